Background: an optimization exercise with open tools, aiming at small area, a short achievable clock period and few clock cycles. Do not read the settings as production practice.
Only simulation tests tie the RTL to the original design; equivalence was not proved.
Order is by start time. A run may have started before the one above it ended, and the first run may already hold edits.
Some runs may be left out. An edit can pass the tests and still lose a function that they never use.
Power and IR drop assume default switching activity.

[design.v]
module ysyx_22041412_booth_code #(DATA_WIDTH = 64)(
    input  [DATA_WIDTH-1:0] multiplicand   , 
    input  [2:0]  code           , 
    output [DATA_WIDTH-1:0] product  
);
wire sign = multiplicand[DATA_WIDTH-1];
reg [DATA_WIDTH:0]op1;  
reg op2;        
always @(*)begin
	case (code)
		3'b000: op1= { (DATA_WIDTH+ 1 ){1'b0}};
		3'b001: op1= { sign, multiplicand    };
		3'b010: op1= { sign, multiplicand    };
		3'b011: op1= { multiplicand, 1'b0    };
		3'b100: op1= {~multiplicand, 1'b1    };
		3'b101: op1= {~sign, ~multiplicand   };
		3'b110: op1= {~sign, ~multiplicand   };
		default: op1= { (DATA_WIDTH + 1 ){1'b0}};
		endcase		
end          	
always @(*)begin
	case (code)
		3'b000: op2= 1'b0;
		3'b001: op2= 1'b0;
		3'b010: op2= 1'b0;
		3'b011: op2= 1'b0;
		3'b100: op2= 1'b1;
		3'b101: op2= 1'b1;
		3'b110: op2= 1'b1;
		default: op2= 1'b0;
		endcase		
end          	
assign product = op1[DATA_WIDTH-1:0] + {{DATA_WIDTH-1{1'b0}},op2};
endmodule
module ysyx_22041412_mul(
	input						clk,
	input						rst,
	input   					flush,			 
	input						mul_vaild_i,	 
	input		    [63:0]		multiplicand_i,	 
	input		    [63:0]		multiplier_i,	 
	input						mulw_i,			 
	input			[1:0]		mul_signed,		 
	input						mul_mode,   
	output  reg 		 	    mul_valid_o, 	 
	input						ready_i,
	output	reg		[63:0]		result_lo_o  	 
);
wire [129:0]multiplicand_abs;
wire [64:0]multiplier_abs;
reg [129:0]   multiplicand_r   	;
reg [66:0] 	  multiplier_r  	;
reg [129:0]   result;
wire [129:0]  product;
assign multiplicand_abs[129:64] = (mulw_i | ~mul_signed[1]) ? 66'b0 : {66{multiplicand_i[63]}};
assign multiplicand_abs[63:32]  = (mulw_i) ? 32'b0 : multiplicand_i[63:32];
assign multiplicand_abs[31:0]   = multiplicand_i[31:0];
assign multiplier_abs  [64]     = (mulw_i | ~mul_signed[0]) ? 1'b0 : multiplier_i[63];
assign multiplier_abs  [63:32]  = (mulw_i) ? 32'b0 : multiplier_i[63:32];
assign multiplier_abs  [31:0]   = multiplier_i[31:0];
reg [1:0]state;
parameter IDLE   = 2'b00;
parameter DOING  = 2'b01;
parameter FINISH = 2'b10;
always@(posedge clk) begin
  if(rst)state<=IDLE;
  else if(state==IDLE)  state<= (mul_vaild_i & ~mul_valid_o) ? DOING : IDLE ;
  else if(state==DOING) state<= (~|multiplier_r | &multiplier_r) ? FINISH :
  								(~mul_vaild_i) ? IDLE : DOING;
  else if(state==FINISH)state<= IDLE;
end
always @(posedge clk) begin
	if(rst)begin
			mul_valid_o         <= 1'b0;
			multiplicand_r		<= 0;
			multiplier_r		<= 0;  
	end else begin
		case (state)
		IDLE:begin
			if(mul_vaild_i & ~mul_valid_o)  begin
				multiplicand_r				<= multiplicand_abs;
				result					<= 0;
				multiplier_r				<= {multiplier_abs[64],multiplier_abs,1'b0};  
			end else if(ready_i)begin   
				mul_valid_o         <= 1'b0;
				multiplicand_r		<= 0;
				multiplier_r		<= 0;  
				result			    <= 0;
				result_lo_o         <= 0;
			end
		end
		DOING:begin
			if( |multiplier_r & ~&multiplier_r) begin
				result          <= result + product;
				multiplicand_r  <= multiplicand_r << 2;  
				multiplier_r    <= {{2{multiplier_r[66]}}, multiplier_r[66:2]};
			end  
		end
		FINISH:begin
			mul_valid_o     <= 1'b1;
			result_lo_o     <= (~mul_mode)?result[63:0] :result[127:64];
			multiplicand_r	<= 0;
			multiplier_r    <= 0;  
		end
		default:;
		endcase
	end
end
  ysyx_22041412_booth_code #(130) code (
	        .multiplicand     ( multiplicand_r     ),
			.code             ( multiplier_r[2:0]  ),
            .product          ( product            )
  );
endmodule
module ysyx_22041412_div (
input       clk,
input       rst,
input [63:0]dividend,   
input [63:0]divisor,    
input       div_valid,  
input       divw     ,  
input       div_signed, 
input       div_mode,   
output reg       out_valid, 
output reg[63:0] div_result
);
wire [31:0]dividend_b ;  
wire [31:0]divisor_b ;   
wire [63:0]dividend_abs;
wire [63:0]divisor_abs;
reg  [127:0]dividend_r;
reg  [63:0]divisor_r; 
reg        div_valid_r;
reg [63:0]quotient;      
reg [64:0]remainder; 	 
reg       div_doing; 
reg [5:0] div_count;              
reg       div_end;
assign dividend_b = (divw) ? (div_signed & dividend[31] )?  ~dividend[31:0] +1'b1 :  dividend[31:0] : 32'b0;
assign divisor_b  = (divw) ? (div_signed & divisor[31]  )?  ~divisor [31:0] +1'b1 :  divisor [31:0] : 32'b0;
assign dividend_abs = (div_signed & dividend[63])? ~dividend[63:0] +1'b1 :  dividend;
assign divisor_abs =  (div_signed & divisor[63]) ? ~divisor [63:0] +1'b1 :  divisor;
wire [64:0] dividend_sub;
assign dividend_sub  = dividend_r[127:63] - {{1'b0},divisor_r};
wire [32:0] dividend_sub_32;
assign dividend_sub_32 = dividend_r[95:63] - {{1'b0},divisor_r[31:0]};
always @(posedge clk)begin
    if(rst)begin
        div_doing<=  1'b0; 
    end else begin
        if(div_valid & ~div_doing)begin
            div_doing<=  1'b1;
        end else if(div_doing & out_valid)begin
            div_doing<=  1'b0;      
        end
        else begin
            div_doing<=  div_doing;   
        end
    end
end
reg dividend_signed;
reg divisor_signed;
wire quotient_signed;
wire remainder_signed;
assign quotient_signed  = (((dividend_signed & ~divisor_signed) || (~dividend_signed & divisor_signed)) && (|divisor_r)) ? 1'b1 :1'b0;
assign remainder_signed = dividend_signed;
always @(posedge clk)begin
    if(rst)begin
        out_valid  <= 1'b0;
        div_end    <= 1'b0;
        div_valid_r<= 1'b0;
    end
    else if(div_valid & ~div_doing)begin    
        div_count  <= divw ? 'd31 : 'd63;
        quotient   <= 64'b0;
        div_end    <= 1'b0;
        dividend_r <=  (~divw) ? {{64{1'b0}},dividend_abs} : {{64{1'b0}},dividend_b,{32{1'b0}}};
        divisor_r  <=  (~divw) ? divisor_abs  : {{32{1'b0}},divisor_b };
        div_valid_r<=  1'b1;
        dividend_signed  <= divw ?  dividend[31] : dividend[63];
        divisor_signed   <= divw ?  divisor[31]  : divisor[63] ;
    end
    else if(div_valid_r & ~div_end & ~out_valid)begin  
        case (divw)
        'b1:begin    
            if ( dividend_r[95:63] >= {{1'b0},divisor_r[31:0]}) begin  
                quotient[div_count] <= 1'b1;  
                dividend_r[95:64]   <=dividend_sub_32[31:0];
                dividend_r[63:0]    <=dividend_r[63:0] <<1 ;
            end  
            else begin  
                quotient[div_count] <= 1'b0;  
                dividend_r          <=dividend_r  <<1 ;
            end  
        end
        default :begin   
            if ( dividend_r[127:63] >= {{1'b0},divisor_r}) begin  
                quotient[div_count] <= 1'b1;  
                dividend_r[127:64]  <=dividend_sub[63:0];
                dividend_r[63:0]    <=dividend_r[63:0] <<1 ;
            end  
            else begin  
                quotient[div_count] <= 1'b0;  
                dividend_r          <=dividend_r  <<1 ;
            end  
        end     
        endcase
        div_count  <= div_count - 1'b1;
        div_end    <= (div_count==0) ?1'b1 :1'b0;
    end else if(div_end)begin
        out_valid  <= 1'b1;
        div_end    <= 1'b0;
        div_result <=  div_mode ? (div_signed & remainder_signed  ) ? ((~dividend_r[127:64]) +1'b1): dividend_r[127:64]:
                                  (div_signed & quotient_signed   ) ? ((~quotient) +1'b1) : quotient;
        div_count  <= 6'd0;
    end 
    else if(out_valid)begin
        out_valid<= 1'b0;
        div_count<= 6'd0;
        dividend_r <=  128'b0;
        divisor_r  <=  64'b0;
        div_valid_r<=  1'b0;
    end
end
endmodule
module ysyx_22041412_mdu(
  input         clk,
  input         rst,
  input         valid_i,     
  input  [2:0]  func3_i,     
  input         word_i,      
  input  [63:0] a_i,         
  input  [63:0] b_i,         
  output        ready_o,     
  output [63:0] result_o
);
  wire        is_div = func3_i[2];
  wire [1:0]  mul_signed = (func3_i==3'b000 || func3_i==3'b001) ? 2'b11 :
                           (func3_i==3'b010)                    ? 2'b10 : 2'b00;
  wire        mul_mode   = |func3_i[1:0];
  wire        div_signed = (func3_i==3'b100 || func3_i==3'b110) ? 1'b1 : 1'b0;
  wire        div_mode   = (func3_i[2:1]==2'b11) ? 1'b1 : 1'b0;
  wire        mul_done;
  wire        div_done;
  wire [63:0] mul_result;
  wire [63:0] div_result;
  ysyx_22041412_mul mul (
    .clk           (clk),
    .rst           (rst),
    .flush         (1'b0),
    .mul_vaild_i   (valid_i & ~is_div),
    .multiplicand_i(a_i),
    .multiplier_i  (b_i),
    .mulw_i        (word_i),
    .mul_signed    (mul_signed),
    .mul_mode      (mul_mode),
    .mul_valid_o   (mul_done),
    .ready_i       (1'b1),
    .result_lo_o   (mul_result)
  );
  ysyx_22041412_div div (
    .clk           (clk),
    .rst           (rst),
    .dividend      (a_i),
    .divisor       (b_i),
    .div_valid     (valid_i & is_div),
    .divw          (word_i),
    .div_signed    (div_signed),
    .div_mode      (div_mode),
    .out_valid     (div_done),
    .div_result    (div_result)
  );
  wire [63:0] res = is_div ? div_result : mul_result;
  assign ready_o  = is_div ? div_done : mul_done;
  assign result_o = word_i ? {{32{res[31]}}, res[31:0]} : res;
endmodule
[run.sh]
#!/bin/bash
# synth_recipe.tcl (not shown) runs the flow's synth.tcl, then flattens the netlist and writes it again
# the make line also repeats each setting of config.mk as NAME=value (left out here)
make -C /OpenROAD-flow-scripts/flow DESIGN_CONFIG=/design/flow/config.mk WORK_HOME=/design/flow/orfs CLKGATE_MAP_FILE= SYNTH_SCRIPT=/design/flow/synth_recipe.tcl finish
[config.mk]
export PLATFORM = sky130hd
export DESIGN_NAME = ysyx_22041412_mdu
export DESIGN_NICKNAME = ysyx_22041412_mdu
export VERILOG_FILES = /design/flow/design.v
export SDC_FILE = /design/flow/constraint.sdc
export NUM_CORES = 4
export LEC_CHECK = 0
export CAP_MARGIN = 20
export CORE_MARGIN = 2
export CORE_UTILIZATION = 40
export PLACE_DENSITY = 0.6
export SLEW_MARGIN = 20
[constraint.sdc]
create_clock -name core_clock -period 6.0 [get_ports {clk}]
set_input_delay 1.2000 -clock core_clock [delete_from_list [all_inputs] [get_ports {clk}]]
set_output_delay 1.2000 -clock core_clock [all_outputs]
set_load 0.01 [all_outputs]
==> run_results.csv, run 1 <==
group,metric,value,unit
clock_network,path_clk_slew,60,ps
sta,setup_viol,0,
critical_path,endpoint_kind,"register",
pwr,power.density,236,nW/um^2
grt,grt_max_degree,201,
clock_network,cts-htree-levels,3,
sta,final.setup_skew,35.5,ps
routing,drc,0,
sta,relSlewSlack,22.4,%
worst_hold_path,hp-class,"register to register",
sta,finalSetupTns,0,ps
job,cap_viol_max_count,0,
die,ios,200,
place,finalWeightedCongestion,0.981,
grt,grt.total_usage,27.8,%
critical_path,r2r_slack,400,ps
grt,antenna_found_initial,10,
synthesis,netlist_top_cells_count,"nand2_1, nor2_1, a21oi_1",
grt,grt.overflow.total,0,
sta,rsz0062_at_grt,"false",
sta,hold_viol_final,0,
clock_network,post_cts_resized,0,
pwr,pwr-share-seq,42.2,%
routing,num_vias,47700,
critical_path,arrival,6040,ps
synthesis,syn_area_per_cell,8.43,sq um
synthesis,yosys.area.top_type,"edfxtp_1",
final_layout,fin_cells,7948,
synthesis,ys_warn_count,3,
clock_network,cts_root_buf,"clkbuf_16",
place,postPlaceCellArea,55600,sq um
pwr,p_int,9.79,mW
place,hpwl,144000,microns
routing,ant_nets,0,
routing,drt_iter0_drc,5031,
clock_network,cts_buffers,87,
pwr,swShare,29.3,%
final_layout,area_delta_synth_final,12.6,%
pwr,power_frac_comb,16.5,%
synthesis,synth-seq-area-share,37.7,%
final_layout,fillCellCount,12800,
critical_path,path_cells,"nor2_1 -> nand2_4 -> buf_4 -> o221ai_1 -> ha_1 -> nand4_1 -> nand2b_1 -> or3_1 -> a211oi_1 -> o21bai_1 -> o31a_1 -> o41ai_2 -> a31o_2 -> a41oi_1 -> xnor2_1 -> and2_1",
place,dp.cells,7784,
routing,via_per_inst,6.00,
synthesis,yosysTopAreaCellShare,30.0,%
critical_path,worstSetupPathType,"register to register",
clock_network,cts.sinks,722,
sta,fin_crit,5600,ps
final_layout,layout-drive-gt1-share,5.14,%
sta,worstMarginPinSlew,1150,ps
die,start_util,40.3,%
critical_path,critPathSlowestCell,"o41ai_2",
clock_network,clock_tree.buffer_depth,3,
final_layout,final_nets,6471,
synthesis,ys_async_sr_fraction,0,%
sta,max_freq,0.179,GHz
routing,dr.pass1.iters,6,
clock_network,ctsHoldBuffers,0,
critical_path,start_kind,"register",
pwr,vdd_ir_drop_max,0.185,mV
synthesis,synth_area_leaders,"edfxtp_1, dfxtp_1, xnor2_1",
die,rows,132,
pwr,pwr-share-clk,41.3,%
synthesis,synth_flop_cell,"edfxtp_1",
die,die_h,365,microns
clock_network,worstSkewPairLatency,710,ps
die,placeableCoreArea,129000,sq um
die,die_x,365,microns
grt,grt_pass1_wl,283000,microns
pwr,p_sw,4.06,mW
synthesis,yosysMostFrequentCell,"nand2_1",
routing,totalWireLength,190000,microns
synthesis,ys_ff_latch,722,
synthesis,synth_enable_flop_cells,520,
synthesis,netlist_area,52100,sq um
critical_path,crit_path_max_incr_delay,580,ps
status,status,"complete, no violations",
clock_network,cts_tree,"done",
die,dieArea,133000,sq um
synthesis,netlist_instances,6186,
sta,fin_crit_sh,93.3,%
clock_network,post-cts-setup-buffers,0,
grt,first_global_vias,44500,
sta,slew_viol_final,0,
critical_path,crit_required,6440,ps
critical_path,path_max_fanout,41,
final_layout,design_area,58700,sq um
routing,routedWlPerCell,23.9,microns
critical_path,path_buf_inv,1,
synthesis,post_synth_num_cell_types,83,
pwr,p_leak,21.0,nW
place,portBuffers,199,
critical_path,cp_top_family,"compound AO/OA/AOI/OAI gates",
## metal layers
layer  track usage, %  wire length [microns]  up-vias  part of all wire (%)
met5                0                     54        -                 0.028
met4             9.71                   6760        8                   3.6
met3             3.59                  12300      304                   6.5
met2             45.3                  88200     1826                    46
met1             37.8                  82500    23100                    43
li1                 -                      -    22500                     -
## kinds of logic after synthesis
kind of cell / count (synthesis) / share of synthesized area (%)
AO/OA/AOI/OAI: 1842 / 22.5
XOR/XNOR: 552 / 9.27
adder cells (fa/ha/maj): 205 / 4.96
buffers and inverters: 583 / 4.23
flip-flops: 722 / 37.7
multiplexers: 87 / 1.75
AND/OR/NAND/NOR: 2195 / 19.6
## power groups by stage
| stage | Clock (mW) | Sequential [mW] | Combinational, mW |
|---|---|---|---|
| 2_1_floorplan | 0 | 5.83 | 1.50 |
| 3_3_place_gp | 0 | 5.94 | 2.24 |
| 3_5_place_dp | 0 | 5.94 | 2.25 |
| 4_1_cts | 5.81 | 5.83 | 2.26 |
| 5_1_grt | 6.00 | 5.86 | 2.49 |
| 6_report | 5.73 | 5.84 | 2.29 |
## worst reg2reg max path, stage by stage (launching register included)
cell	delay, ps
dfxtp_1	440
nor2_1	140
nand2_4	270
buf_4	490
o221ai_1	200
ha_1	430
nand4_1	140
nand2b_1	250
or3_1	380
a211oi_1	480
o21bai_1	290
o31a_1	450
o41ai_2	580
a31o_2	330
a41oi_1	150
xnor2_1	150
and2_1	150
## worst paths after layout
check,start,to,cells after the start
setup / recovery,mul.multiplier_r[1],mul.result[122],16
hold / removal,mul.multiplicand_r[127],mul.multiplicand_r[127],2
setup reg to reg,mul.multiplier_r[1],mul.result[122],16
hold reg to reg,mul.multiplicand_r[127],mul.multiplicand_r[127],2
## cell type report
type	count	area [sq um]	area share, %
antenna	1	2.50	0.00426
clock buffer	112	2370	4.03
clock inverter	51	728	1.24
inverter	167	627	1.07
multi-input combinational	4881	30500	51.9
sequential	722	19700	33.5
tap	1742	2180	3.71
timing repair buffer	272	2660	4.53
## metrics by stage
step	hold slack (ps)	power [mW]	setup slack (ps)	util [%]
2_1_floorplan	450	7.33	225	-
3_3_place_gp	483	8.18	620	42.9
3_5_place_dp	497	8.19	522	42.9
4_1_cts	508	13.9	460	45.3
5_1_grt	516	14.3	64.9	45.3
6_report	508	13.9	400	45.3
## registers in the layout, summed over array words and instances (netlist names), 2 cells and up
register            cells
div.dividend_r        128
mul.multiplicand_r    128
mul.result            128
mul.multiplier_r       67
div.div_result         64
div.divisor_r          64
div.quotient           64
mul.result_lo_o        64
div.div_count           6
mul.state               2
## cell usage in the layout, fill, tap and decap left out, drive strengths merged, types with 50 or more instances in the layout
master / n
nand4: 105
edfxtp: 520
o221ai: 131
o21ai: 360
inv: 171
a21boi: 74
clkdlybuf4s50: 196
ha: 202
o21bai: 61
nand2: 684
a21o: 93
a21oi: 588
nand3: 75
a22oi: 126
a31oi: 50
a211oi: 179
dfxtp: 202
xor2: 177
or3: 57
and2: 139
mux2i: 53
nor4: 87
xnor2: 375
clkbuf: 112
buf: 76
nor3: 201
nor2: 668
Testbench counts, summed over its fixed seeds: cycles 152,522.
==> inputs of run 2 (changes only) <==
==> design.v (replaced) <==
module ysyx_22041412_mdu(
  input         clk,
  input         rst,
  input         valid_i,
  input  [2:0]  func3_i,
  input         word_i,
  input  [63:0] a_i,
  input  [63:0] b_i,
  output        ready_o,
  output [63:0] result_o
);
  localparam [2:0] S_IDLE = 3'd0, S_MUL = 3'd1, S_ABS = 3'd2, S_DIV = 3'd3,
                   S_FIXR = 3'd4, S_FIXQ = 3'd5, S_DONE = 3'd6;
  reg  [2:0]  state;
  reg  [2:0]  nstate;
  reg         align;       
  reg  [6:0]  cnt;         
  reg  [69:0] X;           
  reg  [67:0] Y;           
  reg  [64:0] M;           
  reg         hi_r;        
  reg         word_r;
  reg         rem_r;       
  reg         negq_r;      
  reg         negr_r;      
  reg         one0, two0, neg0, one1, two1, neg1, cin1;
  wire idle   = (state == S_IDLE);
  wire is_div = func3_i[2];
  wire sgn_d = ~func3_i[0];                                    
  wire sa    = is_div ? sgn_d : (func3_i[1:0] != 2'b11);        
  wire sb    = is_div ? sgn_d : ~func3_i[1];                    
  wire wdiv  = word_i & is_div;
  wire [63:0] ap = wdiv   ? {{32{sa & a_i[31]}}, a_i[31:0]} : a_i;
  wire [63:0] bp = word_i ? {{32{sb & b_i[31]}}, b_i[31:0]} : b_i;
  wire ea = sa & ap[63];
  wire eb = sb & bp[63];
  wire bzero = ~|bp;
  wire [15:0] bgrp;
  genvar gi, gj;
  generate for (gi = 0; gi < 16; gi = gi + 1) begin : g_bgrp
    assign bgrp[gi] = (bp[4*gi+3:4*gi] == {4{eb}});
  end endgenerate
  wire [31:0] rest_zero;
  assign rest_zero[31:17] = {15{1'b1}};
  assign rest_zero[0]     = 1'b0;
  generate for (gi = 1; gi < 17; gi = gi + 1) begin : g_rz
    assign rest_zero[gi] = (&bgrp[15:gi]) & (bp[4*gi-1] == eb);
  end endgenerate
  wire [6:0] cnt1 = cnt + 7'd1;
  wire mul_fin = rest_zero[cnt1[4:0]];
  wire [63:0] dp = M[63:0] ^ {64{M[64]}};
  wire [7:0]  gor;
  generate for (gi = 0; gi < 8; gi = gi + 1) begin : g_gor
    assign gor[gi] = |dp[8*gi+7:8*gi];
  end endgenerate
  wire [7:0] gabove;           
  assign gabove[7] = 1'b0;
  generate for (gi = 0; gi < 7; gi = gi + 1) begin : g_gab
    assign gabove[gi] = |gor[7:gi+1];
  end endgenerate
  wire [63:0] hm;              
  generate for (gi = 0; gi < 8; gi = gi + 1) begin : g_hmg
    for (gj = 0; gj < 8; gj = gj + 1) begin : g_hmb
      if (gj == 7) assign hm[8*gi+gj] = ~gabove[gi];
      else         assign hm[8*gi+gj] = ~(gabove[gi] | (|dp[8*gi+7:8*gi+gj+1]));
    end
  end endgenerate
  wire dnz = |gor;             
  wire [63:0] v16 = {X[47:0], Y[67:52]};
  wire [63:0] v4  = {X[59:0], Y[67:64]};
  wire pok    = ~X[69] & dnz;
  wire skip16 = pok & ~|X[63:48] & ~|(v16 & hm) & (cnt <= 7'd48);
  wire skip4  = pok & ~|X[63:60] & ~|(v4  & hm) & (cnt <= 7'd60);
  wire [65:0] pp0 = (({M[64], M} & {66{one0}}) | ({M, 1'b0} & {66{two0}})) ^ {66{neg0}};
  wire [65:0] pp1 = (({M[64], M} & {66{one1}}) | ({M, 1'b0} & {66{two1}})) ^ {66{neg1}};
  reg [69:0] acc;
  always @(*) begin
    case (state)
      S_MUL:   acc = {{4{X[69]}}, X[69:4]};
      S_DIV:   acc = {X[68:0], Y[67]};
      S_FIXR:  acc = X ^ {70{negr_r}};
      default: acc = {6'd0, ~Y[67:4]};      
    endcase
  end
  wire [69:0] t0 = {{4{pp0[65]}}, pp0};
  wire [69:0] t1 = {{2{pp1[65]}}, pp1, neg1, neg0};
  wire [69:0] cs_s = acc ^ t0 ^ t1;
  wire [69:0] cs_c = {((acc[68:0] & t0[68:0]) | (acc[68:0] & t1[68:0]) | (t0[68:0] & t1[68:0])), neg1};
  wire [70:0] sum_w = {cs_s, 1'b1} + {cs_c, cin1};
  wire [69:0] sum = sum_w[70:1];
  wire a_neg = ap[63];
  wire b_neg = bp[63];
  reg  next_align;
  always @(*) begin
    nstate     = state;
    next_align = align;
    case (state)
      S_IDLE: begin
        next_align = 1'b0;
        if (valid_i) nstate = is_div ? (ea ? S_ABS : S_DIV) : S_MUL;
      end
      S_MUL: begin
        if (align && cnt <= 7'd13) begin
          if (cnt == 7'd13) nstate = S_DONE;
        end else begin
          if (mul_fin) next_align = 1'b1;
          if (cnt == 7'd16) nstate = S_DONE;
        end
      end
      S_ABS: nstate = S_DIV;
      S_DIV: begin
        if (skip16 ? (cnt == 7'd48) : skip4 ? (cnt == 7'd60) : (cnt == 7'd63)) begin
          if (rem_r) nstate = (negr_r | (~(skip16 | skip4) & sum[69])) ? S_FIXR : S_DONE;
          else       nstate = negq_r ? S_FIXQ : S_DONE;
        end
      end
      S_FIXR: nstate = S_DONE;
      S_FIXQ: nstate = S_DONE;
      default: nstate = S_IDLE;      
    endcase
  end
  reg [2:0] nc0, nc1;
  reg       ncin;
  wire      bneg = M[64];            
  wire      npneg = (state == S_DIV) ? (~(skip16 | skip4) & sum[69]) : 1'b0;    
  always @(*) begin
    nc0 = 3'b000; nc1 = 3'b000; ncin = 1'b0;
    case (nstate)
      S_MUL: if (!next_align) begin
        if (idle) begin
          nc0 = {bp[1], bp[0], 1'b0};
          nc1 = bp[3:1];
        end else begin
          nc0 = Y[5:3];
          nc1 = Y[7:5];
        end
      end
      S_DIV: nc0 = (npneg == (idle ? eb : bneg)) ? 3'b110 : 3'b001;   
      S_FIXR: begin
        if (npneg) nc0 = (negr_r ^ bneg) ? 3'b110 : 3'b001;
        ncin = negr_r;
      end
      S_ABS, S_FIXQ: ncin = 1'b1;
      default: ;
    endcase
  end
  always @(posedge clk) begin
    one0 <= (nc0 == 3'b001) | (nc0 == 3'b010) | (nc0 == 3'b101) | (nc0 == 3'b110);
    two0 <= (nc0 == 3'b011) | (nc0 == 3'b100);
    neg0 <= (nc0 == 3'b100) | (nc0 == 3'b101) | (nc0 == 3'b110);
    one1 <= (nc1 == 3'b001) | (nc1 == 3'b010) | (nc1 == 3'b101) | (nc1 == 3'b110);
    two1 <= (nc1 == 3'b011) | (nc1 == 3'b100);
    neg1 <= (nc1 == 3'b100) | (nc1 == 3'b101) | (nc1 == 3'b110);
    cin1 <= ((nc1 == 3'b100) | (nc1 == 3'b101) | (nc1 == 3'b110)) | ncin;
  end
  always @(posedge clk) begin
    if (idle) begin
      M      <= is_div ? {eb, bp} : {ea, ap};
      word_r <= word_i;
      rem_r  <= func3_i[1];
      hi_r   <= is_div ? func3_i[1] : (func3_i[1:0] != 2'b00);
      negq_r <= sgn_d & (a_neg ^ b_neg) & ~bzero;
      negr_r <= sgn_d & a_neg;
    end
  end
  always @(posedge clk) begin
    X    <= sum;
    Y    <= {X[3:0], Y[67:4]};
    cnt  <= cnt1;
    case (state)
      S_IDLE: begin
        X   <= 70'd0;
        cnt <= 7'd0;
        Y   <= is_div ? {ap, 4'd0} : {{4{eb}}, bp};
      end
      S_MUL: begin
        if (align && cnt <= 7'd13) begin
          X   <= {{16{X[69]}}, X[69:16]};
          Y   <= {X[15:0], Y[67:16]};
          cnt <= cnt + 7'd4;
        end
      end
      S_ABS: begin
        X   <= 70'd0;
        cnt <= 7'd0;
        Y   <= {sum[63:0], 4'd0};
      end
      S_DIV: begin
        if (skip16) begin
          X   <= {X[53:0], Y[67:52]};
          Y   <= {Y[51:4], 20'd0};
          cnt <= cnt + 7'd16;
        end else if (skip4) begin
          X   <= {X[65:0], Y[67:64]};
          Y   <= {Y[63:4], 8'd0};
          cnt <= cnt + 7'd4;
        end else begin
          Y   <= {Y[66:4], ~sum[69], 4'd0};
        end
      end
      S_FIXQ: Y <= {sum[63:0], 4'd0};
      default: ;
    endcase
  end
  always @(posedge clk) begin
    if (rst) begin
      state <= S_IDLE;
      align <= 1'b0;
    end else begin
      state <= nstate;
      align <= next_align;
    end
  end
  wire [63:0] res = hi_r ? X[63:0] : Y[67:4];
  assign ready_o  = (state == S_DONE);
  assign result_o = word_r ? {{32{res[31]}}, res[31:0]} : res;
endmodule
--- a/config.mk
+++ b/config.mk
@@ -8,5 +8,5 @@
 export CAP_MARGIN = 20
 export CORE_MARGIN = 2
-export CORE_UTILIZATION = 40
-export PLACE_DENSITY = 0.6
+export CORE_UTILIZATION = 30
+export PLACE_DENSITY = 0.55
 export SLEW_MARGIN = 20
==> run 2 against run 1 <==
Net effect:
- worst setup slack got worse by 270 ps
- routed wire length decreased by 5.4%
- cell count decreased by 31%
- critical endpoint is now cin1
==> run_results.csv, run 2 <==
group,metric,value,unit
place,hpwl,138000,microns
grt,first_global_vias,32700,
place,dp.cells,5405,
clock_network,cts.sinks,223,
routing,via_per_inst,6.42,
sta,final.setup_skew,25.9,ps
synthesis,synthSimpleGateAreaFrac,16.4,%
clock_network,worstSkewPairLatency,590,ps
critical_path,cp_top_family,"simple AND/OR/NAND/NOR gates",
synthesis,synth_compound_area_share,33.0,%
critical_path,r2r-start,"state[2]",
critical_path,r2r-end,"cin1",
critical_path,critPathSlowestCell,"or4_1",
final_layout,utilization,37.3,%
final_layout,area_delta_synth_final,23.3,%
status,status,"complete, no violations",
final_layout,ff_latch_area,5230,sq um
critical_path,crit_path_max_incr_delay,570,ps
die,placeableCoreArea,96600,sq um
synthesis,yosysMostFrequentCell,"a21oi_1",
grt,grtUsageMet2,49.7,%
place,finalWeightedCongestion,1.06,
synthesis,synth-seq-area-share,17.9,%
place,postPlaceCellArea,34800,sq um
clock_network,cts-htree-levels,1,
critical_path,endpoint_kind,"register",
grt,grt.total_usage,34.5,%
final_layout,mostFrequentLayoutCells,"buf_4, a21oi_1, nand2_1",
sta,setup_viol,0,
final_layout,largest_reg_flops,70,
die,die_h,316,microns
synthesis,netlist_area,29200,sq um
synthesis,synth.mux.area_fraction,8.09,%
synthesis,ys_warn_count,2,
critical_path,cp_num_cells,24,
synthesis,yosysTopAreaCellShare,10.2,%
grt,grt.busiest_layer,"met2",
synthesis,post_synth_num_cell_types,107,
sta,fin_crit_sh,97.8,%
die,die_x,316,microns
synthesis,synthXorXnorAreaFrac,9.15,%
final_layout,layout-drive-gt1-share,16.0,%
routing,totalWireLength,180000,microns
critical_path,r2r_slack,130,ps
synthesis,syn_area_per_cell,7.48,sq um
routing,drc,0,
synthesis,ys_ff_latch,223,
worst_hold_path,hp-class,"register to register",
final_layout,design_area,36000,sq um
synthesis,netlist_top_cells_count,"a21oi_1, nand2_1, clkbuf_1",
synthesis,synthAdderAreaFrac,8.46,%
sta,max_freq,0.170,GHz
die,rows,114,
synthesis,synth_top_family_by_area,"compound AO/OA/AOI/OAI gates",
sta,slew_viol_final,0,
final_layout,layout_commonest_cell,"buf_4",
synthesis,ys_async_sr_fraction,0,%
synthesis,synth_flop_cell,"dfxtp_1",
sta,hold_viol_final,0,
routing,ant_nets,0,
critical_path,path_max_fanout,15,
critical_path,path_buf_inv,4,
critical_path,endpoint,"cin1",
worst_hold_path,hold_start,"cnt[4]",
grt,grt.overflow.total,0,
final_layout,final_nets,4460,
grt,grt_max_degree,79,
critical_path,crit_required,6450,ps
die,start_util,30.2,%
routing,dr.pass1.iters,6,
place,portBuffers,199,
critical_path,path_cells,"buf_4 -> nand2b_1 -> nor2_1 -> a21oi_1 -> nor2_1 -> a221oi_1 -> buf_4 -> fa_1 -> ha_1 -> nand2_1 -> nor2_1 -> nand2_1 -> or4_1 -> nand3_1 -> a31oi_2 -> xnor2_2 -> buf_12 -> a41o_4 -> nand3_2 -> or2_1 -> buf_4 -> ha_1 -> nor3_2 -> o221ai_1",
grt,grt_pass1_wl,248000,microns
die,dieArea,99800,sq um
critical_path,arrival,6320,ps
sta,worstMarginPinSlew,1040,ps
grt,grt_use_met1,44.1,%
final_layout,multi_input_area,22100,sq um
sta,fin_crit,5870,ps
clock_network,clock_tree.buffer_depth,3,
synthesis,netlist_instances,3903,
final_layout,fin_cells,5474,
critical_path,crit_start,"state[2]",
clock_network,ctsHoldBuffers,0,
routing,routedWlPerCell,32.8,microns
final_layout,largestRegisters,"X x70, M x65, Y x65",
routing,num_vias,35200,
clock_network,cts_tree,"done",
critical_path,start_kind,"register",
grt,antenna_found_initial,10,
sta,whs,563,ps
synthesis,synth_area_leaders,"dfxtp_1, xnor2_1, edfxtp_1",
routing,drt_iter0_drc,5473,
clock_network,cts_root_buf,"clkbuf_16",
synthesis,synth_enable_flop_cells,75,
die,ios,200,
synthesis,yosys.area.top_type,"dfxtp_1",
grt,grt_util_met3,12.0,%
sta,relSlewSlack,29.1,%
clock_network,cts_buffers,27,
critical_path,worstSetupPathType,"register to register",
job,cap_viol_max_count,0,
final_layout,regMostFlops,"X",
critical_path,worstRegToRegCells,24,
final_layout,fillCellCount,10100,
clock_network,path_clk_slew,60,ps
==> run 2: layer usage <==
| layer | part of all wire (%) | wire (microns) |
|---|---|---|
| met1 | 39 | 69800 |
| met3 | 13 | 23800 |
| met2 | 40 | 72300 |
| met4 | 7.6 | 13700 |
| met5 | 0.0072 | 13 |
==> run 2: worst min path at each step <==
stage | end | slack, ps | cells after the start
6_report | cnt[4] | 560 | 1
4_1_cts | cnt[4] | 560 | 1
5_1_grt | cnt[4] | 610 | 1
2_1_floorplan | Y[5] | 490 | 2
3_5_place_dp | cnt[4] | 550 | 1
3_3_place_gp | cnt[4] | 540 | 1
==> run 2: cell families (layout without fill, tap and decap cells) <==
| kind of cell | after synthesis | count (layout) |
|---|---|---|
| AOI/OAI and AO/OA | 1467 | 1467 |
| and+or+nand+nor | 1009 | 1011 |
| buffers and inverters | 522 | 806 |
| xor gates and xnor gates | 305 | 305 |
| DFF | 223 | 223 |
| muxes | 221 | 221 |
| adders and majority gates | 156 | 156 |
| other | 0 | 9 |
==> run 2: per-stage QoR <==
stage	worst slack, ps	TNS [ps]
floorplan	59.7	0
global placement	13.1	0
detailed placement	-24.6	-24.6
CTS	76.0	0
global route	-13.5	-13.5
finish	134	0
==> run 2: worst register-to-register path, delay by kind of cell (launching register included) <==
kind	cells	cell delay [ps]
simple gates	11	2320
compound gates	5	1040
fa+ha+maj	3	940
xor+xnor	1	310
buf+inv	4	770
flops	1	340
==> run 2: cell type report <==
type | instances | area share, %
multi-input cells | 3160 | 61.5
repair buffers | 658 | 15.9
flip-flops and latches | 223 | 14.5
well taps | 1276 | 4.44
clock buffers | 35 | 2.02
inverters | 99 | 1.04
clock inverters | 14 | 0.577
diodes | 9 | 0.0626
==> run 2: timing repair <==
item	CTS	global route
setup endpoints to repair	1	15
cloned	1	2
buffers inserted	0	8
resized for setup	3	15
pin swaps	1	5
Testbench counts for the RTL of run 2, summed over its fixed seeds: cycles 60,683.
Power of run 2 is left out: the tool's default activity adds up to more than one toggle a clock period on the data nets, which glitch-free logic cannot reach.
==> inputs of run 3 (changes only) <==
--- a/design.v
+++ b/design.v
@@ -24,5 +24,8 @@
   reg         negq_r;      
   reg         negr_r;      
-  reg         one0, two0, neg0, one1, two1, neg1, cin1;
+  reg         one0r, two0, neg0r, one1, two1, neg1, cin1;
+  reg         dsgn_r;      
+  reg         fixr_r;      
+  reg         am_r, ad_r, af_r;    
   wire idle   = (state == S_IDLE);
   wire is_div = func3_i[2];
@@ -72,20 +75,37 @@
   wire skip16 = pok & ~|X[63:48] & ~|(v16 & hm) & (cnt <= 7'd48);
   wire skip4  = pok & ~|X[63:60] & ~|(v4  & hm) & (cnt <= 7'd60);
+  wire one0 = one0r | (fixr_r & X[69]);
+  wire neg0 = neg0r ^ (dsgn_r & X[69]);
   wire [65:0] pp0 = (({M[64], M} & {66{one0}}) | ({M, 1'b0} & {66{two0}})) ^ {66{neg0}};
   wire [65:0] pp1 = (({M[64], M} & {66{one1}}) | ({M, 1'b0} & {66{two1}})) ^ {66{neg1}};
-  reg [69:0] acc;
-  always @(*) begin
-    case (state)
-      S_MUL:   acc = {{4{X[69]}}, X[69:4]};
-      S_DIV:   acc = {X[68:0], Y[67]};
-      S_FIXR:  acc = X ^ {70{negr_r}};
-      default: acc = {6'd0, ~Y[67:4]};      
-    endcase
-  end
+  wire [69:0] acc = am_r ? {{4{X[69]}}, X[69:4]} :
+                    ad_r ? {X[68:0], Y[67]} :
+                    af_r ? X ^ {70{negr_r}} :
+                           {6'd0, ~Y[67:4]};      
   wire [69:0] t0 = {{4{pp0[65]}}, pp0};
   wire [69:0] t1 = {{2{pp1[65]}}, pp1, neg1, neg0};
   wire [69:0] cs_s = acc ^ t0 ^ t1;
   wire [69:0] cs_c = {((acc[68:0] & t0[68:0]) | (acc[68:0] & t1[68:0]) | (t0[68:0] & t1[68:0])), neg1};
-  wire [70:0] sum_w = {cs_s, 1'b1} + {cs_c, cin1};
+  wire [70:0] ax = {cs_s, 1'b1};
+  wire [70:0] bx = {cs_c, cin1};
+  wire [70:0] g0 = ax & bx, p0 = ax ^ bx;
+  wire [70:0] G [0:7];
+  wire [70:0] P [0:7];
+  assign G[0] = g0;
+  assign P[0] = p0;
+  genvar l, bi;
+  generate for (l = 0; l < 7; l = l + 1) begin : g_lv
+    for (bi = 0; bi < 71; bi = bi + 1) begin : g_bt
+      if (((bi >> l) & 1) == 1) begin : g_op
+        localparam integer J = ((bi >> l) << l) - 1;
+        assign G[l+1][bi] = G[l][bi] | (P[l][bi] & G[l][J]);
+        assign P[l+1][bi] = P[l][bi] & P[l][J];
+      end else begin : g_pass
+        assign G[l+1][bi] = G[l][bi];
+        assign P[l+1][bi] = P[l][bi];
+      end
+    end
+  end endgenerate
+  wire [70:0] sum_w = p0 ^ {G[7][69:0], 1'b0};
   wire [69:0] sum = sum_w[70:1];
   wire a_neg = ap[63];
@@ -111,5 +131,5 @@
       S_DIV: begin
         if (skip16 ? (cnt == 7'd48) : skip4 ? (cnt == 7'd60) : (cnt == 7'd63)) begin
-          if (rem_r) nstate = (negr_r | (~(skip16 | skip4) & sum[69])) ? S_FIXR : S_DONE;
+          if (rem_r) nstate = S_FIXR;
           else       nstate = negq_r ? S_FIXQ : S_DONE;
         end
@@ -122,6 +142,5 @@
   reg [2:0] nc0, nc1;
   reg       ncin;
-  wire      bneg = M[64];            
-  wire      npneg = (state == S_DIV) ? (~(skip16 | skip4) & sum[69]) : 1'b0;    
+  wire      bneg = idle ? eb : M[64];       
   always @(*) begin
     nc0 = 3'b000; nc1 = 3'b000; ncin = 1'b0;
@@ -136,7 +155,7 @@
         end
       end
-      S_DIV: nc0 = (npneg == (idle ? eb : bneg)) ? 3'b110 : 3'b001;   
+      S_DIV: nc0 = bneg ? 3'b001 : 3'b110;        
       S_FIXR: begin
-        if (npneg) nc0 = (negr_r ^ bneg) ? 3'b110 : 3'b001;
+        nc0 = (negr_r ^ bneg) ? 3'b111 : 3'b000;  
         ncin = negr_r;
       end
@@ -146,11 +165,16 @@
   end
   always @(posedge clk) begin
-    one0 <= (nc0 == 3'b001) | (nc0 == 3'b010) | (nc0 == 3'b101) | (nc0 == 3'b110);
-    two0 <= (nc0 == 3'b011) | (nc0 == 3'b100);
-    neg0 <= (nc0 == 3'b100) | (nc0 == 3'b101) | (nc0 == 3'b110);
-    one1 <= (nc1 == 3'b001) | (nc1 == 3'b010) | (nc1 == 3'b101) | (nc1 == 3'b110);
-    two1 <= (nc1 == 3'b011) | (nc1 == 3'b100);
-    neg1 <= (nc1 == 3'b100) | (nc1 == 3'b101) | (nc1 == 3'b110);
-    cin1 <= ((nc1 == 3'b100) | (nc1 == 3'b101) | (nc1 == 3'b110)) | ncin;
+    one0r  <= (nc0 == 3'b001) | (nc0 == 3'b010) | (nc0 == 3'b101) | (nc0 == 3'b110);
+    two0   <= (nc0 == 3'b011) | (nc0 == 3'b100);
+    neg0r  <= (nc0 == 3'b100) | (nc0 == 3'b101) | (nc0 == 3'b110) | (nc0 == 3'b111 && nstate == S_FIXR);
+    one1   <= (nc1 == 3'b001) | (nc1 == 3'b010) | (nc1 == 3'b101) | (nc1 == 3'b110);
+    two1   <= (nc1 == 3'b011) | (nc1 == 3'b100);
+    neg1   <= (nc1 == 3'b100) | (nc1 == 3'b101) | (nc1 == 3'b110);
+    cin1   <= ((nc1 == 3'b100) | (nc1 == 3'b101) | (nc1 == 3'b110)) | ncin;
+    dsgn_r <= (nstate == S_DIV);
+    fixr_r <= (nstate == S_FIXR);
+    am_r   <= (nstate == S_MUL);
+    ad_r   <= (nstate == S_DIV);
+    af_r   <= (nstate == S_FIXR);
   end
   always @(posedge clk) begin
==> run 3 against run 2 <==
Net effect:
- still clean on timing, DRC and antenna
- worst setup slack improved by 32 ps
- register-to-register slack improved by 30 ps
- die area fell by 2.6%
- non-clock buffer count fell by 79
- critical endpoint is now X[69]
==> run_results.csv, run 3 <==
group,metric,value,unit
clock_network,cts.sinks,226,
sta,relSlewSlack,25.9,%
die,placeableCoreArea,93600,sq um
clock_network,clock_tree.buffer_depth,3,
critical_path,endpoint_kind,"register",
die,die_h,312,microns
grt,antenna_found_initial,10,
die,rows,112,
job,cap_viol_max_count,0,
final_layout,largestRegisters,"X x70, M x65, Y x65",
synthesis,syn_area_per_cell,7.57,sq um
die,dieArea,97200,sq um
synthesis,yosysMostFrequentCell,"a21oi_1",
routing,dr.pass1.iters,6,
critical_path,crit_path_max_incr_delay,760,ps
clock_network,cts_root_buf,"clkbuf_16",
synthesis,ys_ff_latch,226,
clock_network,worstSkewPairLatency,600,ps
sta,setup_viol,0,
final_layout,area_delta_synth_final,21.9,%
critical_path,critPathSlowestCell,"or4b_2",
critical_path,path_max_fanout,18,
synthesis,synth-seq-area-share,18.6,%
sta,fin_crit_sh,97.2,%
sta,max_freq,0.171,GHz
grt,grtUsageMet2,47.1,%
synthesis,synth_enable_flop_cells,75,
clock_network,path_clk_slew,70,ps
routing,num_vias,32700,
final_layout,regMostFlops,"X",
critical_path,crit_start,"negr_r",
final_layout,final_nets,4279,
grt,grt_use_met1,42.1,%
synthesis,netlist_instances,3757,
die,die_x,312,microns
clock_network,cts_buffers,27,
routing,drt_iter0_drc,4881,
critical_path,worstSetupPathType,"register to register",
critical_path,path_buf_inv,8,
final_layout,fin_cells,5263,
synthesis,netlist_top_cells_count,"a21oi_1, nand2_1, nor2_1",
grt,first_global_vias,30500,
die,ios,200,
synthesis,ys_async_sr_fraction,0,%
sta,worstMarginPinSlew,1100,ps
critical_path,cp_top_family,"compound AO/OA/AOI/OAI gates",
critical_path,arrival,6160,ps
synthesis,yosys.area.top_type,"dfxtp_1",
grt,grt.total_usage,32.1,%
routing,routedWlPerCell,31.1,microns
grt,grt_max_degree,121,
sta,final.setup_skew,23.0,ps
clock_network,cts_tree,"done",
synthesis,netlist_area,28400,sq um
final_layout,layout-drive-gt1-share,14.9,%
place,postPlaceCellArea,33600,sq um
critical_path,endpoint,"X[69]",
die,start_util,30.4,%
grt,grt.overflow.total,0,
synthesis,synth_area_leaders,"dfxtp_1, edfxtp_1, xnor2_1",
critical_path,worstRegToRegCells,24,
sta,rsz0062_at_grt,"false",
status,status,"complete, no violations",
clock_network,ctsHoldBuffers,0,
sta,slew_viol_final,0,
routing,via_per_inst,6.21,
critical_path,start_kind,"register",
synthesis,yosysTopAreaCellShare,10.6,%
place,finalWeightedCongestion,1.02,
critical_path,crit_top_cell,"buf_4",
sta,fin_crit,5830,ps
routing,totalWireLength,164000,microns
place,hpwl,126000,microns
place,dp.cells,5199,
final_layout,fillCellCount,9979,
synthesis,ys_warn_count,2,
final_layout,mostFrequentLayoutCells,"buf_4, a21oi_1, nand2_1",
grt,grt.busiest_layer,"met2",
critical_path,path_cells,"buf_12 -> buf_12 -> xnor2_1 -> mux2_2 -> o21ai_0 -> mux2i_1 -> fa_1 -> inv_1 -> ha_4 -> nand4_1 -> inv_2 -> nand4_1 -> a211oi_2 -> buf_4 -> o2111ai_4 -> a21oi_2 -> buf_4 -> buf_4 -> nor2_1 -> or4b_2 -> a211o_1 -> o211ai_1 -> buf_4 -> o2bb2ai_1",
synthesis,synth_flop_cell,"dfxtp_1",
clock_network,cts-htree-levels,1,
sta,hold_viol_final,0,
synthesis,post_synth_num_cell_types,96,
final_layout,largest_reg_flops,70,
critical_path,cp_num_cells,24,
worst_hold_path,hp-class,"register to register",
final_layout,layout_commonest_cell,"buf_4",
place,portBuffers,199,
critical_path,r2r_slack,170,ps
critical_path,crit_required,6330,ps
critical_path,r2r-end,"X[69]",
final_layout,design_area,34600,sq um
routing,ant_nets,0,
routing,drc,0,
critical_path,r2r-start,"negr_r",
grt,grt_pass1_wl,228000,microns
grt,grt_util_met3,7.61,%
run 3: stage by stage:
stage / TNS, ps / hold WS (ps) / worst slack, ps / util, %
2_1_floorplan: 0 / 477 / 31.0 / -
3_3_place_gp: -30.9 / 523 / -30.9 / 35.8
3_5_place_dp: -112 / 523 / -112 / 35.8
4_1_cts: 0 / 531 / 4.58 / 36.8
5_1_grt: 0 / 582 / 16.3 / 37.0
6_report: 0 / 541 / 167 / 37.0
run 3: how the worst min path moves through the flow:
stage | slack, ps | endpoint | cells after the start | start
3_3_place_gp | 520 | cnt[4] | 1 | cnt[4]
6_report | 540 | cnt[4] | 1 | cnt[4]
2_1_floorplan | 480 | cnt[4] | 1 | cnt[4]
5_1_grt | 580 | cnt[4] | 1 | cnt[4]
3_5_place_dp | 520 | cnt[4] | 1 | cnt[4]
4_1_cts | 530 | cnt[4] | 1 | cnt[4]
run 3: layout make-up:
type | count | area, sq um | area share, %
diodes | 6 | 15.0 | 0.0433
clock buffers | 43 | 841 | 2.43
clock inverters | 6 | 58.8 | 0.170
inverters | 209 | 787 | 2.27
multi-input cells | 2940 | 21000 | 60.6
flip-flops and latches | 226 | 5290 | 15.3
well taps | 1254 | 1570 | 4.53
repair buffers | 579 | 5090 | 14.7
run 3: logic make-up after synthesis:
family,count (synthesis),share of synthesized area (%)
AOI/OAI and AO/OA,1265,29.4
and+or+nand+nor,929,14.9
buffers and inverters,591,8.24
muxes,304,11.2
xor gates and xnor gates,281,8.66
DFF,226,18.6
adders and majority gates,161,9.07
run 3: metal layers:
metal,vias to the layer above,part of all wire (%)
met3,609,12
li1,14100,-
met5,-,0.040
met4,10,7.7
met2,2405,41
met1,15600,39
run 3: what timing repair did:
item | in CTS | in global routing
buffers inserted | 0 | 9
resized for setup | 6 | 17
pin swaps | 0 | 7
endpoints found under the setup margin | 1 | 8
gates cloned | 0 | 0
Testbench counts for the RTL of run 3, summed over its fixed seeds: cycles 61,237.
Power of run 3 is left out for the same reason.
==> inputs of run 4 (changes only) <==
==> design.v (replaced) <==
module ysyx_22041412_mdu(
  input         clk,
  input         rst,
  input         valid_i,
  input  [2:0]  func3_i,
  input         word_i,
  input  [63:0] a_i,
  input  [63:0] b_i,
  output        ready_o,
  output [63:0] result_o
);
  localparam [2:0] S_IDLE = 3'd0, S_MUL = 3'd1, S_ABS = 3'd2, S_DIV = 3'd3,
                   S_FIXR = 3'd4, S_FIXQ = 3'd5, S_DONE = 3'd6;
  reg  [2:0]  state;
  reg  [2:0]  nstate;
  reg         align;       
  reg  [6:0]  cnt;         
  reg  [69:0] X;           
  reg  [67:0] Y;           
  reg  [64:0] M;           
  reg         hi_r;        
  reg         word_r;
  reg         rem_r;       
  reg         negq_r;      
  reg         negr_r;      
  reg         one0r, two0, neg0r, one1, two1, neg1, cin1;
  reg         dsgn_r;      
  reg         fixr_r;      
  reg         am_r, ad_r, af_r;    
  wire idle   = (state == S_IDLE);
  wire is_div = func3_i[2];
  wire sgn_d = ~func3_i[0];                                    
  wire sa    = is_div ? sgn_d : (func3_i[1:0] != 2'b11);        
  wire sb    = is_div ? sgn_d : ~func3_i[1];                    
  wire wdiv  = word_i & is_div;
  wire [63:0] ap = wdiv   ? {{32{sa & a_i[31]}}, a_i[31:0]} : a_i;
  wire [63:0] bp = word_i ? {{32{sb & b_i[31]}}, b_i[31:0]} : b_i;
  wire ea = sa & ap[63];
  wire eb = sb & bp[63];
  wire bzero = ~|bp;
  wire [15:0] bgrp;
  genvar gi, gj;
  generate for (gi = 0; gi < 16; gi = gi + 1) begin : g_bgrp
    assign bgrp[gi] = (bp[4*gi+3:4*gi] == {4{eb}});
  end endgenerate
  wire [31:0] rest_zero;
  assign rest_zero[31:17] = {15{1'b1}};
  assign rest_zero[0]     = 1'b0;
  generate for (gi = 1; gi < 17; gi = gi + 1) begin : g_rz
    assign rest_zero[gi] = (&bgrp[15:gi]) & (bp[4*gi-1] == eb);
  end endgenerate
  wire [6:0] cnt1 = cnt + 7'd1;
  wire mul_fin = rest_zero[cnt1[4:0]];
  wire [63:0] dp = M[63:0] ^ {64{M[64]}};
  wire [7:0]  gor;
  generate for (gi = 0; gi < 8; gi = gi + 1) begin : g_gor
    assign gor[gi] = |dp[8*gi+7:8*gi];
  end endgenerate
  wire [7:0] gabove;           
  assign gabove[7] = 1'b0;
  generate for (gi = 0; gi < 7; gi = gi + 1) begin : g_gab
    assign gabove[gi] = |gor[7:gi+1];
  end endgenerate
  wire [63:0] hm;              
  generate for (gi = 0; gi < 8; gi = gi + 1) begin : g_hmg
    for (gj = 0; gj < 8; gj = gj + 1) begin : g_hmb
      if (gj == 7) assign hm[8*gi+gj] = ~gabove[gi];
      else         assign hm[8*gi+gj] = ~(gabove[gi] | (|dp[8*gi+7:8*gi+gj+1]));
    end
  end endgenerate
  wire dnz = |gor;             
  wire [63:0] v16 = {X[47:0], Y[67:52]};
  wire [63:0] v4  = {X[59:0], Y[67:64]};
  wire pok    = ~X[69] & dnz;
  wire skip16 = pok & ~|X[63:48] & ~|(v16 & hm) & (cnt <= 7'd48);
  wire skip4  = pok & ~|X[63:60] & ~|(v4  & hm) & (cnt <= 7'd60);
  wire one0 = one0r | (fixr_r & X[69]);
  wire neg0 = neg0r ^ (dsgn_r & X[69]);
  wire [65:0] pp0 = (({M[64], M} & {66{one0}}) | ({M, 1'b0} & {66{two0}})) ^ {66{neg0}};
  wire [65:0] pp1 = (({M[64], M} & {66{one1}}) | ({M, 1'b0} & {66{two1}})) ^ {66{neg1}};
  wire [69:0] acc = am_r ? {{4{X[69]}}, X[69:4]} :
                    ad_r ? {X[68:0], Y[67]} :
                    af_r ? X ^ {70{negr_r}} :
                           {6'd0, ~Y[67:4]};      
  wire [69:0] t0 = {{4{pp0[65]}}, pp0};
  wire [69:0] t1 = {{2{pp1[65]}}, pp1, neg1, neg0};
  wire [69:0] cs_s = acc ^ t0 ^ t1;
  wire [69:0] cs_c = {((acc[68:0] & t0[68:0]) | (acc[68:0] & t1[68:0]) | (t0[68:0] & t1[68:0])), neg1};
  wire [70:0] ax = {cs_s, 1'b1};
  wire [70:0] bx = {cs_c, cin1};
  wire [70:0] sum_w;
  ysyx_22041412_add71 u_add (.a(ax), .b(bx), .s(sum_w));
  wire [69:0] sum = sum_w[70:1];
  wire a_neg = ap[63];
  wire b_neg = bp[63];
  reg  next_align;
  always @(*) begin
    nstate     = state;
    next_align = align;
    case (state)
      S_IDLE: begin
        next_align = 1'b0;
        if (valid_i) nstate = is_div ? (ea ? S_ABS : S_DIV) : S_MUL;
      end
      S_MUL: begin
        if (align && cnt <= 7'd13) begin
          if (cnt == 7'd13) nstate = S_DONE;
        end else begin
          if (mul_fin) next_align = 1'b1;
          if (cnt == 7'd16) nstate = S_DONE;
        end
      end
      S_ABS: nstate = S_DIV;
      S_DIV: begin
        if (skip16 ? (cnt == 7'd48) : skip4 ? (cnt == 7'd60) : (cnt == 7'd63)) begin
          if (rem_r) nstate = S_FIXR;
          else       nstate = negq_r ? S_FIXQ : S_DONE;
        end
      end
      S_FIXR: nstate = S_DONE;
      S_FIXQ: nstate = S_DONE;
      default: nstate = S_IDLE;      
    endcase
  end
  reg [2:0] nc0, nc1;
  reg       ncin;
  wire      bneg = idle ? eb : M[64];       
  always @(*) begin
    nc0 = 3'b000; nc1 = 3'b000; ncin = 1'b0;
    case (nstate)
      S_MUL: if (!next_align) begin
        if (idle) begin
          nc0 = {bp[1], bp[0], 1'b0};
          nc1 = bp[3:1];
        end else begin
          nc0 = Y[5:3];
          nc1 = Y[7:5];
        end
      end
      S_DIV: nc0 = bneg ? 3'b001 : 3'b110;        
      S_FIXR: begin
        nc0 = (negr_r ^ bneg) ? 3'b111 : 3'b000;  
        ncin = negr_r;
      end
      S_ABS, S_FIXQ: ncin = 1'b1;
      default: ;
    endcase
  end
  always @(posedge clk) begin
    one0r  <= (nc0 == 3'b001) | (nc0 == 3'b010) | (nc0 == 3'b101) | (nc0 == 3'b110);
    two0   <= (nc0 == 3'b011) | (nc0 == 3'b100);
    neg0r  <= (nc0 == 3'b100) | (nc0 == 3'b101) | (nc0 == 3'b110) | (nc0 == 3'b111 && nstate == S_FIXR);
    one1   <= (nc1 == 3'b001) | (nc1 == 3'b010) | (nc1 == 3'b101) | (nc1 == 3'b110);
    two1   <= (nc1 == 3'b011) | (nc1 == 3'b100);
    neg1   <= (nc1 == 3'b100) | (nc1 == 3'b101) | (nc1 == 3'b110);
    cin1   <= ((nc1 == 3'b100) | (nc1 == 3'b101) | (nc1 == 3'b110)) | ncin;
    dsgn_r <= (nstate == S_DIV);
    fixr_r <= (nstate == S_FIXR);
    am_r   <= (nstate == S_MUL);
    ad_r   <= (nstate == S_DIV);
    af_r   <= (nstate == S_FIXR);
  end
  always @(posedge clk) begin
    if (idle) begin
      M      <= is_div ? {eb, bp} : {ea, ap};
      word_r <= word_i;
      rem_r  <= func3_i[1];
      hi_r   <= is_div ? func3_i[1] : (func3_i[1:0] != 2'b00);
      negq_r <= sgn_d & (a_neg ^ b_neg) & ~bzero;
      negr_r <= sgn_d & a_neg;
    end
  end
  always @(posedge clk) begin
    X    <= sum;
    Y    <= {X[3:0], Y[67:4]};
    cnt  <= cnt1;
    case (state)
      S_IDLE: begin
        X   <= 70'd0;
        cnt <= 7'd0;
        Y   <= is_div ? {ap, 4'd0} : {{4{eb}}, bp};
      end
      S_MUL: begin
        if (align && cnt <= 7'd13) begin
          X   <= {{16{X[69]}}, X[69:16]};
          Y   <= {X[15:0], Y[67:16]};
          cnt <= cnt + 7'd4;
        end
      end
      S_ABS: begin
        X   <= 70'd0;
        cnt <= 7'd0;
        Y   <= {sum[63:0], 4'd0};
      end
      S_DIV: begin
        if (skip16) begin
          X   <= {X[53:0], Y[67:52]};
          Y   <= {Y[51:4], 20'd0};
          cnt <= cnt + 7'd16;
        end else if (skip4) begin
          X   <= {X[65:0], Y[67:64]};
          Y   <= {Y[63:4], 8'd0};
          cnt <= cnt + 7'd4;
        end else begin
          Y   <= {Y[66:4], ~sum[69], 4'd0};
        end
      end
      S_FIXQ: Y <= {sum[63:0], 4'd0};
      default: ;
    endcase
  end
  always @(posedge clk) begin
    if (rst) begin
      state <= S_IDLE;
      align <= 1'b0;
    end else begin
      state <= nstate;
      align <= next_align;
    end
  end
  wire [63:0] res = hi_r ? X[63:0] : Y[67:4];
  assign ready_o  = (state == S_DONE);
  assign result_o = word_r ? {{32{res[31]}}, res[31:0]} : res;
endmodule
module ysyx_22041412_add71(
  input  [70:0] a,
  input  [70:0] b,
  output [70:0] s
);
  wire [70:0] g0 = a & b, p0 = a ^ b;
  wire [70:0] G [0:7];
  wire [70:0] P [0:7];
  assign G[0] = g0;
  assign P[0] = p0;
  genvar l, bi;
  generate for (l = 0; l < 7; l = l + 1) begin : g_lv
    for (bi = 0; bi < 71; bi = bi + 1) begin : g_bt
      if (((bi >> l) & 1) == 1) begin : g_op
        localparam integer J = ((bi >> l) << l) - 1;
        assign G[l+1][bi] = G[l][bi] | (P[l][bi] & G[l][J]);
        assign P[l+1][bi] = P[l][bi] & P[l][J];
      end else begin : g_pass
        assign G[l+1][bi] = G[l][bi];
        assign P[l+1][bi] = P[l][bi];
      end
    end
  end endgenerate
  assign s = p0 ^ {G[7][69:0], 1'b0};
endmodule
--- a/config.mk
+++ b/config.mk
@@ -10,3 +10,6 @@
 export CORE_UTILIZATION = 30
 export PLACE_DENSITY = 0.55
+export SETUP_SLACK_MARGIN = 2.0
 export SLEW_MARGIN = 20
+export SYNTH_HIERARCHICAL = 1
+export SYNTH_MINIMUM_KEEP_SIZE = 0
==> run 4 against run 3 <==
Net effect:
- the layout now fails its checks (max-capacitance violations, max-slew violations)
- maximum frequency rose by 2.9%
- synthesized cell count rose by 2.2%
- die area rose by 1.1%
- via count rose by 5.6%
- hold slack improved by 98 ps
- sequential share of layout area fell by 1.6 points
- first-iteration DRC count fell by 2.0%
- sequential cell count did not move
- cell count rose by 3.0%
- routed wire length rose by 5.3%
- synthesized area rose by 1.1%
- critical path depth rose by 1
- critical endpoint is now Y[67]
==> run_results.csv, run 4 <==
group,metric,value,unit
status,status,"failed layout checks",
status,violations,"max-capacitance violations, max-slew violations",
sta,whs,639,ps
clock_network,worstSkewPairLatency,630,ps
grt,grt.total_usage,32.2,%
final_layout,layout_commonest_cell,"a21oi_1",
final_layout,mostFrequentLayoutCells,"a21oi_1, buf_4, nand2_1",
place,dp_slack,-116,ps
place,finalWeightedCongestion,1.02,
critical_path,crit_required,6470,ps
place,portBuffers,199,
grt,grt.overflow.total,0,
sta,fin_crit_sh,94.5,%
clock_network,cts-htree-levels,1,
sta,fin_crit,5670,ps
final_layout,area_delta_synth_final,35.3,%
clock_network,cts_buffers,31,
clock_network,ctsHoldBuffers,0,
sta,max_freq,0.176,GHz
critical_path,worstSetupPathType,"register to register",
routing,totalWireLength,172000,microns
final_layout,final_nets,4424,
sta,rsz0062_at_grt,"true",
die,die_x,314,microns
critical_path,arrival,6140,ps
routing,num_vias,34500,
clock_network,path_clk_slew,70,ps
sta,hold_viol_final,0,
sta,worstMarginPinSlew,1530,ps
sta,setup_viol,0,
critical_path,crit_path_max_incr_delay,580,ps
critical_path,cp_top_family,"compound AO/OA/AOI/OAI gates",
die,ios,200,
place,hpwl,124000,microns
sta,final.setup_skew,31.4,ps
critical_path,crit_start,"negr_r",
final_layout,layout-drive-gt1-share,26.5,%
critical_path,endpoint_kind,"register",
critical_path,critPathSlowestCell,"or4_4",
critical_path,path_buf_inv,5,
sta,relSlewSlack,-3.25,%
synthesis,syn_area_per_cell,7.49,sq um
final_layout,regMostFlops,"X",
synthesis,ys_warn_count,9,
job,cap_viol_max_count,1,
clock_network,cts_root_buf,"clkbuf_16",
worst_hold_path,hp-class,"register to register",
clock_network,clock_tree.buffer_depth,3,
clock_network,cts.sinks,226,
die,dieArea,98300,sq um
routing,ant_nets,0,
synthesis,netlist_instances,3839,
critical_path,r2r-start,"negr_r",
die,die_h,314,microns
critical_path,path_max_fanout,6,
grt,antenna_found_initial,7,
sta,worst_slack,330,ps
grt,first_global_vias,31100,
die,start_util,30.3,%
grt,grt_max_degree,83,
clock_network,cts_tree,"done",
routing,dr.pass1.iters,9,
routing,drt_iter0_drc,4783,
die,rows,113,
synthesis,netlist_area,28700,sq um
critical_path,start_kind,"register",
grt,grt_pass1_wl,231000,microns
routing,drc,0,
final_layout,largestRegisters,"X x70, M x65, Y x65",
routing,via_per_inst,6.36,
final_layout,largest_reg_flops,70,
worst_hold_path,hold_start,"Y[13]",
sta,slew_viol_final,2,
routing,routedWlPerCell,31.8,microns
die,placeableCoreArea,95000,sq um
## run 4: metal layers
metal  global-route usage, %  routed length [microns]  share of wire, %
met5                       0                       25             0.015
met4                    17.8                    12900               7.5
met3                    9.65                    23300                14
met2                    47.2                    69900                41
met1                    42.2                    66100                38
## run 4: layout make-up
type	instances	area [sq um]
clock buffers	42	837
inverters	156	591
fillers	9689	56100
diodes	6	15.0
well taps	1265	1580
repair inverters	1	7.51
flip-flops and latches	226	5300
clock inverters	13	67.6
repair buffers	644	6300
multi-input cells	3067	24200
## run 4: stage by stage
step	std cells	instance area, sq um	utilization, %	TNS [ps]
after floorplan	3839	29400	-	0
after global placement	5170	33500	35.2	-152
after detailed placement	5170	33500	35.2	-116
after CTS	5299	35900	37.8	0
after global routing	5416	38900	40.9	0
final	5420	38900	40.9	0
## run 4: path summary, 6_finish.rpt
check / endpoint / slack (ps) / cells past startpoint
worst max-delay path: Y[67] / 330 / 25
worst min-delay path: Y[9] / 640 / 2
worst max register to register: Y[67] / 330 / 25
worst min register to register: Y[9] / 640 / 2
## run 4: timing repair
item	in CTS	in global routing
setup buffers	70	100
cloned	4	15
endpoints found under the setup margin	191	188
pin swaps	113	187
hold endpoints to repair	0	0
gates resized for setup	156	436
## run 4: worst reg2reg max path: stages (launching register included)
cell       delay, ps
edfxtp_1         380
buf_6            150
buf_12           160
buf_4            150
xnor2_1          130
a211oi_2         260
a211oi_2          70
a21oi_2          170
fa_1             440
ha_1             370
nand4_1          140
or4_4            580
a21oi_4          200
o21ai_2          100
buf_12           150
o41ai_4          190
buf_4            190
a2bb2oi_4        180
a21oi_2           90
o21a_1           190
o21bai_2         140
fa_2             530
o221ai_2         200
a21oi_1          110
a221oi_2         190
a21oi_1           70
Testbench counts for the RTL of run 4, summed over its fixed seeds: cycles 61,237.
Power of run 4 is left out for the same reason.
==> inputs of run 5 (changes only) <==
--- a/design.v
+++ b/design.v
@@ -75,21 +75,31 @@
   wire skip16 = pok & ~|X[63:48] & ~|(v16 & hm) & (cnt <= 7'd48);
   wire skip4  = pok & ~|X[63:60] & ~|(v4  & hm) & (cnt <= 7'd60);
-  wire one0 = one0r | (fixr_r & X[69]);
-  wire neg0 = neg0r ^ (dsgn_r & X[69]);
-  wire [65:0] pp0 = (({M[64], M} & {66{one0}}) | ({M, 1'b0} & {66{two0}})) ^ {66{neg0}};
-  wire [65:0] pp1 = (({M[64], M} & {66{one1}}) | ({M, 1'b0} & {66{two1}})) ^ {66{neg1}};
-  wire [69:0] acc = am_r ? {{4{X[69]}}, X[69:4]} :
-                    ad_r ? {X[68:0], Y[67]} :
-                    af_r ? X ^ {70{negr_r}} :
-                           {6'd0, ~Y[67:4]};      
-  wire [69:0] t0 = {{4{pp0[65]}}, pp0};
-  wire [69:0] t1 = {{2{pp1[65]}}, pp1, neg1, neg0};
-  wire [69:0] cs_s = acc ^ t0 ^ t1;
-  wire [69:0] cs_c = {((acc[68:0] & t0[68:0]) | (acc[68:0] & t1[68:0]) | (t0[68:0] & t1[68:0])), neg1};
-  wire [70:0] ax = {cs_s, 1'b1};
-  wire [70:0] bx = {cs_c, cin1};
-  wire [70:0] sum_w;
-  ysyx_22041412_add71 u_add (.a(ax), .b(bx), .s(sum_w));
-  wire [69:0] sum = sum_w[70:1];
+  wire [69:0] Xn;
+  wire [67:0] Yn;
+  wire [67:0] yload = is_div ? {ap, 4'd0} : {{4{eb}}, bp};
+  reg  xs_zero, xs_a16, xs_k16, xs_k4;
+  reg  ys_load, ys_a16, ys_sum, ys_k16, ys_k4, ys_dstep;
+  always @(*) begin
+    xs_zero = 1'b0; xs_a16 = 1'b0; xs_k16 = 1'b0; xs_k4 = 1'b0;
+    ys_load = 1'b0; ys_a16 = 1'b0; ys_sum = 1'b0; ys_k16 = 1'b0; ys_k4 = 1'b0; ys_dstep = 1'b0;
+    case (state)
+      S_IDLE: begin xs_zero = 1'b1; ys_load = 1'b1; end
+      S_MUL:  if (align && cnt <= 7'd13) begin xs_a16 = 1'b1; ys_a16 = 1'b1; end
+      S_ABS:  begin xs_zero = 1'b1; ys_sum = 1'b1; end
+      S_DIV:  if (skip16) begin xs_k16 = 1'b1; ys_k16 = 1'b1; end
+              else if (skip4) begin xs_k4 = 1'b1; ys_k4 = 1'b1; end
+              else ys_dstep = 1'b1;
+      S_FIXQ: ys_sum = 1'b1;
+      default: ;
+    endcase
+  end
+  ysyx_22041412_dp u_dp (
+    .X(X), .Y(Y), .M(M), .yload(yload),
+    .one0r(one0r), .two0(two0), .neg0r(neg0r), .one1(one1), .two1(two1), .neg1(neg1), .cin1(cin1),
+    .dsgn(dsgn_r), .fixr(fixr_r), .am(am_r), .ad(ad_r), .af(af_r), .negr(negr_r),
+    .xs_zero(xs_zero), .xs_a16(xs_a16), .xs_k16(xs_k16), .xs_k4(xs_k4),
+    .ys_load(ys_load), .ys_a16(ys_a16), .ys_sum(ys_sum), .ys_k16(ys_k16), .ys_k4(ys_k4), .ys_dstep(ys_dstep),
+    .Xn(Xn), .Yn(Yn)
+  );
   wire a_neg = ap[63];
   wire b_neg = bp[63];
@@ -172,40 +182,11 @@
   end
   always @(posedge clk) begin
-    X    <= sum;
-    Y    <= {X[3:0], Y[67:4]};
-    cnt  <= cnt1;
+    X <= Xn;
+    Y <= Yn;
     case (state)
-      S_IDLE: begin
-        X   <= 70'd0;
-        cnt <= 7'd0;
-        Y   <= is_div ? {ap, 4'd0} : {{4{eb}}, bp};
-      end
-      S_MUL: begin
-        if (align && cnt <= 7'd13) begin
-          X   <= {{16{X[69]}}, X[69:16]};
-          Y   <= {X[15:0], Y[67:16]};
-          cnt <= cnt + 7'd4;
-        end
-      end
-      S_ABS: begin
-        X   <= 70'd0;
-        cnt <= 7'd0;
-        Y   <= {sum[63:0], 4'd0};
-      end
-      S_DIV: begin
-        if (skip16) begin
-          X   <= {X[53:0], Y[67:52]};
-          Y   <= {Y[51:4], 20'd0};
-          cnt <= cnt + 7'd16;
-        end else if (skip4) begin
-          X   <= {X[65:0], Y[67:64]};
-          Y   <= {Y[63:4], 8'd0};
-          cnt <= cnt + 7'd4;
-        end else begin
-          Y   <= {Y[66:4], ~sum[69], 4'd0};
-        end
-      end
-      S_FIXQ: Y <= {sum[63:0], 4'd0};
-      default: ;
+      S_IDLE, S_ABS: cnt <= 7'd0;
+      S_MUL:   cnt <= (align && cnt <= 7'd13) ? cnt + 7'd4 : cnt1;
+      S_DIV:   cnt <= skip16 ? cnt + 7'd16 : skip4 ? cnt + 7'd4 : cnt1;
+      default: cnt <= cnt1;
     endcase
   end
@@ -223,14 +204,56 @@
   assign result_o = word_r ? {{32{res[31]}}, res[31:0]} : res;
 endmodule
-module ysyx_22041412_add71(
+module ysyx_22041412_dp(
+  input  [69:0] X,
+  input  [67:0] Y,
+  input  [64:0] M,
+  input  [67:0] yload,
+  input         one0r, two0, neg0r, one1, two1, neg1, cin1,
+  input         dsgn, fixr, am, ad, af, negr,
+  input         xs_zero, xs_a16, xs_k16, xs_k4,
+  input         ys_load, ys_a16, ys_sum, ys_k16, ys_k4, ys_dstep,
+  output [69:0] Xn,
+  output [67:0] Yn
+);
+  wire one0 = one0r | (fixr & X[69]);
+  wire neg0 = neg0r ^ (dsgn & X[69]);
+  wire [65:0] pp0 = (({M[64], M} & {66{one0}}) | ({M, 1'b0} & {66{two0}})) ^ {66{neg0}};
+  wire [65:0] pp1 = (({M[64], M} & {66{one1}}) | ({M, 1'b0} & {66{two1}})) ^ {66{neg1}};
+  wire        ay  = ~(am | ad | af);
+  wire [69:0] acc = ({70{am}} & {{4{X[69]}}, X[69:4]}) |
+                    ({70{ad}} & {X[68:0], Y[67]}) |
+                    ({70{af}} & (X ^ {70{negr}})) |
+                    ({70{ay}} & {6'd0, ~Y[67:4]});      
+  wire [69:0] t0 = {{4{pp0[65]}}, pp0};
+  wire [69:0] t1 = {{2{pp1[65]}}, pp1, neg1, neg0};
+  wire [69:0] cs_s = acc ^ t0 ^ t1;
+  wire [69:0] cs_c = {((acc[68:0] & t0[68:0]) | (acc[68:0] & t1[68:0]) | (t0[68:0] & t1[68:0])), neg1};
+  wire [70:0] p, c;
+  ysyx_22041412_pfx u_pfx (.a({cs_s, 1'b1}), .b({cs_c, cin1}), .p(p), .c(c));
+  wire [70:0] sum_w = p ^ c;
+  wire [69:0] sum = sum_w[70:1];
+  wire [69:0] xo = ({70{xs_a16}} & {{16{X[69]}}, X[69:16]}) |
+                   ({70{xs_k16}} & {X[53:0], Y[67:52]}) |
+                   ({70{xs_k4}}  & {X[65:0], Y[67:64]});
+  wire        xsum = ~(xs_zero | xs_a16 | xs_k16 | xs_k4);
+  assign Xn = xsum ? sum : xo;
+  wire [67:0] yo = ({68{ys_load}} & yload) |
+                   ({68{ys_a16}}  & {X[15:0], Y[67:16]}) |
+                   ({68{ys_k16}}  & {Y[51:4], 20'd0}) |
+                   ({68{ys_k4}}   & {Y[63:4], 8'd0}) |
+                   ({68{ys_dstep}} & {Y[66:4], 5'd0}) |
+                   ({68{~(ys_load | ys_a16 | ys_k16 | ys_k4 | ys_sum | ys_dstep)}} & {X[3:0], Y[67:4]});
+  assign Yn = ys_sum ? {sum[63:0], 4'd0} : (yo | {63'd0, ys_dstep & ~sum[69], 4'd0});
+endmodule
+module ysyx_22041412_pfx(
   input  [70:0] a,
   input  [70:0] b,
-  output [70:0] s
+  output [70:0] p,
+  output [70:0] c
 );
-  wire [70:0] g0 = a & b, p0 = a ^ b;
   wire [70:0] G [0:7];
   wire [70:0] P [0:7];
-  assign G[0] = g0;
-  assign P[0] = p0;
+  assign G[0] = a & b;
+  assign P[0] = a ^ b;
   genvar l, bi;
   generate for (l = 0; l < 7; l = l + 1) begin : g_lv
@@ -246,4 +269,5 @@
     end
   end endgenerate
-  assign s = p0 ^ {G[7][69:0], 1'b0};
+  assign p = P[0];
+  assign c = {G[7][69:0], 1'b0};
 endmodule
--- a/config.mk
+++ b/config.mk
@@ -10,5 +10,5 @@
 export CORE_UTILIZATION = 30
 export PLACE_DENSITY = 0.55
-export SETUP_SLACK_MARGIN = 2.0
+export SETUP_SLACK_MARGIN = 1.5
 export SLEW_MARGIN = 20
 export SYNTH_HIERARCHICAL = 1
==> run 5 against run 4 <==
Net effect:
- register-to-register slack improved by 530 ps
- critical path type unchanged
- via count fell by 16%
- the run now finishes clean
- non-clock buffer count fell by 188
- cell count fell by 23%
==> run_results.csv, run 5 <==
group,metric,value,unit
routing,ant_nets,0,
die,dieArea,82500,sq um
place,dp.cells,3960,
critical_path,worstSetupPathType,"register to register",
routing,routedWlPerCell,35.5,microns
status,status,"complete, no violations",
synthesis,ys_warn_count,9,
critical_path,path_max_fanout,9,
clock_network,path_clk_slew,70,ps
routing,totalWireLength,148000,microns
sta,slew_viol_final,0,
critical_path,start_kind,"register",
synthesis,syn_area_per_cell,8.55,sq um
sta,rsz0062_at_grt,"true",
sta,max_freq,0.195,GHz
final_layout,layout-drive-gt1-share,21.5,%
sta,worstMarginPinSlew,1120,ps
final_layout,largestRegisters,"X x70, M x65, Y x65",
sta,relSlewSlack,25.1,%
sta,final.setup_skew,22.1,ps
final_layout,area_delta_synth_final,33.5,%
routing,num_vias,28800,
clock_network,cts-htree-levels,1,
critical_path,crit_required,6470,ps
grt,grt.overflow.total,0,
worst_hold_path,hp-class,"register to register",
clock_network,worstSkewPairLatency,630,ps
final_layout,final_nets,3363,
final_layout,layout_commonest_cell,"a21oi_1",
final_layout,mostFrequentLayoutCells,"a21oi_1, a22oi_1, clkdlybuf4s50_1",
die,die_h,287,microns
grt,grt_pass1_wl,200000,microns
final_layout,fin_cells,4151,
die,placeableCoreArea,79300,sq um
place,portBuffers,199,
routing,via_per_inst,6.95,
grt,grt.total_usage,33.5,%
critical_path,endpoint_kind,"register",
job,cap_viol_max_count,0,
die,rows,103,
final_layout,regMostFlops,"X",
sta,fin_crit_sh,85.7,%
die,ios,200,
place,postPlaceCellArea,27600,sq um
synthesis,netlist_instances,2815,
final_layout,design_area,32100,sq um
die,die_x,287,microns
final_layout,largest_reg_flops,70,
place,finalWeightedCongestion,1.02,
clock_network,cts_tree,"done",
synthesis,netlist_area,24100,sq um
routing,dr.pass1.iters,19,
place,hpwl,98600,microns
sta,fin_crit,5140,ps
sta,hold_viol_final,0,
sta,setup_viol,0,
clock_network,clock_tree.buffer_depth,3,
routing,drc,0,
grt,antenna_found_initial,8,
grt,first_global_vias,26500,
routing,drt_iter0_drc,5992,
grt,grt_max_degree,138,
die,start_util,30.4,%
clock_network,cts_root_buf,"clkbuf_16",
clock_network,ctsHoldBuffers,0,
clock_network,cts.sinks,226,
clock_network,cts_buffers,31,
critical_path,arrival,5620,ps
run 5: cell types whose count changed in the layout (fill, tap and decap cells not counted), sizes merged, moves of 55 or more:
cell	delta
a211oi	-68
nand2	-138
a222oi	+176
buf	-193
a22oi	+71
nor2	-146
inv	-97
nor2b	-55
o21ai	-91
mux2i	-79
a21oi	-251
run 5: what timing repair did:
action	4_1_cts	5_1_grt
pin swaps	89	80
cloned	31	6
setup buffers	60	32
endpoints found under the hold margin	0	0
gates resized for setup	279	111
endpoints found under the setup margin	155	171
run 5: final timing paths:
kind          start  endpoint  slack [ps]  cells after the start
max           M[10]     Y[34]         860                     15
min reg2reg  negq_r  state[1]         650                      3
max reg2reg   M[10]     Y[34]         860                     15
min          negq_r  state[1]         650                      3
run 5: worst max-delay path: stages (launching register included):
cell and delay, ps:
edfxtp_1 630, or4_4 590, mux2_4 290, or4_4 550, nor4_4 560, nor4_4 160
and4b_1 260, nand3b_1 230, nand2b_4 200, nor2_4 50, buf_12 170, buf_4 180
a222oi_1 540, nand2_1 200, a211oi_1 280, a21oi_1 70
run 5: area by class of cell:
type | count | area (sq um)
Antenna cell | 5 | 12.5
Clock buffer | 40 | 908
Clock inverter | 17 | 245
Fill cell | 7891 | 47100
Inverter | 56 | 213
Multi-Input combinational cell | 2301 | 19000
Sequential cell | 226 | 5290
Tap cell | 1050 | 1310
Timing Repair Buffer | 456 | 5130
run 5: stage by stage:
step                TNS, ps  setup WS (ps)  hold WS [ps]  utilization (%)
floorplan                 0           1500           535                -
global placement      -4750           -240           648             34.9
detailed placement     -803           -152           655             34.9
CTS                       0           1020           652             39.3
global route              0            842           722             40.5
finish                    0            859           647             40.6
run 5: per-layer routing:
layer  wire length, microns  track usage, %
met4                  12000            20.5
met3                  22500            13.1
met2                  58900            47.8
met1                  54100            42.2
met5                    114           0.698
Testbench counts for the RTL of run 5, summed over its fixed seeds: cycles 61,237.
Power of run 5 is left out for the same reason.
==> inputs of run 6 (changes only) <==
--- a/design.v
+++ b/design.v
@@ -27,5 +27,5 @@
   reg         dsgn_r;      
   reg         fixr_r;      
-  reg         am_r, ad_r, af_r;    
+  reg         am_r, ad_r, afp_r, afn_r, ay_r;    
   wire idle   = (state == S_IDLE);
   wire is_div = func3_i[2];
@@ -52,27 +52,14 @@
   wire [6:0] cnt1 = cnt + 7'd1;
   wire mul_fin = rest_zero[cnt1[4:0]];
-  wire [63:0] dp = M[63:0] ^ {64{M[64]}};
-  wire [7:0]  gor;
-  generate for (gi = 0; gi < 8; gi = gi + 1) begin : g_gor
-    assign gor[gi] = |dp[8*gi+7:8*gi];
-  end endgenerate
-  wire [7:0] gabove;           
-  assign gabove[7] = 1'b0;
-  generate for (gi = 0; gi < 7; gi = gi + 1) begin : g_gab
-    assign gabove[gi] = |gor[7:gi+1];
-  end endgenerate
-  wire [63:0] hm;              
-  generate for (gi = 0; gi < 8; gi = gi + 1) begin : g_hmg
-    for (gj = 0; gj < 8; gj = gj + 1) begin : g_hmb
-      if (gj == 7) assign hm[8*gi+gj] = ~gabove[gi];
-      else         assign hm[8*gi+gj] = ~(gabove[gi] | (|dp[8*gi+7:8*gi+gj+1]));
-    end
-  end endgenerate
-  wire dnz = |gor;             
-  wire [63:0] v16 = {X[47:0], Y[67:52]};
-  wire [63:0] v4  = {X[59:0], Y[67:64]};
-  wire pok    = ~X[69] & dnz;
-  wire skip16 = pok & ~|X[63:48] & ~|(v16 & hm) & (cnt <= 7'd48);
-  wire skip4  = pok & ~|X[63:60] & ~|(v4  & hm) & (cnt <= 7'd60);
+  wire       dv;
+  wire [5:0] dpos;
+  ysyx_22041412_msb64 u_msbd (.x(bp ^ {64{eb}}), .v(dv), .pos(dpos));
+  reg        dnz_r;          
+  reg  [5:0] mpos_r;
+  wire s16raw, s4raw;
+  ysyx_22041412_skipchk u_skc (.mpos(mpos_r), .X(X[63:0]), .Ytop(Y[67:52]), .s16(s16raw), .s4(s4raw));
+  wire pok    = ~X[69] & dnz_r;
+  wire skip16 = pok & s16raw & (cnt <= 7'd48);
+  wire skip4  = pok & s4raw  & (cnt <= 7'd60);
   wire [69:0] Xn;
   wire [67:0] Yn;
@@ -97,9 +84,10 @@
     .X(X), .Y(Y), .M(M), .yload(yload),
     .one0r(one0r), .two0(two0), .neg0r(neg0r), .one1(one1), .two1(two1), .neg1(neg1), .cin1(cin1),
-    .dsgn(dsgn_r), .fixr(fixr_r), .am(am_r), .ad(ad_r), .af(af_r), .negr(negr_r),
+    .dsgn(dsgn_r), .fixr(fixr_r), .am(am_r), .ad(ad_r), .afp(afp_r), .afn(afn_r), .ay(ay_r),
     .xs_zero(xs_zero), .xs_a16(xs_a16), .xs_k16(xs_k16), .xs_k4(xs_k4),
     .ys_load(ys_load), .ys_a16(ys_a16), .ys_sum(ys_sum), .ys_k16(ys_k16), .ys_k4(ys_k4), .ys_dstep(ys_dstep),
     .Xn(Xn), .Yn(Yn)
   );
+  wire fixr_free = ~X[69] & ~negr_r;
   wire a_neg = ap[63];
   wire b_neg = bp[63];
@@ -128,5 +116,5 @@
         end
       end
-      S_FIXR: nstate = S_DONE;
+      S_FIXR: nstate = fixr_free ? S_IDLE : S_DONE;    
       S_FIXQ: nstate = S_DONE;
       default: nstate = S_IDLE;      
@@ -169,5 +157,7 @@
     am_r   <= (nstate == S_MUL);
     ad_r   <= (nstate == S_DIV);
-    af_r   <= (nstate == S_FIXR);
+    afp_r  <= (nstate == S_FIXR) & ~negr_r;
+    afn_r  <= (nstate == S_FIXR) & negr_r;
+    ay_r   <= (nstate == S_ABS) | (nstate == S_FIXQ);
   end
   always @(posedge clk) begin
@@ -175,4 +165,6 @@
       M      <= is_div ? {eb, bp} : {ea, ap};
       word_r <= word_i;
+      dnz_r  <= dv;
+      mpos_r <= dpos;
       rem_r  <= func3_i[1];
       hi_r   <= is_div ? func3_i[1] : (func3_i[1:0] != 2'b00);
@@ -201,5 +193,5 @@
   end
   wire [63:0] res = hi_r ? X[63:0] : Y[67:4];
-  assign ready_o  = (state == S_DONE);
+  assign ready_o  = (state == S_DONE) | ((state == S_FIXR) & fixr_free);
   assign result_o = word_r ? {{32{res[31]}}, res[31:0]} : res;
 endmodule
@@ -210,5 +202,5 @@
   input  [67:0] yload,
   input         one0r, two0, neg0r, one1, two1, neg1, cin1,
-  input         dsgn, fixr, am, ad, af, negr,
+  input         dsgn, fixr, am, ad, afp, afn, ay,
   input         xs_zero, xs_a16, xs_k16, xs_k4,
   input         ys_load, ys_a16, ys_sum, ys_k16, ys_k4, ys_dstep,
@@ -220,9 +212,9 @@
   wire [65:0] pp0 = (({M[64], M} & {66{one0}}) | ({M, 1'b0} & {66{two0}})) ^ {66{neg0}};
   wire [65:0] pp1 = (({M[64], M} & {66{one1}}) | ({M, 1'b0} & {66{two1}})) ^ {66{neg1}};
-  wire        ay  = ~(am | ad | af);
-  wire [69:0] acc = ({70{am}} & {{4{X[69]}}, X[69:4]}) |
-                    ({70{ad}} & {X[68:0], Y[67]}) |
-                    ({70{af}} & (X ^ {70{negr}})) |
-                    ({70{ay}} & {6'd0, ~Y[67:4]});      
+  wire [69:0] acc = ({70{am}}  & {{4{X[69]}}, X[69:4]}) |
+                    ({70{ad}}  & {X[68:0], Y[67]}) |
+                    ({70{afp}} & X) |
+                    ({70{afn}} & ~X) |
+                    ({70{ay}}  & {6'd0, ~Y[67:4]});      
   wire [69:0] t0 = {{4{pp0[65]}}, pp0};
   wire [69:0] t1 = {{2{pp1[65]}}, pp1, neg1, neg0};
@@ -261,6 +253,6 @@
       if (((bi >> l) & 1) == 1) begin : g_op
         localparam integer J = ((bi >> l) << l) - 1;
-        assign G[l+1][bi] = G[l][bi] | (P[l][bi] & G[l][J]);
-        assign P[l+1][bi] = P[l][bi] & P[l][J];
+        ysyx_22041412_pgc u_pgc (.gh(G[l][bi]), .ph(P[l][bi]), .gl(G[l][J]), .pl(P[l][J]),
+                                 .g(G[l+1][bi]), .p(P[l+1][bi]));
       end else begin : g_pass
         assign G[l+1][bi] = G[l][bi];
@@ -272,2 +264,49 @@
   assign c = {G[7][69:0], 1'b0};
 endmodule
+module ysyx_22041412_pgc(
+  input  gh, ph, gl, pl,
+  output g, p
+);
+  assign g = gh | (ph & gl);
+  assign p = ph & pl;
+endmodule
+module ysyx_22041412_msb64(
+  input  [63:0] x,
+  output        v,
+  output [5:0]  pos
+);
+  wire [15:0] nv;
+  wire [1:0]  np [0:15];
+  genvar i;
+  generate for (i = 0; i < 16; i = i + 1) begin : g_nib
+    assign nv[i] = |x[4*i+3:4*i];
+    assign np[i] = x[4*i+3] ? 2'd3 : x[4*i+2] ? 2'd2 : x[4*i+1] ? 2'd1 : 2'd0;
+  end endgenerate
+  wire [3:0] gv;
+  wire [3:0] gp [0:3];
+  generate for (i = 0; i < 4; i = i + 1) begin : g_grp
+    wire [1:0] sel = nv[4*i+3] ? 2'd3 : nv[4*i+2] ? 2'd2 : nv[4*i+1] ? 2'd1 : 2'd0;
+    assign gv[i] = |nv[4*i+3:4*i];
+    assign gp[i] = {sel, np[4*i+sel]};
+  end endgenerate
+  wire [1:0] tsel = gv[3] ? 2'd3 : gv[2] ? 2'd2 : gv[1] ? 2'd1 : 2'd0;
+  assign v   = |gv;
+  assign pos = {tsel, gp[tsel]};
+endmodule
+module ysyx_22041412_skipchk(
+  input  [5:0]  mpos,
+  input  [63:0] X,
+  input  [15:0] Ytop,
+  output        s16,
+  output        s4
+);
+  wire [63:0] hm;            
+  genvar i;
+  generate for (i = 0; i < 64; i = i + 1) begin : g_hm
+    assign hm[i] = (i >= mpos);
+  end endgenerate
+  wire [63:0] v16 = {X[47:0], Ytop};
+  wire [63:0] v4  = {X[59:0], Ytop[15:12]};
+  assign s16 = ~|X[63:48] & ~|(v16 & hm);
+  assign s4  = ~|X[63:60] & ~|(v4  & hm);
+endmodule
--- a/config.mk
+++ b/config.mk
@@ -9,5 +9,5 @@
 export CORE_MARGIN = 2
 export CORE_UTILIZATION = 30
-export PLACE_DENSITY = 0.55
+export PLACE_DENSITY = 0.5
 export SETUP_SLACK_MARGIN = 1.5
 export SLEW_MARGIN = 20
==> run 6 against run 5 <==
Net effect:
- still clean on timing, DRC and antenna
- synthesized cell count is 15% higher
- global-route usage fell by 3.6 points
- die area is 12% higher
- hold slack got worse by 82 ps
- critical endpoint is now two0
- largest cell class unchanged
==> run_results.csv, run 6 <==
group,metric,value,unit
sta,max_freq,0.208,GHz
final_layout,mostFrequentLayoutCells,"nand2_1, a22oi_1, a21o_1",
final_layout,layout-drive-gt1-share,19.5,%
sta,setup_viol,0,
clock_network,path_clk_slew,70,ps
grt,first_global_vias,27700,
clock_network,cts_root_buf,"clkbuf_16",
grt,grt.overflow.total,0,
die,start_util,30.1,%
sta,slew_viol_final,0,
critical_path,r2r-start,"mpos_r[1]",
final_layout,fin_cells,4563,
synthesis,netlist_area,27000,sq um
critical_path,worstSetupPathType,"register to register",
final_layout,final_nets,3652,
critical_path,path_cells,"buf_6 -> buf_4 -> nand3_1 -> a21o_1 -> a2111oi_4 -> nand3_1 -> nor4_4 -> buf_6 -> nand4bb_1 -> or4_4 -> a31oi_4 -> o21ai_2 -> a211oi_2 -> buf_4 -> buf_6 -> nor2_4 -> a22o_1 -> a31o_1 -> ha_2 -> mux2_4",
routing,drt_iter0_drc,5349,
critical_path,arrival,5300,ps
clock_network,worstSkewPairLatency,610,ps
synthesis,syn_area_per_cell,8.36,sq um
critical_path,crit_required,6490,ps
critical_path,path_max_fanout,8,
grt,grt.total_usage,29.9,%
die,die_h,304,microns
die,placeableCoreArea,89700,sq um
routing,via_per_inst,6.49,
clock_network,ctsHoldBuffers,0,
final_layout,regMostFlops,"X",
grt,grt_max_degree,140,
sta,relSlewSlack,13.8,%
die,dieArea,92600,sq um
sta,fin_crit_sh,80.2,%
sta,finalSetupTns,0,ps
grt,antenna_found_initial,4,
clock_network,cts.sinks,236,
place,dp.cells,4398,
final_layout,area_delta_synth_final,25.2,%
routing,num_vias,29600,
routing,routedWlPerCell,32.5,microns
critical_path,crit_top_cell,"buf_6",
final_layout,largest_reg_flops,70,
final_layout,largestRegisters,"X x70, M x65, Y x65",
routing,ant_nets,0,
place,portBuffers,199,
sta,worstMarginPinSlew,1290,ps
place,dp_slack,461,ps
critical_path,start_kind,"register",
final_layout,layout_commonest_cell,"nand2_1",
sta,hold_viol_final,0,
critical_path,crit_path_max_incr_delay,540,ps
die,rows,110,
worst_hold_path,hp-class,"register to register",
sta,rsz0062_at_grt,"true",
job,cap_viol_max_count,0,
place,finalWeightedCongestion,0.989,
clock_network,cts_buffers,30,
routing,drc,0,
synthesis,ys_warn_count,10,
status,status,"complete, no violations",
sta,final.setup_skew,14.7,ps
die,die_x,304,microns
grt,grt_pass1_wl,205000,microns
clock_network,cts_tree,"done",
critical_path,crit_start,"mpos_r[1]",
die,ios,200,
clock_network,clock_tree.buffer_depth,3,
sta,worst_slack,1190,ps
synthesis,netlist_instances,3236,
critical_path,endpoint_kind,"register",
worst_hold_path,hold_start,"cnt[0]",
place,hpwl,104000,microns
routing,totalWireLength,148000,microns
routing,dr.pass1.iters,14,
clock_network,cts-htree-levels,1,
critical_path,critPathSlowestCell,"or4_4",
sta,fin_crit,4810,ps
-- run 6: per-stage QoR --
stage	util (%)	area [sq um]	hold slack [ps]
CTS	36.1	32400	561
floorplan	-	27100	467
detailed placement	33.5	30100	560
global placement	33.5	30100	543
finish	37.7	33900	564
global route	37.7	33900	592
-- run 6: timing repair --
action	in CTS	in global routing
setup buffers	49	40
cloned	7	11
setup endpoints to repair	151	150
pin swaps	46	82
resized for setup	145	183
-- run 6: final cells by class --
| cell class | count | area (sq um) |
|---|---|---|
| Clock buffer | 35 | 832 |
| Sequential cell | 236 | 5600 |
| Timing Repair Buffer | 420 | 4330 |
| Timing Repair inverter | 1 | 5.00 |
| Inverter | 108 | 430 |
| Fill cell | 9152 | 55900 |
| Tap cell | 1176 | 1470 |
| Multi-Input combinational cell | 2564 | 21000 |
| Clock inverter | 21 | 188 |
| Antenna cell | 2 | 5.00 |
-- run 6: path summary, 6_finish.rpt --
| path | endpoint | cells after the start | slack, ps |
|---|---|---|---|
| worst max-delay path | two0 | 20 | 1190 |
| worst min-delay path | cnt[0] | 1 | 560 |
| worst max register to register | two0 | 20 | 1190 |
| worst min register to register | cnt[0] | 1 | 560 |
-- run 6: per-layer routing --
layer / up-vias / part of all wire [%] / global-route usage, %
li1: 12500 / - / -
met1: 14500 / 40 / 40.4
met2: 2123 / 42 / 44.0
met3: 475 / 12 / 7.98
met4: 2 / 6.0 / 14.3
met5: - / 0.0047 / 0
-- run 6: worst max-delay path, delay by kind of cell (launching register included) --
family                   cells  cell delay [ps]
AO/OA/AOI/OAI                7             1600
AND/OR/NAND/NOR              6             1400
buffers and inverters        5              750
flip-flops                   1              480
multiplexers                 1              260
adder cells (fa/ha/maj)      1              190
Testbench counts for the RTL of run 6, summed over its fixed seeds: cycles 60,683.
Power of run 6 is not shown: the default activity estimate is doubtful for this run.
==> inputs of run 7 (changes only) <==
--- a/design.v
+++ b/design.v
@@ -56,7 +56,7 @@
   ysyx_22041412_msb64 u_msbd (.x(bp ^ {64{eb}}), .v(dv), .pos(dpos));
   reg        dnz_r;          
-  reg  [5:0] mpos_r;
+  reg  [7:0] gt_r, geq_r, jt_r;    
   wire s16raw, s4raw;
-  ysyx_22041412_skipchk u_skc (.mpos(mpos_r), .X(X[63:0]), .Ytop(Y[67:52]), .s16(s16raw), .s4(s4raw));
+  ysyx_22041412_skipchk u_skc (.gt(gt_r), .geq(geq_r), .jt(jt_r), .X(X[63:0]), .Ytop(Y[67:52]), .s16(s16raw), .s4(s4raw));
   wire pok    = ~X[69] & dnz_r;
   wire skip16 = pok & s16raw & (cnt <= 7'd48);
@@ -89,4 +89,6 @@
     .Xn(Xn), .Yn(Yn)
   );
+  wire e48 = (cnt == 7'd48), e60 = (cnt == 7'd60), e63 = (cnt == 7'd63);
+  wire div_exit = skip16 ? e48 : skip4 ? e60 : e63;    
   wire fixr_free = ~X[69] & ~negr_r;
   wire a_neg = ap[63];
@@ -111,8 +113,5 @@
       S_ABS: nstate = S_DIV;
       S_DIV: begin
-        if (skip16 ? (cnt == 7'd48) : skip4 ? (cnt == 7'd60) : (cnt == 7'd63)) begin
-          if (rem_r) nstate = S_FIXR;
-          else       nstate = negq_r ? S_FIXQ : S_DONE;
-        end
+        if (div_exit) nstate = fix_state;
       end
       S_FIXR: nstate = fixr_free ? S_IDLE : S_DONE;    
@@ -121,44 +120,44 @@
     endcase
   end
-  reg [2:0] nc0, nc1;
-  reg       ncin;
-  wire      bneg = idle ? eb : M[64];       
-  always @(*) begin
-    nc0 = 3'b000; nc1 = 3'b000; ncin = 1'b0;
-    case (nstate)
-      S_MUL: if (!next_align) begin
-        if (idle) begin
-          nc0 = {bp[1], bp[0], 1'b0};
-          nc1 = bp[3:1];
-        end else begin
-          nc0 = Y[5:3];
-          nc1 = Y[7:5];
+  wire bneg = idle ? eb : M[64];       
+  function [13:0] ctl;                 
+    input [2:0] nst;
+    input       nalign, fromidle;
+    input [3:0] bq;                    
+    input [4:0] yq;                    
+    input       bn, nr;
+    reg   [2:0] c0, c1;
+    reg         cin, fx;
+    begin
+      c0 = 3'b000; c1 = 3'b000; cin = 1'b0; fx = 1'b0;
+      case (nst)
+        S_MUL: if (!nalign) begin
+          c0 = fromidle ? {bq[1], bq[0], 1'b0} : yq[2:0];
+          c1 = fromidle ? bq[3:1] : yq[4:2];
         end
-      end
-      S_DIV: nc0 = bneg ? 3'b001 : 3'b110;        
-      S_FIXR: begin
-        nc0 = (negr_r ^ bneg) ? 3'b111 : 3'b000;  
-        ncin = negr_r;
-      end
-      S_ABS, S_FIXQ: ncin = 1'b1;
-      default: ;
-    endcase
-  end
-  always @(posedge clk) begin
-    one0r  <= (nc0 == 3'b001) | (nc0 == 3'b010) | (nc0 == 3'b101) | (nc0 == 3'b110);
-    two0   <= (nc0 == 3'b011) | (nc0 == 3'b100);
-    neg0r  <= (nc0 == 3'b100) | (nc0 == 3'b101) | (nc0 == 3'b110) | (nc0 == 3'b111 && nstate == S_FIXR);
-    one1   <= (nc1 == 3'b001) | (nc1 == 3'b010) | (nc1 == 3'b101) | (nc1 == 3'b110);
-    two1   <= (nc1 == 3'b011) | (nc1 == 3'b100);
-    neg1   <= (nc1 == 3'b100) | (nc1 == 3'b101) | (nc1 == 3'b110);
-    cin1   <= ((nc1 == 3'b100) | (nc1 == 3'b101) | (nc1 == 3'b110)) | ncin;
-    dsgn_r <= (nstate == S_DIV);
-    fixr_r <= (nstate == S_FIXR);
-    am_r   <= (nstate == S_MUL);
-    ad_r   <= (nstate == S_DIV);
-    afp_r  <= (nstate == S_FIXR) & ~negr_r;
-    afn_r  <= (nstate == S_FIXR) & negr_r;
-    ay_r   <= (nstate == S_ABS) | (nstate == S_FIXQ);
-  end
+        S_DIV: c0 = bn ? 3'b001 : 3'b110;        
+        S_FIXR: begin fx = nr ^ bn; cin = nr; end  
+        S_ABS, S_FIXQ: cin = 1'b1;
+        default: ;
+      endcase
+      ctl = {(c0 == 3'b001) | (c0 == 3'b010) | (c0 == 3'b101) | (c0 == 3'b110),
+             (c0 == 3'b011) | (c0 == 3'b100),
+             (c0 == 3'b100) | (c0 == 3'b101) | (c0 == 3'b110) | fx,
+             (c1 == 3'b001) | (c1 == 3'b010) | (c1 == 3'b101) | (c1 == 3'b110),
+             (c1 == 3'b011) | (c1 == 3'b100),
+             (c1 == 3'b100) | (c1 == 3'b101) | (c1 == 3'b110),
+             (c1 == 3'b100) | (c1 == 3'b101) | (c1 == 3'b110) | cin,
+             nst == S_DIV, nst == S_FIXR, nst == S_MUL, nst == S_DIV,
+             (nst == S_FIXR) & ~nr, (nst == S_FIXR) & nr,
+             (nst == S_ABS) | (nst == S_FIXQ)};
+    end
+  endfunction
+  wire [2:0]  fix_state = rem_r ? S_FIXR : negq_r ? S_FIXQ : S_DONE;
+  wire [13:0] ctl_div   = ctl(S_DIV, 1'b0, 1'b0, 4'd0, 5'd0, bneg, negr_r);
+  wire [13:0] ctl_fix   = ctl(fix_state, 1'b0, 1'b0, 4'd0, 5'd0, bneg, negr_r);
+  wire [13:0] ctl_oth   = ctl(nstate, next_align, idle, bp[3:0], Y[7:3], bneg, negr_r);
+  wire [13:0] ctl_next  = (state == S_DIV) ? (div_exit ? ctl_fix : ctl_div) : ctl_oth;
+  always @(posedge clk)
+    {one0r, two0, neg0r, one1, two1, neg1, cin1, dsgn_r, fixr_r, am_r, ad_r, afp_r, afn_r, ay_r} <= ctl_next;
   always @(posedge clk) begin
     if (idle) begin
@@ -166,5 +165,7 @@
       word_r <= word_i;
       dnz_r  <= dv;
-      mpos_r <= dpos;
+      gt_r   <= ~(8'hff >> (3'd7 - dpos[5:3])) ;
+      geq_r  <= 8'd1 << dpos[5:3];
+      jt_r   <= 8'hff << dpos[2:0];
       rem_r  <= func3_i[1];
       hi_r   <= is_div ? func3_i[1] : (func3_i[1:0] != 2'b00);
@@ -295,5 +296,7 @@
 endmodule
 module ysyx_22041412_skipchk(
-  input  [5:0]  mpos,
+  input  [7:0]  gt,
+  input  [7:0]  geq,
+  input  [7:0]  jt,
   input  [63:0] X,
   input  [15:0] Ytop,
@@ -304,5 +307,5 @@
   genvar i;
   generate for (i = 0; i < 64; i = i + 1) begin : g_hm
-    assign hm[i] = (i >= mpos);
+    assign hm[i] = gt[i/8] | (geq[i/8] & jt[i%8]);
   end endgenerate
   wire [63:0] v16 = {X[47:0], Ytop};
==> run 7 against run 6 <==
Net effect:
- global-route usage shrank 1.1 points
- utilization shrank 1.2 points
- cell count shrank 0.66%
- maximum frequency grew 6.7%
- final area shrank 1.4%
- register-to-register slack gained 300 ps
- routed wire length shrank 1.8%
- clock skew grew 29 ps
- worst setup slack gained 300 ps
- die area grew 1.9%
- first-iteration DRC count grew 14%
- sequential share of layout area grew 1.7 points
- critical endpoint is now Y[40]
- largest cell class unchanged
==> run_results.csv, run 7 <==
group,metric,value,unit
grt,grt_pass1_wl,200000,microns
critical_path,critPathSlowestCell,"or4_4",
routing,dr.pass1.iters,14,
critical_path,crit_top_cell,"buf_12",
final_layout,layout_commonest_cell,"a21o_1",
routing,ant_nets,0,
grt,grt_max_degree,131,
critical_path,cp_top_family,"simple AND/OR/NAND/NOR gates",
synthesis,ys_warn_count,10,
critical_path,start_kind,"register",
final_layout,final_nets,3605,
routing,num_vias,29400,
critical_path,arrival,5020,ps
die,dieArea,94300,sq um
routing,totalWireLength,146000,microns
final_layout,utilization,36.5,%
critical_path,worstSetupPathType,"register to register",
routing,drt_iter0_drc,6076,
critical_path,endpoint_kind,"register",
die,ios,200,
routing,routedWlPerCell,32.1,microns
sta,max_freq,0.222,GHz
sta,worstMarginPinSlew,1050,ps
die,rows,111,
place,finalWeightedCongestion,1.01,
sta,hold_viol_final,0,
sta,finalSetupTns,0,ps
place,portBuffers,199,
grt,antenna_found_initial,6,
place,hpwl,100000,microns
final_layout,fillCellCount,9377,
synthesis,syn_area_per_cell,8.50,sq um
clock_network,cts.sinks,252,
die,die_x,307,microns
job,cap_viol_max_count,0,
worst_hold_path,hp-class,"register to register",
synthesis,netlist_area,27600,sq um
grt,grt.overflow.total,0,
sta,fin_crit,4510,ps
final_layout,largestRegisters,"X x70, M x65, Y x65",
clock_network,cts_buffers,34,
critical_path,path_cells,"a22o_1 -> a22oi_1 -> nand4_1 -> or4_1 -> nor4_4 -> buf_6 -> o211ai_1 -> buf_4 -> nand2_4 -> nor2_4 -> or4_4 -> nor3_4 -> buf_12 -> buf_12 -> clkbuf_16 -> a211oi_1 -> a21oi_1",
critical_path,path_buf_inv,5,
clock_network,ctsHoldBuffers,0,
sta,fin_crit_sh,75.2,%
final_layout,largest_reg_flops,70,
clock_network,cts_tree,"done",
clock_network,worstSkewPairLatency,590,ps
clock_network,cts_root_buf,"clkbuf_16",
clock_network,cts-htree-levels,2,
synthesis,netlist_instances,3243,
sta,relSlewSlack,29.9,%
final_layout,regMostFlops,"X",
sta,slew_viol_final,0,
status,status,"complete, no violations",
grt,grt.total_usage,28.8,%
grt,first_global_vias,27200,
die,placeableCoreArea,91400,sq um
clock_network,path_clk_slew,60,ps
sta,rsz0062_at_grt,"false",
routing,via_per_inst,6.49,
clock_network,clock_tree.buffer_depth,3,
critical_path,path_max_fanout,16,
critical_path,crit_path_max_incr_delay,620,ps
final_layout,layout-drive-gt1-share,15.2,%
final_layout,mostFrequentLayoutCells,"a21o_1, a22oi_1, nand2_1",
sta,final.setup_skew,43.2,ps
critical_path,crit_required,6510,ps
sta,setup_viol,0,
die,die_h,307,microns
final_layout,area_delta_synth_final,21.1,%
routing,drc,0,
die,start_util,30.2,%
[run 7: stage by stage]
step	cells	setup slack (ps)	instance area [sq um]	hold WS, ps
global route	4526	1470	33400	585
CTS	4494	1460	32200	564
detailed placement	4382	456	30300	558
finish	4533	1490	33400	582
global placement	4382	538	30300	554
floorplan	3248	1520	27600	470
[run 7: area by class of cell]
class	count	area (sq um)	share of cell area, %
diodes	7	17.5	0.0525
clock buffers	43	935	2.80
clock inverters	19	223	0.667
inverters	119	447	1.34
multi-input cells	2543	20500	61.4
flip-flops and latches	252	6090	18.2
well taps	1186	1480	4.44
repair buffers	364	3690	11.1
[run 7: worst register-to-register path, stage by stage, from the launching register on]
cell       delay [ps]
dfxtp_1           580
a22o_1            320
a22oi_1           220
nand4_1           120
or4_1             600
nor4_4            340
buf_6             210
o211ai_1           90
buf_4             180
nand2_4            90
nor2_4            100
or4_4             620
nor3_4            210
buf_12            180
buf_12            130
clkbuf_16         190
a211oi_1           90
a21oi_1           160
[run 7: what timing repair did]
item / 4_1_cts / 5_1_grt
gates resized for setup: 66 / 139
gates cloned: 4 / 13
endpoints found under the setup margin: 150 / 179
buffers inserted: 46 / 19
pin swaps: 11 / 28
[run 7: routing by layer]
metal / vias to the layer above / part of all wire (%) / GRT usage [%]
met3: 496 / 13 / 8.46
met2: 2233 / 41 / 41.3
met4: 8 / 6.1 / 14.0
met5: - / 0.069 / 0.517
li1: 12500 / - / -
met1: 14200 / 40 / 39.2
[run 7: final timing paths]
check	startpoint	end	slack, ps	cells past startpoint
min reg2reg	negr_r	afp_r	580	1
max	X[21]	Y[40]	1490	17
min	negr_r	afp_r	580	1
max reg2reg	X[21]	Y[40]	1490	17
Testbench counts for the RTL of run 7, summed over its fixed seeds: cycles 60,683.
Power of run 7 is not shown: the default activity estimate is doubtful for this run.
==> inputs of run 8 (changes only) <==
--- a/design.v
+++ b/design.v
@@ -47,7 +47,8 @@
   assign rest_zero[31:17] = {15{1'b1}};
   assign rest_zero[0]     = 1'b0;
-  generate for (gi = 1; gi < 17; gi = gi + 1) begin : g_rz
+  generate for (gi = 1; gi < 16; gi = gi + 1) begin : g_rz
     assign rest_zero[gi] = (&bgrp[15:gi]) & (bp[4*gi-1] == eb);
   end endgenerate
+  assign rest_zero[16] = (bp[63] == eb);
   wire [6:0] cnt1 = cnt + 7'd1;
   wire mul_fin = rest_zero[cnt1[4:0]];
@@ -87,4 +88,6 @@
     .xs_zero(xs_zero), .xs_a16(xs_a16), .xs_k16(xs_k16), .xs_k4(xs_k4),
     .ys_load(ys_load), .ys_a16(ys_a16), .ys_sum(ys_sum), .ys_k16(ys_k16), .ys_k4(ys_k4), .ys_dstep(ys_dstep),
+    .o0base(ctl_next[13]), .o0en(o0en), .n0base(ctl_next[11]), .n0en(n0en),
+    .one0n(one0n), .neg0n(neg0n),
     .Xn(Xn), .Yn(Yn)
   );
@@ -158,6 +161,13 @@
   wire [13:0] ctl_oth   = ctl(nstate, next_align, idle, bp[3:0], Y[7:3], bneg, negr_r);
   wire [13:0] ctl_next  = (state == S_DIV) ? (div_exit ? ctl_fix : ctl_div) : ctl_oth;
-  always @(posedge clk)
+  wire dstep = (state == S_DIV) & ~skip16 & ~skip4;
+  wire o0en  = dstep & ctl_next[5];
+  wire n0en  = dstep & ctl_next[6];
+  wire one0n, neg0n;
+  always @(posedge clk) begin
     {one0r, two0, neg0r, one1, two1, neg1, cin1, dsgn_r, fixr_r, am_r, ad_r, afp_r, afn_r, ay_r} <= ctl_next;
+    one0r <= one0n;
+    neg0r <= neg0n;
+  end
   always @(posedge clk) begin
     if (idle) begin
@@ -206,9 +216,11 @@
   input         xs_zero, xs_a16, xs_k16, xs_k4,
   input         ys_load, ys_a16, ys_sum, ys_k16, ys_k4, ys_dstep,
+  input         o0base, o0en, n0base, n0en,
+  output        one0n, neg0n,
   output [69:0] Xn,
   output [67:0] Yn
 );
-  wire one0 = one0r | (fixr & X[69]);
-  wire neg0 = neg0r ^ (dsgn & X[69]);
+  wire one0 = one0r;
+  wire neg0 = neg0r;
   wire [65:0] pp0 = (({M[64], M} & {66{one0}}) | ({M, 1'b0} & {66{two0}})) ^ {66{neg0}};
   wire [65:0] pp1 = (({M[64], M} & {66{one1}}) | ({M, 1'b0} & {66{two1}})) ^ {66{neg1}};
@@ -226,4 +238,6 @@
   wire [70:0] sum_w = p ^ c;
   wire [69:0] sum = sum_w[70:1];
+  assign one0n = o0base | (o0en & sum[69]);
+  assign neg0n = n0base ^ (n0en & sum[69]);
   wire [69:0] xo = ({70{xs_a16}} & {{16{X[69]}}, X[69:16]}) |
                    ({70{xs_k16}} & {X[53:0], Y[67:52]}) |
==> run 8 against run 7 <==
Net effect:
- largest cell class unchanged
- hold slack worse by 9.3 ps
- still clean
- cell count is 2.2% higher
- maximum frequency is 0.95% lower
- sequential share of layout area hardly changed
- routed wire length is 0.57% higher
- sequential cell count is 1 lower
- utilization is 0.27 points lower
==> run_results.csv, run 8 <==
group,metric,value,unit
final_layout,mostFrequentLayoutCells,"xnor2_1, a21o_1, clkdlybuf4s50_1",
worst_hold_path,hp-class,"register to register",
final_layout,regMostFlops,"X",
grt,grt.overflow.total,0,
sta,fin_crit,4550,ps
clock_network,path_clk_slew,60,ps
grt,grt_max_degree,131,
critical_path,r2r_slack,1450,ps
clock_network,cts_tree,"done",
job,cap_viol_max_count,0,
sta,relSlewSlack,29.3,%
place,hpwl,106000,microns
clock_network,ctsHoldBuffers,0,
status,status,"complete, no violations",
die,dieArea,95700,sq um
final_layout,layout-drive-gt1-share,15.0,%
place,postPlaceCellArea,30900,sq um
final_layout,ff_latch_area,6090,sq um
final_layout,final_nets,3649,
die,die_x,309,microns
final_layout,area_delta_synth_final,19.4,%
grt,first_global_vias,27300,
grt,antenna_found_initial,6,
routing,ant_nets,0,
die,ios,200,
die,placeableCoreArea,92100,sq um
grt,grt.total_usage,29.4,%
synthesis,netlist_area,28000,sq um
synthesis,syn_area_per_cell,8.54,sq um
sta,fin_crit_sh,75.9,%
sta,whs,573,ps
sta,finalSetupTns,0,ps
clock_network,worstSkewPairLatency,570,ps
critical_path,crit_required,6440,ps
die,rows,111,
sta,max_freq,0.220,GHz
critical_path,start_kind,"register",
final_layout,largest_reg_flops,70,
sta,final.setup_skew,25.5,ps
routing,drc,0,
grt,grt_pass1_wl,205000,microns
critical_path,arrival,4990,ps
critical_path,worstSetupPathType,"register to register",
die,die_h,309,microns
clock_network,cts-htree-levels,2,
final_layout,multi_input_area,20400,sq um
place,finalWeightedCongestion,0.975,
critical_path,endpoint_kind,"register",
routing,via_per_inst,6.38,
clock_network,cts_root_buf,"clkbuf_16",
sta,worstMarginPinSlew,1060,ps
synthesis,ys_warn_count,9,
clock_network,clock_tree.buffer_depth,3,
place,portBuffers,199,
sta,hold_viol_final,0,
critical_path,path_max_fanout,6,
routing,dr.pass1.iters,14,
final_layout,fillCellCount,9480,
sta,setup_viol,0,
final_layout,largestRegisters,"X x70, M x65, Y x65",
routing,drt_iter0_drc,5635,
routing,totalWireLength,146000,microns
final_layout,design_area,33400,sq um
clock_network,cts_buffers,34,
synthesis,netlist_instances,3274,
sta,rsz0062_at_grt,"true",
routing,num_vias,29600,
sta,slew_viol_final,0,
routing,routedWlPerCell,31.6,microns
final_layout,layout_commonest_cell,"xnor2_1",
die,start_util,30.4,%
clock_network,cts.sinks,251,
-- run 8: critical path, stage by stage (launching register included) --
cell,delay [ps]
dfxtp_4,370
or4_4,540
a221o_1,290
a221oi_2,310
nand4_1,220
nor4_4,390
buf_6,220
o21ai_4,90
a32o_2,320
o2bb2ai_4,140
a31oi_4,240
nor2b_4,210
nand2b_1,100
a21boi_1,160
ha_1,220
nor3_2,160
nor2_1,60
a22o_1,250
xnor2_1,120
-- run 8: worst paths after layout --
path	from	cells past startpoint	end
worst max-delay path	X[56]	18	neg0r
worst min-delay path	X[56]	2	X[60]
worst max register to register	X[56]	18	neg0r
worst min register to register	X[56]	2	X[60]
-- run 8: cell type report --
class,count,area share (%)
clock buffers,52,3.21
well taps,1243,4.66
diodes,4,0.0300
clock inverters,10,0.318
flip-flops and latches,251,18.2
inverters,125,1.41
multi-input cells,2553,61.1
repair buffers,394,11.0
-- run 8: timing repair --
item	in CTS	in global routing
pin swaps	12	39
gates resized for setup	63	84
setup buffers	47	37
endpoints found under the setup margin	87	145
-- run 8: metrics by stage --
step,utilization [%],cells,setup slack [ps]
detailed placement,33.5,4482,634
floorplan,-,3279,1340
global placement,33.5,4482,567
CTS,35.5,4591,1440
finish,36.3,4632,1450
global route,36.3,4628,1390
-- run 8: routing by layer --
metal / global-route usage (%) / wire (microns) / vias up
li1: - / - / 12700
met1: 40.5 / 60600 / 14300
met4: 13.1 / 8110 / 4
met2: 43.0 / 59900 / 2142
met3: 7.25 / 17800 / 455
met5: 0 / 28 / -
Testbench counts for the RTL of run 8, summed over its fixed seeds: cycles 60,683.
Power of run 8 is not shown: the default activity estimate is doubtful for this run.
==> inputs of run 9 (changes only) <==
--- a/design.v
+++ b/design.v
@@ -68,4 +68,6 @@
   reg  xs_zero, xs_a16, xs_k16, xs_k4;
   reg  ys_load, ys_a16, ys_sum, ys_k16, ys_k4, ys_dstep;
+  wire ys_def = (state == S_MUL) ? ~(align && cnt <= 7'd13) :
+                ~((state == S_IDLE) | (state == S_ABS) | (state == S_DIV));
   always @(*) begin
     xs_zero = 1'b0; xs_a16 = 1'b0; xs_k16 = 1'b0; xs_k4 = 1'b0;
@@ -87,5 +89,5 @@
     .dsgn(dsgn_r), .fixr(fixr_r), .am(am_r), .ad(ad_r), .afp(afp_r), .afn(afn_r), .ay(ay_r),
     .xs_zero(xs_zero), .xs_a16(xs_a16), .xs_k16(xs_k16), .xs_k4(xs_k4),
-    .ys_load(ys_load), .ys_a16(ys_a16), .ys_sum(ys_sum), .ys_k16(ys_k16), .ys_k4(ys_k4), .ys_dstep(ys_dstep),
+    .ys_load(ys_load), .ys_a16(ys_a16), .ys_sum(ys_sum), .ys_k16(ys_k16), .ys_k4(ys_k4), .ys_dstep(ys_dstep), .ys_def(ys_def),
     .o0base(ctl_next[13]), .o0en(o0en), .n0base(ctl_next[11]), .n0en(n0en),
     .one0n(one0n), .neg0n(neg0n),
@@ -157,6 +159,6 @@
   endfunction
   wire [2:0]  fix_state = rem_r ? S_FIXR : negq_r ? S_FIXQ : S_DONE;
-  wire [13:0] ctl_div   = ctl(S_DIV, 1'b0, 1'b0, 4'd0, 5'd0, bneg, negr_r);
-  wire [13:0] ctl_fix   = ctl(fix_state, 1'b0, 1'b0, 4'd0, 5'd0, bneg, negr_r);
+  wire [13:0] ctl_div   = ctl(S_DIV, 1'b0, 1'b0, 4'd0, 5'd0, M[64], negr_r);
+  wire [13:0] ctl_fix   = ctl(fix_state, 1'b0, 1'b0, 4'd0, 5'd0, M[64], negr_r);
   wire [13:0] ctl_oth   = ctl(nstate, next_align, idle, bp[3:0], Y[7:3], bneg, negr_r);
   wire [13:0] ctl_next  = (state == S_DIV) ? (div_exit ? ctl_fix : ctl_div) : ctl_oth;
@@ -215,5 +217,5 @@
   input         dsgn, fixr, am, ad, afp, afn, ay,
   input         xs_zero, xs_a16, xs_k16, xs_k4,
-  input         ys_load, ys_a16, ys_sum, ys_k16, ys_k4, ys_dstep,
+  input         ys_load, ys_a16, ys_sum, ys_k16, ys_k4, ys_dstep, ys_def,
   input         o0base, o0en, n0base, n0en,
   output        one0n, neg0n,
@@ -250,5 +252,5 @@
                    ({68{ys_k4}}   & {Y[63:4], 8'd0}) |
                    ({68{ys_dstep}} & {Y[66:4], 5'd0}) |
-                   ({68{~(ys_load | ys_a16 | ys_k16 | ys_k4 | ys_sum | ys_dstep)}} & {X[3:0], Y[67:4]});
+                   ({68{ys_def}}   & {X[3:0], Y[67:4]});
   assign Yn = ys_sum ? {sum[63:0], 4'd0} : (yo | {63'd0, ys_dstep & ~sum[69], 4'd0});
 endmodule
==> run 9 against run 8 <==
Net effect:
- worst setup slack lost 69 ps
- first-iteration DRC count shrank 17%
- final area shrank 0.19%
- critical endpoint unchanged
- die area shrank 0.46%
- utilization is essentially flat
- sequential cell count is the same
- largest cell class unchanged
- sequential share of layout area shrank 0.096 points
- hold slack gained 4.0 ps
- synthesized area shrank 0.47%
- via count shrank 1.6%
==> run_results.csv, run 9 <==
group,metric,value,unit
status,status,"complete, no violations",
final_layout,layout_commonest_cell,"a22oi_1",
grt,grt.total_usage,29.0,%
routing,via_per_inst,6.35,
sta,worst_slack,1380,ps
final_layout,mostFrequentLayoutCells,"a22oi_1, xnor2_1, a21o_1",
routing,num_vias,29100,
synthesis,netlist_instances,3226,
grt,grt_pass1_wl,202000,microns
critical_path,start_kind,"register",
die,placeableCoreArea,91800,sq um
sta,fin_crit,4620,ps
worst_hold_path,hp-class,"register to register",
critical_path,path_max_fanout,5,
grt,antenna_found_initial,6,
routing,drt_iter0_drc,4691,
die,rows,111,
place,hpwl,106000,microns
die,die_x,309,microns
clock_network,cts_buffers,34,
critical_path,crit_required,6440,ps
final_layout,fillCellCount,9457,
final_layout,regMostFlops,"X",
final_layout,area_delta_synth_final,19.7,%
critical_path,arrival,5060,ps
critical_path,cp_top_family,"compound AO/OA/AOI/OAI gates",
critical_path,path_buf_inv,2,
synthesis,syn_area_per_cell,8.63,sq um
critical_path,worstSetupPathType,"register to register",
clock_network,ctsHoldBuffers,0,
routing,routedWlPerCell,31.4,microns
synthesis,ys_warn_count,9,
clock_network,cts.sinks,251,
sta,hold_viol_final,0,
critical_path,r2r_slack,1380,ps
die,dieArea,95300,sq um
sta,worstMarginPinSlew,1120,ps
job,cap_viol_max_count,0,
grt,grt_max_degree,135,
final_layout,final_nets,3602,
place,postPlaceCellArea,31000,sq um
die,ios,200,
clock_network,path_clk_slew,60,ps
sta,setup_viol,0,
grt,grt.overflow.total,0,
routing,drc,0,
critical_path,crit_top_cell,"nor4_4",
final_layout,layout-drive-gt1-share,14.0,%
routing,ant_nets,0,
sta,final.setup_skew,41.2,ps
die,die_h,309,microns
clock_network,clock_tree.buffer_depth,3,
routing,totalWireLength,144000,microns
critical_path,critPathSlowestCell,"or4_4",
grt,first_global_vias,27200,
final_layout,largestRegisters,"X x70, M x65, Y x65",
final_layout,largest_reg_flops,70,
place,dp_slack,496,ps
synthesis,netlist_area,27800,sq um
clock_network,cts-htree-levels,2,
final_layout,utilization,36.3,%
critical_path,endpoint_kind,"register",
critical_path,crit_path_max_incr_delay,560,ps
clock_network,cts_root_buf,"clkbuf_16",
sta,rsz0062_at_grt,"true",
final_layout,design_area,33300,sq um
sta,slew_viol_final,0,
sta,finalSetupTns,0,ps
clock_network,cts_tree,"done",
sta,fin_crit_sh,77.0,%
place,portBuffers,199,
clock_network,worstSkewPairLatency,570,ps
sta,max_freq,0.216,GHz
sta,relSlewSlack,24.7,%
place,finalWeightedCongestion,1.02,
routing,dr.pass1.iters,15,
critical_path,path_cells,"a22o_1 -> a22oi_2 -> nand4_1 -> or4_4 -> nor4_4 -> buf_6 -> o21ai_4 -> a32oi_2 -> o22ai_2 -> a311oi_4 -> buf_4 -> nor2_4 -> a32o_1 -> ha_2 -> nor4_4 -> a311oi_2 -> xnor2_1",
die,start_util,30.3,%
## run 9: layer usage
metal	wire, microns	vias up	track usage, %
met5	23	-	0
met4	7780	4	12.6
met3	15900	435	7.02
met2	60200	1953	43.3
met1	60200	14200	39.6
li1	-	12500	-
## run 9: timing repair
action / in CTS / in global routing
setup endpoints to repair: 129 / 88
resized for setup: 60 / 71
pin swaps: 14 / 45
gates cloned: 0 / 0
setup buffers: 20 / 31
## run 9: final timing paths
check | startpoint | endpoint | depth (start not counted)
worst max-delay path | jt_r[0] | neg0r | 17
worst min-delay path | negr_r | afp_r | 1
worst max register to register | jt_r[0] | neg0r | 17
worst min register to register | negr_r | afp_r | 1
## run 9: final cells by class
type                       instances  area [sq um]  share of cell area, %
inverter                         145           553                   1.66
clock inverter                    20           314                  0.942
sequential                       251          6050                   18.1
timing repair buffer             390          3680                   11.0
multi-input combinational       2490         20300                   60.8
antenna                            5          12.5                 0.0375
clock buffer                      40           895                   2.68
tap                             1243          1560                   4.67
## run 9: through the flow
stage / hold slack (ps) / instances
global route: 602 / 4579
detailed placement: 556 / 4468
finish: 577 / 4584
CTS: 566 / 4548
global placement: 567 / 4468
floorplan: 488 / 3231
Testbench counts for the RTL of run 9, summed over its fixed seeds: cycles 60,683.
Power of run 9 is not shown: the default activity estimate is doubtful for this run.
==> inputs of run 10 (changes only) <==
--- a/config.mk
+++ b/config.mk
@@ -8,6 +8,6 @@
 export CAP_MARGIN = 20
 export CORE_MARGIN = 2
-export CORE_UTILIZATION = 30
-export PLACE_DENSITY = 0.5
+export CORE_UTILIZATION = 40
+export PLACE_DENSITY = 0.6
 export SETUP_SLACK_MARGIN = 1.5
 export SLEW_MARGIN = 20
==> run 10 against run 9 <==
Net effect:
- still clean on timing, DRC and antenna
- count of clock-buffer cells in the layout down 5
- first-iteration DRC count increased by 15%
- sequential cell count unchanged
- maximum frequency down 1.3%
- global-route usage is 7.5 points higher
- die area fell by 25%
- clock skew decreased by 21 ps
- cell count fell by 7.3%
==> run_results.csv, run 10 <==
group,metric,value,unit
final_layout,mostFrequentLayoutCells,"a22oi_1, xnor2_1, a21o_1",
final_layout,largestRegisters,"X x70, M x65, Y x65",
final_layout,final_nets,3583,
die,start_util,40.5,%
synthesis,netlist_instances,3226,
grt,first_global_vias,27500,
clock_network,cts_buffers,30,
worst_hold_path,hold_depth,1,
clock_network,cts_root_buf,"clkbuf_16",
sta,final.setup_skew,20.4,ps
critical_path,worstRegToRegCells,14,
critical_path,path_cells,"mux2i_1 -> nand2_1 -> fa_1 -> ha_1 -> a21o_1 -> a21o_1 -> a21o_1 -> a21o_1 -> a21o_4 -> a21o_2 -> a21o_4 -> xnor2_2 -> a21oi_4 -> a22oi_1",
clock_network,cts.sinks,251,
routing,num_vias,29300,
critical_path,endpoint_kind,"register",
critical_path,crit_required,6440,ps
job,cap_viol_max_count,0,
sta,finalSetupTns,0,ps
sta,slew_viol_final,0,
critical_path,crit_top_cell,"a21o_1",
clock_network,ctsHoldBuffers,0,
die,die_h,268,microns
place,finalWeightedCongestion,1.02,
sta,rsz0062_at_grt,"true",
grt,grt.total_usage,36.5,%
sta,fin_crit,4680,ps
sta,relSlewSlack,22.5,%
die,ios,200,
grt,antenna_found_initial,1,
critical_path,crit_path_max_incr_delay,930,ps
place,hpwl,100000,microns
critical_path,critPathSlowestCell,"dfxtp_1",
grt,grt.overflow.total,0,
clock_network,cts-htree-levels,1,
clock_network,cts_tree,"done",
die,die_x,268,microns
place,dp_slack,491,ps
final_layout,fillCellCount,6668,
final_layout,layout-drive-gt1-share,13.9,%
critical_path,path_max_fanout,10,
routing,drc,0,
critical_path,arrival,5120,ps
routing,totalWireLength,137000,microns
worst_hold_path,hp-class,"register to register",
routing,met2_wirelength,56600,microns
sta,worst_slack,1320,ps
routing,via_per_inst,6.90,
routing,wl_met3,17800,microns
die,placeableCoreArea,68700,sq um
final_layout,ff_latch_area,6060,sq um
sta,setup_viol,0,
final_layout,layout_commonest_cell,"a22oi_1",
final_layout,regMostFlops,"X",
final_layout,area_delta_synth_final,16.8,%
synthesis,syn_area_per_cell,8.63,sq um
clock_network,path_clk_slew,70,ps
final_layout,utilization,47.3,%
critical_path,r2r_slack,1320,ps
sta,hold_viol_final,0,
die,dieArea,71700,sq um
sta,max_freq,0.214,GHz
synthesis,netlist_area,27800,sq um
routing,drt-met1-wl,53300,microns
critical_path,start_kind,"register",
grt,grt_pass1_wl,192000,microns
die,rows,96,
clock_network,clock_tree.buffer_depth,3,
status,status,"complete, no violations",
routing,drt_iter0_drc,5393,
routing,routed.top_layer,"met5",
final_layout,multi_input_area,20200,sq um
routing,routedWlPerCell,32.2,microns
critical_path,worstSetupPathType,"register to register",
final_layout,largest_reg_flops,70,
final_layout,diodes,0,
synthesis,ys_warn_count,9,
sta,fin_crit_sh,78.1,%
clock_network,worstSkewPairLatency,600,ps
place,portBuffers,199,
sta,worstMarginPinSlew,1150,ps
routing,ant_nets,0,
grt,grt_max_degree,118,
routing,dr.pass1.iters,14,
-- run 10: final timing paths --
path / from / to
max: X[8] / Y[4]
min: negr_r / afp_r
max reg2reg: X[8] / Y[4]
min reg2reg: negr_r / afp_r
-- run 10: area by class of cell --
type	count	share of cell area, %
well taps	931	3.58
flip-flops and latches	251	18.6
inverters	145	1.69
clock buffers	35	2.50
repair buffers	375	10.8
clock inverters	21	0.835
multi-input cells	2490	62.0
-- run 10: what timing repair did --
| action | in CTS | in global routing |
|---|---|---|
| resized for setup | 62 | 77 |
| buffers inserted | 40 | 13 |
| pin swaps | 11 | 23 |
| endpoints found under the setup margin | 96 | 113 |
-- run 10: layer usage --
layer / up-vias / GRT usage, %
met2: 2248 / 54.5
li1: 12500 / -
met1: 14100 / 48.4
met4: 2 / 18.4
met3: 515 / 9.77
met5: - / 0
-- run 10: worst max-delay path: cells and delay by family (launching register included) --
family,cells,cell delay (ps)
AO/OA/AOI/OAI,9,2170
XOR/XNOR,1,190
adder cells (fa/ha/maj),2,830
flip-flops,1,930
multiplexers,1,280
AND/OR/NAND/NOR,1,120
-- run 10: per-stage QoR --
step / cell area [sq um] / hold slack, ps / instances
4_1_cts: 32100 / 541 / 4235
3_5_place_dp: 30500 / 530 / 4139
5_1_grt: 32500 / 569 / 4248
2_1_floorplan: 27900 / 488 / 3231
6_report: 32500 / 543 / 4248
3_3_place_gp: 30500 / 535 / 4139
Power of run 10 is not shown: the default activity estimate is doubtful for this run.
==> inputs of run 11 (changes only) <==
==> design.v: back to that of run 7 <==
==> run 11 against run 10 <==
Net effect:
- synthesized cell count up 0.53%
- global-route usage increased by 0.44 points
- synthesized area down 1.0%
- hold slack improved by 8.9 ps
- clock skew fell by 0.62 ps
- routed wire length increased by 0.66%
- count of clock-buffer cells in the layout is 6 higher
- critical path depth rose by 2
- first-iteration DRC count increased by 4.6%
==> run_results.csv, run 11 <==
group,metric,value,unit
status,status,"complete, no violations",
final_layout,fillCellCount,6497,
final_layout,utilization,47.4,%
clock_network,cts-htree-levels,1,
routing,dr.pass1.iters,15,
routing,drt_iter0_drc,5639,
routing,routedWlPerCell,32.8,microns
critical_path,start_kind,"register",
routing,ant_nets,0,
critical_path,r2r-end,"Y[36]",
critical_path,path_cells,"a22o_1 -> a221oi_1 -> nand4_1 -> nor4_4 -> buf_6 -> nor4bb_4 -> o21a_1 -> inv_1 -> nand2_2 -> nor2_4 -> or4_4 -> nor3_4 -> buf_12 -> clkbuf_16 -> a211oi_1 -> a21oi_1",
sta,worstMarginPinSlew,1080,ps
final_layout,layout-drive-gt1-share,13.5,%
sta,finalSetupTns,0,ps
synthesis,netlist_area,27600,sq um
critical_path,cp_top_family,"simple AND/OR/NAND/NOR gates",
critical_path,r2r-start,"Y[64]",
critical_path,r2r_slack,1480,ps
routing,totalWireLength,138000,microns
critical_path,path_max_fanout,33,
final_layout,largestRegisters,"X x70, M x65, Y x65",
sta,relSlewSlack,28.2,%
clock_network,path_clk_slew,70,ps
grt,grt.total_usage,36.9,%
critical_path,arrival,5030,ps
synthesis,syn_area_per_cell,8.50,sq um
sta,max_freq,0.221,GHz
worst_hold_path,hp-class,"register to register",
grt,first_global_vias,27700,
sta,slew_viol_final,0,
clock_network,cts_buffers,30,
die,dieArea,71000,sq um
die,start_util,40.3,%
critical_path,crit_start,"Y[64]",
place,dp_slack,343,ps
sta,final.setup_skew,19.8,ps
routing,num_vias,29400,
die,die_h,266,microns
critical_path,critPathSlowestCell,"dfxtp_1",
critical_path,worstSetupPathType,"register to register",
critical_path,cp_num_cells,16,
sta,fin_crit_sh,75.3,%
clock_network,cts.sinks,252,
sta,setup_viol,0,
routing,via_per_inst,6.99,
job,cap_viol_max_count,0,
final_layout,layout_commonest_cell,"a21o_1",
final_layout,mostFrequentLayoutCells,"a21o_1, a22oi_1, nand2_1",
clock_network,cts_tree,"done",
grt,grt_pass1_wl,194000,microns
final_layout,diodes,0,
sta,fin_crit,4520,ps
place,hpwl,99100,microns
sta,rsz0062_at_grt,"true",
clock_network,ctsHoldBuffers,0,
final_layout,largest_reg_flops,70,
clock_network,worstSkewPairLatency,610,ps
place,finalWeightedCongestion,0.995,
place,portBuffers,199,
critical_path,worstRegToRegCells,16,
die,die_x,266,microns
routing,drc,0,
place,postPlaceCellArea,30000,sq um
die,ios,200,
clock_network,cts_root_buf,"clkbuf_16",
final_layout,final_nets,3590,
critical_path,crit_path_max_incr_delay,660,ps
critical_path,crit_required,6520,ps
final_layout,regMostFlops,"X",
critical_path,endpoint,"Y[36]",
synthesis,ys_warn_count,10,
synthesis,netlist_instances,3243,
final_layout,design_area,32400,sq um
grt,grt.overflow.total,0,
grt,grt_max_degree,138,
die,rows,96,
clock_network,clock_tree.buffer_depth,3,
sta,worst_slack,1480,ps
sta,hold_viol_final,0,
die,placeableCoreArea,68300,sq um
grt,antenna_found_initial,10,
critical_path,path_buf_inv,4,
final_layout,area_delta_synth_final,17.4,%
critical_path,endpoint_kind,"register",
==> run 11: how the worst min path moves through the flow <==
stage                 from  cells past startpoint  slack [ps]     to
finish              negr_r                      1         550  afp_r
global route        negr_r                      1         590  afp_r
CTS                 negr_r                      1         550  afp_r
detailed placement  negr_r                      1         530  afp_r
global placement    negr_r                      1         530  afp_r
floorplan           negr_r                      1         470  afp_r
==> run 11: per-stage QoR <==
stage,hold slack [ps],cells
CTS,545,4177
finish,552,4205
global route,587,4205
floorplan,470,3248
detailed placement,533,4087
global placement,529,4087
==> run 11: final cells by class <==
class	instances	area, sq um	share of cell area, %
Multi-Input combinational cell	2540	20100	62.3
Inverter	119	450	1.39
Timing Repair inverter	1	5.00	0.0155
Tap cell	882	1100	3.41
Clock buffer	41	911	2.81
Timing Repair Buffer	355	3500	10.8
Clock inverter	15	179	0.553
Sequential cell	252	6070	18.8
==> run 11: what timing repair did <==
action / CTS / global route
setup buffers: 32 / 26
gates cloned: 2 / 2
setup endpoints to repair: 158 / 194
gates resized for setup: 49 / 89
pin swaps: 5 / 18
==> run 11: layer usage <==
metal | GRT usage [%] | vias up | wire length (microns)
li1 | - | 12500 | -
met3 | 11.5 | 535 | 18000
met2 | 54.3 | 2235 | 57000
met1 | 48.3 | 14200 | 53900
met5 | 0 | - | 137
met4 | 19.3 | 10 | 8830
Testbench counts for the RTL of run 11, summed over its fixed seeds: cycles 60,683.
Power of run 11 is not shown: the default activity estimate is doubtful for this run.

-- afterwards: timing with drivers on the ports --
The results above use ideal ports. As a check the final layouts listed here were re-extracted and re-timed, cells and wires unchanged.
Step 1: set_driving_cell puts a clkbuf_16 on clk and a buf_2 on each other input, an assumption about the parent block.
Step 2 moves the port delays by t, midway between the first and last clock arrival at a register: inputs arrive t later, outputs are due t later. That takes back most of the time a late clock gives input paths.
Slacks: ideal ports / drivers / drivers and shift; pairs: ideal ports / drivers.
| run | t, ns | setup slack, ns | hold slack, ns | clock arrival spread, ns | worst data-port slew with drivers (ns) |
|---|---|---|---|---|---|
| run 1 | 0.766 | 0.400 / 0.400 / 0.400 | 0.508 / 0.508 / 0.508 | 0.035 / 0.035 | 0.10 |
| run 2 | 0.639 | 0.134 / 0.134 / 0.039 | 0.563 / 0.563 / 0.563 | 0.026 / 0.025 | 0.06 |
| run 3 | 0.647 | 0.167 / 0.167 / 0.162 | 0.541 / 0.541 / 0.541 | 0.023 / 0.023 | 0.06 |
| run 4 | 0.683 | 0.330 / 0.330 / 0.330 | 0.639 / 0.639 / 0.639 | 0.031 / 0.032 | 0.07 |
| run 5 | 0.687 | 0.859 / 0.859 / 0.859 | 0.647 / 0.647 / 0.647 | 0.022 / 0.022 | 0.07 |
| run 6 | 0.669 | 1.187 / 1.187 / 0.724 | 0.564 / 0.564 / 0.564 | 0.015 / 0.015 | 0.05 |
| run 7 | 0.633 | 1.491 / 1.491 / 1.047 | 0.582 / 0.582 / 0.582 | 0.044 / 0.043 | 0.05 |
| run 8 | 0.629 | 1.447 / 1.447 / 0.926 | 0.573 / 0.573 / 0.573 | 0.026 / 0.025 | 0.08 |
| run 9 | 0.618 | 1.378 / 1.378 / 0.850 | 0.577 / 0.577 / 0.577 | 0.041 / 0.042 | 0.09 |
| run 10 | 0.649 | 1.316 / 1.316 / 0.989 | 0.543 / 0.543 / 0.543 | 0.020 / 0.020 | 0.05 |
| run 11 | 0.663 | 1.485 / 1.485 / 1.016 | 0.552 / 0.552 / 0.552 | 0.020 / 0.020 | 0.05 |
The setup slack of run 9, which loses most, moves by 0.000 ns with the drivers and by -0.528 ns with both steps.
